Context: an optimization exercise on an open-source flow, tuned for a short achievable clock period and few clock cycles. The choices shown serve that exercise and are no tape-out recipe.
In this exercise RTL edits were held to simulation tests only and were not proved equivalent to the original.
The runs stand in the order in which they began. Some may have run side by side, so a run need not build on the results above it, and the first need not be the original design.
The series may have gaps, and a smaller design here may also do less where the tests do not look.
Power and IR drop assume default switching activity.

==> flow/design.v <==
module Processor (
    input wire clk,
    input wire reset,
    output reg [31:0] mem_addr,
    output reg [31:0] mem_wdata,
    input wire [31:0] mem_rdata,
    output reg mem_wen
);
    localparam FETCH=0, DECODE=1, EXEC=2, MEM=3, WRITEBACK=4;
    reg [2:0] state, next_state;
    reg [31:0] PC, IR, MDR, A, B, ALUOut;
    reg [31:0] RegFile [0:15];
    wire [5:0] opcode = IR[31:26];
    wire [3:0] rs = IR[24:21];  
    wire [3:0] rt = IR[19:16];
    wire [3:0] rd = IR[14:11];
    wire [15:0] imm = IR[15:0];
    wire [31:0] sign_ext_imm = {{16{imm[15]}}, imm};
    wire [25:0] jump_addr = IR[25:0];
    integer i;
    always @(posedge clk or posedge reset) begin
        if (reset) begin
            for (i=0; i<16; i=i+1) RegFile[i] <= 0;
            PC <= 0;
            state <= FETCH;
            MDR <= 0;
        end else begin
            RegFile[0] <= 0;  
            state <= next_state;
            if (state == FETCH)  IR <= mem_rdata; 
            if (state == DECODE) begin A <= RegFile[rs]; B <= RegFile[rt]; end
            if (state == MEM)    MDR <= mem_rdata; 
            if (state == DECODE && opcode == 6'h03) RegFile[15] <= PC; 
            if (state == WRITEBACK) begin
                if (opcode == 6'h00) RegFile[rd] <= ALUOut;
                else if (opcode == 6'h23) RegFile[rt] <= MDR;
                else if (opcode[5:3] == 3'b001) RegFile[rt] <= ALUOut;
            end
            if (state == FETCH) PC <= PC + 1;
            else if (state == EXEC) begin
               if (opcode == 6'h04 && A == B) PC <= PC + sign_ext_imm;
               if (opcode == 6'h05 && A != B) PC <= PC + sign_ext_imm;
               if (opcode == 6'h02) PC <= jump_addr;
               if (opcode == 6'h03) PC <= jump_addr;
               if (opcode == 6'h00 && IR[5:0] == 6'h08) PC <= A;
            end
        end
    end
    reg [31:0] ALUResult;
    reg [31:0] Operand2;
    always @(*) begin
        if (state == EXEC && (opcode[5:3] == 3'b001 || opcode == 6'h23 || opcode == 6'h2B)) 
            Operand2 = sign_ext_imm;
        else 
            Operand2 = B;
        case (opcode)
            6'h00: begin  
                case (IR[5:0]) 
                    6'h20: ALUResult = A + Operand2; 
                    6'h22: ALUResult = A - Operand2; 
                    6'h24: ALUResult = A & Operand2; 
                    6'h25: ALUResult = A | Operand2; 
                    6'h2A: ALUResult = (A < Operand2) ? 1 : 0; 
                    default: ALUResult = 0;
                endcase
            end
            6'h08: ALUResult = A + Operand2; 
            6'h0C: ALUResult = A & Operand2; 
            6'h23: ALUResult = A + Operand2;  
            6'h2B: ALUResult = A + Operand2;  
            default: ALUResult = 0;
        endcase
    end
    always @(posedge clk) if (state == EXEC || state == DECODE) ALUOut <= ALUResult;
    always @(*) begin
        mem_wen = 0;
        mem_addr = PC;
        mem_wdata = B; 
        case (state)
            FETCH: begin mem_addr = PC; next_state = DECODE; end
            DECODE: next_state = EXEC; 
            EXEC: begin
                if (opcode == 6'h23 || opcode == 6'h2B) next_state = MEM;
                else if (opcode == 6'h00 || opcode[5:3] == 3'b001) next_state = WRITEBACK;
                else next_state = FETCH;
            end
            MEM: begin
                mem_addr = ALUOut; 
                if (opcode == 6'h2B) begin mem_wen = 1; next_state = FETCH; end 
                else next_state = WRITEBACK; 
            end
            WRITEBACK: next_state = FETCH;
            default: next_state = FETCH;
        endcase
    end
endmodule
==> flow/run.sh <==
#!/bin/bash
# synth_recipe.tcl (not shown) runs the flow's synth.tcl, then flattens the netlist and writes it again
# the make line also repeats each setting of config.mk as NAME=value (left out here)
make -C /OpenROAD-flow-scripts/flow DESIGN_CONFIG=/design/flow/config.mk WORK_HOME=/design/flow/orfs CLKGATE_MAP_FILE= SYNTH_SCRIPT=/design/flow/synth_recipe.tcl finish
==> flow/config.mk <==
export PLATFORM = sky130hd
export DESIGN_NAME = Processor
export DESIGN_NICKNAME = Processor
export VERILOG_FILES = /design/flow/design.v
export SDC_FILE = /design/flow/constraint.sdc
export NUM_CORES = 4
export LEC_CHECK = 0
export CAP_MARGIN = 20
export CORE_MARGIN = 2
export CORE_UTILIZATION = 40
export PLACE_DENSITY = 0.6
export SLEW_MARGIN = 20
==> flow/constraint.sdc <==
create_clock -name core_clock -period 5.5 [get_ports {clk}]
set_input_delay 1.1000 -clock core_clock [delete_from_list [all_inputs] [get_ports {clk}]]
set_output_delay 1.1000 -clock core_clock [all_outputs]
set_load 0.01 [all_outputs]
==> impl_metrics.tcl, run 1 <==
set metrics [dict create \
    worstHoldStart "RegFile[7][12]$_DFFE_PP0P_" \
    cp.required_ns 5.92 \
    max_freq_mhz 201 \
    place_ws_ns 0.716 \
    sw_frac_of_total_pct 42.5 \
    hold_end "RegFile[7][12]$_DFFE_PP0P_" \
    hpwl_mm 117 \
    setup_ws_ns 0.524 \
    wire_per_inst_microns 30.4 \
    leakagePower_nw 19.3 \
    critPathMaxFanout 10 \
    rows 118 \
    max_stage_delay_ns 0.56 \
    slowest_stage "o211ai_1" \
    power_density_nw_per_um2 487 \
    power.internal_mw 13.1 \
    via_per_inst 6.57 \
    antenna_found_initial 10 \
    cap_violations 0 \
    grt_pass1_wl_mm 260 \
    clkLatencyLatePin_ns 0.67 \
    pin_count 99 \
    holdBufCountCts 0 \
    ant_nets 0 \
    tns_ns 0 \
    gr-usage-met2_pct 49.0 \
    hold_violations 0 \
    synth.most_common_cell "dfrtp_1" \
    clock-root-buffer "clkbuf_16" \
    setup.worst_path.end_class "flip-flop" \
    rr_worst_depth 16 \
    wl_mm 180 \
    synthArstFlopShare_pct 81.9 \
    yosys_register_bits 707 \
    cts_num_sinks 707 \
    core-area_sq_um 103000 \
    synth_area_leaders "dfrtp_1 (35%), edfxtp_1 (9.3%), a22oi_1 (8.0%)" \
    startpoint_type "flip-flop" \
    fin_crit_sh_pct 90.5 \
    synthFlopType "dfrtp_1" \
    grt_most_used_layer "met2" \
    grt_use_met1_pct 43.6 \
    hold_path.class "flip-flop to flip-flop" \
    grt_pass1_vias 37000 \
    holdPathStages 2 \
    grt_usage_pct 33.0 \
    die_x_microns 326 \
    cts_buffer_depth 3 \
    status "finished clean" \
    reg2reg_from "IR[26]$_DFFE_PP_" \
    dr.pass1.iters 9 \
    start_util_pct 40.2 \
    r2r_setup_slack_ns 0.52 \
    htreeDepth 3 \
    syn_area_sq_um 41500 \
    layoutNonFillerInstCount 5923 \
    setup_viol 0 \
    finalMaxSlewViolations 0 \
    placed_area_sq_um 44100 \
    vdd_drop_max_v 0.000329 \
    cp_cell_sequence "nand3_1 > nor3_1 > o211ai_1 > buf_4 > mux2_2 > inv_1 > ha_1 > o211ai_1 > or2_1 > nor3_1 > o22ai_1 > o22ai_1 > o21ai_0 > a21oi_1 > xnor2_1 > o21ai_1" \
    cts_buffers 78 \
    cts_tree "yes" \
    drive_above_1_share_pct 10.4 \
    synth_nets 4695 \
    switching_power_mw 9.71 \
    p_comb_share_pct 39.5 \
    met3_usage_pct 9.39 \
    critPathBufInv 2 \
    r2r-end "ALUOut[27]$_DFFE_PP_" \
    crit_family "compound AO/OA/AOI/OAI gates" \
    finalNetCount 4642 \
    ys_seq_area_share_pct 44.2 \
    timing.slew.headroom_pct 19.3 \
    post_cts_resized 0 \
    postCtsSetupBuffers 0 \
    stdcell_area_sq_um 46900 \
    syn_area_per_cell_sq_um 9.17 \
    synth_top_cell_by_area "dfrtp_1" \
    drc 0 \
    pwr-share-clk_pct 24.9 \
    gp_congestion 0.977 \
    synth_common_cells "dfrtp_1 (579), a21oi_1 (563), nor2_1 (530)" \
    area_growth_pct 12.9 \
    yosys_warnings 2 \
    timing.critical_path.arrival_ns 5.39 \
    dieArea_sq_um 106000 \
    p_seq_share_pct 35.5 \
    port_buffers 98 \
    worst_slew_pin_slew_ns 1.21 \
    period_needed_ns 4.98 \
    die_y_microns 326 \
    placed_cells_incl_taps 5776 \
    synth-edff-count 128 \
    grt_start_max_net_pins 131 \
    clkTransAtPathRegs_ns 0.07 \
    gr-total-overflow 0 \
    vias 38900 \
    post-synth-top-area-fraction_pct 34.9 \
    synthesis.instances 4529 \
    power_mw 22.8 \
    worstSetupPathType "flip-flop to flip-flop" \
    grt_setup_unrepaired "false" \
    drtIter0Drc 5007 \
    synth_cell_types 102 \
    skew_ns 0.0379 \
]
worst max-delay path by stage:
stage | startpoint | to | slack, ns | cells past startpoint
after floorplan | reset | A[0]$_DFFE_PP_ | -6.24 | 2
after global placement | IR[26]$_DFFE_PP_ | ALUOut[30]$_DFFE_PP_ | 0.76 | 16
after detailed placement | IR[26]$_DFFE_PP_ | ALUOut[30]$_DFFE_PP_ | 0.72 | 16
after CTS | IR[26]$_DFFE_PP_ | ALUOut[30]$_DFFE_PP_ | 0.70 | 16
after global routing | IR[26]$_DFFE_PP_ | ALUOut[27]$_DFFE_PP_ | 0.39 | 16
final | IR[26]$_DFFE_PP_ | ALUOut[27]$_DFFE_PP_ | 0.52 | 16
kinds of logic (layout without fill, tap and decap cells):
family	count (synthesis)	in the layout	share of synthesized area (%)
AND/OR/NAND/NOR	1188	1188	13.1
other	0	4	0
multiplexers	153	153	3.93
flip-flops	707	707	44.2
buffers and inverters	490	500	4.79
AO/OA/AOI/OAI	1762	1762	28.0
XOR/XNOR	97	97	2.05
adder cells (fa/ha/maj)	132	132	4.03
state kept, by name, summed over array words and instances, names as in the netlist:
signal / flops
A: 32
B: 32
ALUOut: 32
MDR: 32
IR: 32
RegFile: 512
PC: 32
state: 3
tightest hold or removal path, cell delays in order, from the launching register on:
cell and delay [ns]:
dfrtp_1 0.36, nand2_1 0.05, o21ai_0 0.06
stage by stage:
stage	utilization (%)	hold slack (ns)
after floorplan	-	0.471
after global placement	42.8	0.486
after detailed placement	42.8	0.496
after CTS	45.4	0.510
after global routing	45.4	0.540
final	45.4	0.511
layout by cell type, fill, tap and decap left out, types with 70 or more instances in the layout:
cell               n
dfrtp_1          579
a21oi_1          561
nor2_1           509
a22oi_1          442
nand2_1          279
o21ai_0          248
buf_4            140
ha_1             129
edfxtp_1         128
inv_1            110
nand4_1          109
clkdlybuf4s50_1   98
clkbuf_16         84
mux2_2            79
nand3_1           78
xnor2_1           75
mux2i_1           70
power groups by stage:
stage          clock network (mW)  logic, mW  registers (mW)
2_1_floorplan                   0       5.95            7.23
3_3_place_gp                    0       8.67            8.08
3_5_place_dp                    0       8.71            8.09
4_1_cts                      5.72       8.77            8.01
5_1_grt                      5.94       9.61            8.18
6_report                     5.69       9.03            8.12
per-layer routing:
layer	up-vias	wire length (microns)	share of wire, %
met5	-	228	0.13
met4	8	10700	6.0
met3	623	21000	12
met2	2585	77300	43
met1	18900	70500	39
li1	16800	-	-
area by class of cell:
type / count / area [sq um]
fillers: 9904 / 56300
multi-input cells: 3332 / 21500
flip-flops and latches: 707 / 18300
clock buffers: 109 / 2320
repair buffers: 243 / 2130
well taps: 1380 / 1730
inverters: 114 / 432
clock inverters: 34 / 418
diodes: 4 / 10.0
Testbench counts, summed over its fixed seeds: cycles 340,854.
==> inputs of run 2 (changes only) <==
==> flow/design.v (replaced) <==
module Processor (
    input wire clk,
    input wire reset,
    output wire [31:0] mem_addr,
    output wire [31:0] mem_wdata,
    input wire [31:0] mem_rdata,
    output wire mem_wen
);
    reg [31:0] fpc;        
    reg [31:0] maddr;      
    reg        wen_q;
    reg [31:0] wdata_q;
    reg        Mv;         
    reg        M_lw;
    reg [3:0]  M_rt;
    reg [31:0] ras;        
    assign mem_addr  = maddr;
    assign mem_wdata = wdata_q;
    assign mem_wen   = wen_q;
    reg [31:0] rf [1:15];
    reg        Dv;
    reg [31:0] IR_D;
    reg [31:0] pc_D;
    reg        Ev;
    reg [31:0] A_E, B_E, O2_E;
    reg [1:0]  fn_E;       
    reg        cin_E;
    reg        we_E;
    reg [3:0]  wd_E;
    reg        isbr_E, bne_E, pred_E, isjr_E, isld_E, isst_E;
    reg        a_rs_E, o2_b_E, inv_E;
    reg [3:0]  rs_E, rt_E;
    reg [31:0] alt_E;      
    reg [31:0] pc_E;
    wire [5:0]  op    = IR_D[31:26];
    wire [3:0]  rs    = IR_D[24:21];
    wire [3:0]  rt    = IR_D[19:16];
    wire [3:0]  rd    = IR_D[14:11];
    wire [5:0]  fnct  = IR_D[5:0];
    wire [31:0] simm  = {{16{IR_D[15]}}, IR_D[15:0]};
    wire d_r    = (op == 6'h00);
    wire d_imm  = (op[5:3] == 3'b001);
    wire d_lw   = (op == 6'h23);
    wire d_sw   = (op == 6'h2B);
    wire d_beq  = (op == 6'h04);
    wire d_bne  = (op == 6'h05);
    wire d_br   = d_beq | d_bne;
    wire d_j    = (op == 6'h02);
    wire d_jal  = (op == 6'h03);
    wire d_jr   = d_r & (fnct == 6'h08);
    wire same_rsrt = (rs == rt);
    wire d_pred = d_beq ? same_rsrt : ~same_rsrt;    
    reg [1:0] d_fn;
    reg       d_inv;       
    reg       d_o2imm;     
    reg       d_o2zero;    
    always @(*) begin
        d_fn = 2'd0; d_inv = 1'b0; d_o2imm = 1'b0; d_o2zero = 1'b0;
        if (d_r) begin
            case (fnct)
                6'h20: d_fn = 2'd0;
                6'h22: begin d_fn = 2'd0; d_inv = 1'b1; end
                6'h24: d_fn = 2'd1;
                6'h25: d_fn = 2'd2;
                6'h2A: begin d_fn = 2'd3; d_inv = 1'b1; end
                default: begin d_fn = 2'd1; d_o2zero = 1'b1; end
            endcase
        end else if (d_imm) begin
            if (op[2:0] == 3'b000) d_o2imm = 1'b1;
            else if (op[2:0] == 3'b100) begin d_fn = 2'd1; d_o2imm = 1'b1; end
            else begin d_fn = 2'd1; d_o2zero = 1'b1; end
        end else if (d_lw | d_sw) begin
            d_o2imm = 1'b1;
        end else if (d_jal) begin
            d_o2zero = 1'b1;
        end
    end
    wire [3:0] d_dest = d_r ? rd : d_jal ? 4'd15 : rt;
    wire d_we = (d_r | d_imm | d_jal) & (d_dest != 4'd0);
    wire [31:0] pcp_D  = pc_D + 32'd1;
    wire [31:0] btgt_D = pcp_D + simm;
    wire d_redir = d_j | d_jal | d_jr | (d_br & d_pred);
    wire [31:0] d_tgt = d_jr ? ras : d_br ? btgt_D : {6'b0, IR_D[25:0]};
    wire [32:0] sum = {1'b0, A_E} + {1'b0, O2_E} + {32'd0, cin_E};
    reg  [31:0] res_E;
    always @(*) begin
        case (fn_E)
            2'd0: res_E = sum[31:0];
            2'd1: res_E = A_E & O2_E;
            2'd2: res_E = A_E | O2_E;
            default: res_E = {31'd0, ~sum[32]};
        endcase
    end
    wire eq_E = (A_E == B_E);
    wire jrmis_E = (A_E != alt_E);
    wire mis_E = isbr_E ? ((bne_E ^ eq_E) != pred_E) : (isjr_E & jrmis_E);
    wire [31:0] etgt = isjr_E ? A_E : alt_E;
    wire e_go   = Ev & ~Mv;
    wire redirE = e_go & mis_E;
    wire toM    = e_go & (isld_E | isst_E);
    wire d_go   = Dv & ~Mv & ~redirE;
    wire redirD = d_go & d_redir;
    wire fetch_ok = ~Mv & ~redirE & ~redirD;
    wire [31:0] nfpc = redirE ? etgt : redirD ? d_tgt : fpc + 32'd1;
    wire byp_a = e_go & we_E & (wd_E == rs);
    wire byp_b = e_go & we_E & (wd_E == rt);
    wire [31:0] rf_a = (rs == 4'd0) ? 32'd0 : rf[rs];
    wire [31:0] rf_b = (rt == 4'd0) ? 32'd0 : rf[rt];
    wire [31:0] va = byp_a ? res_E : rf_a;
    wire [31:0] vb = byp_b ? res_E : rf_b;
    wire sm_E = wen_q & Ev & (maddr == pc_E);
    wire sm_D = wen_q & Dv & (maddr == pc_D);
    always @(posedge clk or posedge reset) begin
        if (reset) begin
            fpc <= 32'd0;
            maddr <= 32'd0;
            wen_q <= 1'b0;
            Mv <= 1'b0;
            Dv <= 1'b0;
            Ev <= 1'b0;
        end else if (Mv) begin
            Mv <= 1'b0;
            wen_q <= 1'b0;
            if (sm_E) begin
                Ev <= 1'b0; Dv <= 1'b0; fpc <= pc_E; maddr <= pc_E;
            end else if (sm_D) begin
                Dv <= 1'b0; fpc <= pc_D; maddr <= pc_D;
            end else begin
                maddr <= fpc;
            end
        end else begin
            fpc <= nfpc;
            maddr <= toM ? sum[31:0] : nfpc;
            Mv <= toM;
            wen_q <= toM & isst_E;
            Dv <= fetch_ok;
            Ev <= d_go;
        end
    end
    always @(posedge clk) begin
        if (Mv) begin
            if (M_lw & Ev) begin
                if (a_rs_E & (rs_E == M_rt)) A_E <= mem_rdata;
                if (rt_E == M_rt) begin
                    B_E <= mem_rdata;
                    if (o2_b_E) O2_E <= inv_E ? ~mem_rdata : mem_rdata;
                end
            end
        end else begin
            if (toM) begin
                wdata_q <= B_E;
                M_lw <= isld_E & (wd_E != 4'd0);
                M_rt <= wd_E;
            end
            if (fetch_ok) begin
                IR_D <= mem_rdata;
                pc_D <= fpc;
            end
            if (d_go & d_jal) ras <= pcp_D;
            if (d_go) begin
                A_E <= d_jal ? pcp_D : va;
                B_E <= vb;
                O2_E <= d_o2zero ? 32'd0 : d_o2imm ? simm : d_inv ? ~vb : vb;
                fn_E <= d_fn;
                cin_E <= d_inv;
                inv_E <= d_inv;
                a_rs_E <= ~d_jal;
                o2_b_E <= ~d_o2zero & ~d_o2imm;
                we_E <= d_we;
                wd_E <= d_dest;
                isbr_E <= d_br;
                bne_E <= d_bne;
                pred_E <= d_pred;
                isjr_E <= d_jr;
                isld_E <= d_lw;
                isst_E <= d_sw;
                rs_E <= rs;
                rt_E <= rt;
                alt_E <= d_jr ? ras : d_pred ? pcp_D : btgt_D;
                pc_E <= pc_D;
            end
        end
    end
    integer i;
    always @(posedge clk or posedge reset) begin
        if (reset) begin
            for (i = 1; i < 16; i = i + 1) rf[i] <= 32'd0;
        end else if (Mv) begin
            if (M_lw) rf[M_rt] <= mem_rdata;
        end else if (Ev & we_E) begin
            rf[wd_E] <= res_E;
        end
    end
endmodule
--- a/flow/config.mk
+++ b/flow/config.mk
@@ -5,8 +5,11 @@
 export SDC_FILE = /design/flow/constraint.sdc
 export NUM_CORES = 4
 export LEC_CHECK = 0
+export ABC_CLOCK_PERIOD_IN_PS = 2200
 export CAP_MARGIN = 20
 export CORE_MARGIN = 2
 export CORE_UTILIZATION = 40
 export PLACE_DENSITY = 0.6
+export SETUP_SLACK_MARGIN = 3.3
 export SLEW_MARGIN = 20
+export TNS_END_PERCENT = 100
==> run 2 against run 1 <==
  * Still clean
  * Non-clock buffer count increased by 702
  * Sequential cell count grew 158
  * Clock skew decreased by 0.0047 ns
  * First-iteration DRC count up 82%
  * Clock-buffer cell count rose by 18
  * Maximum frequency grew 19%
  * Utilization up 12 points
  * Cell count up 27%
==> impl_metrics.tcl, run 2 <==
set metrics [dict create \
    status "finished clean" \
    rr_worst_depth 17 \
    cts_buffers 97 \
    reg2reg_from "pc_D[0]$_DFFE_PP_" \
    ant_nets 0 \
    cp_cell_sequence "buf_4 > nand2_4 > nor4_4 > buf_6 > nand4_1 > xnor2_2 > ha_1 > and3_4 > buf_4 > a221oi_2 > nor2b_1 > a311o_1 > a221oi_4 > o21ai_2 > mux2i_2 > o21ai_2 > a211oi_2" \
    clkLatencyLatePin_ns 0.72 \
    grt_pass1_wl_mm 356 \
    dr.pass1.iters 17 \
    hold_path.class "flip-flop to flip-flop" \
    max_freq_mhz 239 \
    drtIter0Drc 9101 \
    synth_top_cell_by_area "dfrtp_1" \
    via_per_inst 6.79 \
    start_util_pct 40.4 \
    path_depth 17 \
    largest_reg_flops 480 \
    wire_per_inst_microns 35.1 \
    gp_congestion 1.04 \
    rows 127 \
    synthArstFlopShare_pct 63.4 \
    cap_violations 0 \
    synth_nets 5290 \
    die_y_microns 352 \
    syn_area_sq_um 48600 \
    layout_commonest_cell "nand2_1" \
    area_growth_pct 43.0 \
    synth.most_common_cell "nand2_1" \
    syn_area_per_cell_sq_um 9.43 \
    skew_ns 0.0332 \
    htreeDepth 3 \
    nFillCells 10000 \
    placed_area_sq_um 52700 \
    setup.worst_path.end_class "flip-flop" \
    die_x_microns 352 \
    cts_buffer_depth 3 \
    cts_num_sinks 865 \
    hold_violations 0 \
    timing.slew.headroom_pct 17.9 \
    post-synth-top-area-fraction_pct 28.2 \
    critPathMaxFanout 5 \
    crit_end "maddr[30]$_DFF_PP0_" \
    slowest_stage "edfxtp_1" \
    core-area_sq_um 120000 \
    yosys_register_bits 865 \
    finalNetCount 5968 \
    port_buffers 98 \
    critPathBufInv 3 \
    clkTransAtPathRegs_ns 0.06 \
    gr-total-overflow 0 \
    dieArea_sq_um 124000 \
    synth_cell_types 109 \
    grt_setup_unrepaired "true" \
    crit_family "compound AO/OA/AOI/OAI gates" \
    grt_usage_pct 39.7 \
    fin_crit_sh_pct 75.9 \
    r2r-end "maddr[30]$_DFF_PP0_" \
    startpoint_type "flip-flop" \
    r2r_setup_slack_ns 1.32 \
    multiInputGateArea_sq_um 29700 \
    hpwl_mm 158 \
    startpoint "pc_D[0]$_DFFE_PP_" \
    period_needed_ns 4.18 \
    final_cell_mix "nand2_1 (690), dfrtp_1 (522), buf_4 (461)" \
    worst_slew_pin_slew_ns 1.23 \
    pin_count 99 \
    antenna_found_initial 14 \
    drive_above_1_share_pct 37.0 \
    finalMaxSlewViolations 0 \
    clock-root-buffer "clkbuf_16" \
    synth-edff-count 317 \
    stdcell_area_sq_um 69400 \
    cp.required_ns 6.11 \
    synth_common_cells "nand2_1 (739), o21ai_0 (609), dfrtp_1 (548)" \
    ys_seq_area_share_pct 47.8 \
    vias 51100 \
    max_stage_delay_ns 0.45 \
    synthFlopType "dfrtp_1" \
    synthesis.instances 5149 \
    grt_start_max_net_pins 132 \
    seq_area_sq_um 23300 \
    grt_pass1_vias 47000 \
    cts_tree "yes" \
    wl_mm 264 \
    timing.critical_path.arrival_ns 4.78 \
    setup_viol 0 \
    worstSetupPathType "flip-flop to flip-flop" \
    yosys_warnings 2 \
    synth_area_leaders "dfrtp_1 (28%), edfxtp_1 (20%), o21ai_0 (6.3%)" \
    drc 0 \
]
run 2: worst min path at each step:
stage / slack [ns] / cells after the start / start / endpoint
global route: 0.52 / 0 / B_E[1]$_DFFE_PP_ / wdata_q[1]$_DFFE_PP_
detailed placement: 0.49 / 0 / B_E[3]$_DFFE_PP_ / wdata_q[3]$_DFFE_PP_
finish: 0.50 / 0 / B_E[3]$_DFFE_PP_ / wdata_q[3]$_DFFE_PP_
global placement: 0.48 / 2 / rf[1][27]$_DFFE_PP0P_ / rf[1][27]$_DFFE_PP0P_
floorplan: 0.42 / 0 / wd_E[0]$_DFFE_PP_ / M_rt[0]$_DFFE_PP_
CTS: 0.50 / 0 / B_E[3]$_DFFE_PP_ / wdata_q[3]$_DFFE_PP_
run 2: repair_timing:
| action | CTS | global route |
|---|---|---|
| buffers inserted | 430 | 142 |
| gates cloned | 59 | 19 |
| pin swaps | 443 | 397 |
| setup endpoints to repair | 1082 | 1134 |
| hold buffers | 0 | 0 |
| endpoints found under the hold margin | 0 | 0 |
| gates resized for setup | 1552 | 802 |
run 2: cells by family (layout without fill, tap and decap cells):
group                    Yosys count  count (layout)  share of synthesized area [%]
flip-flops                       865             865                           47.8
AO/OA/AOI/OAI                   1711            1714                           22.4
buffers and inverters            498            1241                           4.06
XOR/XNOR                         318             318                           5.77
AND/OR/NAND/NOR                 1510            1521                           14.2
multiplexers                     140             140                           2.99
other                              0               4                              0
adder cells (fa/ha/maj)          107             107                           2.80
run 2: area by class of cell:
class | count | share of cell area (%)
multi-input cells | 3800 | 42.8
flip-flops and latches | 865 | 33.5
repair buffers | 945 | 15.3
clock buffers | 127 | 3.86
well taps | 1612 | 2.91
clock inverters | 51 | 0.879
inverters | 117 | 0.762
diodes | 4 | 0.0144
repair inverters | 1 | 0.0126
run 2: worst reg2reg max path, delay by kind of cell (launching register included):
family / cells / cell delay [ns]
buf+inv: 3 / 0.48
compound gates: 6 / 1.42
fa+ha+maj: 1 / 0.37
mux: 1 / 0.24
xor+xnor: 1 / 0.37
flops: 1 / 0.45
simple gates: 5 / 0.75
run 2: metal layers:
metal,track usage [%],up-vias,share of wire (%)
met5,0,-,0.13
met4,29.2,20,9.7
met3,13.1,1310,14
met2,58.2,4413,42
met1,48.9,24900,35
li1,-,20400,-
run 2: stage by stage:
stage	hold WS [ns]	util, %	cells	setup TNS [ns]	setup slack [ns]
after global placement	0.481	43.8	6689	0	0.780
after global routing	0.516	57.8	7518	0	1.19
after CTS	0.502	54.3	7357	0	1.47
after detailed placement	0.488	43.8	6690	0	0.705
final	0.496	57.8	7522	0	1.32
after floorplan	0.424	-	5149	-1674.62	-3.06
Testbench counts for the RTL of run 2, summed over its fixed seeds: cycles 127,179.
Power of run 2 is not shown: the default activity estimate is doubtful for this run.
==> inputs of run 3 (changes only) <==
--- a/flow/design.v
+++ b/flow/design.v
@@ -17,21 +17,41 @@
     assign mem_addr  = maddr;
     assign mem_wdata = wdata_q;
     assign mem_wen   = wen_q;
+    localparam BB = 4;             
+    localparam BT = 6;             
+    localparam BN = 1 << BB;
+    reg          btb_v   [0:BN-1];
+    reg [BT-1:0] btb_tag [0:BN-1];
+    reg [31:0]   btb_tgt [0:BN-1];
+    reg          btb_ret [0:BN-1];
+    wire [BB-1:0] fidx  = fpc[BB-1:0];
+    wire          bhit  = btb_v[fidx] & (btb_tag[fidx] == fpc[BB+BT-1:BB]);
+    wire [31:0]   bpred = btb_ret[fidx] ? ras : btb_tgt[fidx];
+    reg          upd_v;
+    reg          upd_set;      
+    reg [31:0]   upd_pc;
+    reg [31:0]   upd_tgt;
+    reg          upd_ret;
     reg [31:0] rf [1:15];
     reg        Dv;
     reg [31:0] IR_D;
     reg [31:0] pc_D;
+    reg [31:0] pcp_D;      
+    reg        hit_D;      
+    reg [31:0] ptgt_D;     
     reg        Ev;
     reg [31:0] A_E, B_E, O2_E;
     reg [1:0]  fn_E;       
     reg        cin_E;
     reg        we_E;
     reg [3:0]  wd_E;
-    reg        isbr_E, bne_E, pred_E, isjr_E, isld_E, isst_E;
+    reg        isbr_E, bne_E, isjr_E, isld_E, isst_E;
     reg        a_rs_E, o2_b_E, inv_E;
     reg [3:0]  rs_E, rt_E;
-    reg [31:0] alt_E;      
-    reg [31:0] pc_E;
+    reg [31:0] pc_E, pcp_E, btgt_E;
+    reg        hit_E;      
+    reg [31:0] ptgt_E;     
+    reg        z_E;        
     wire [5:0]  op    = IR_D[31:26];
     wire [3:0]  rs    = IR_D[24:21];
     wire [3:0]  rt    = IR_D[19:16];
@@ -47,9 +67,8 @@
     wire d_br   = d_beq | d_bne;
     wire d_j    = (op == 6'h02);
     wire d_jal  = (op == 6'h03);
+    wire d_jj   = d_j | d_jal;
     wire d_jr   = d_r & (fnct == 6'h08);
-    wire same_rsrt = (rs == rt);
-    wire d_pred = d_beq ? same_rsrt : ~same_rsrt;    
     reg [1:0] d_fn;
     reg       d_inv;       
     reg       d_o2imm;     
@@ -77,10 +96,11 @@
     end
     wire [3:0] d_dest = d_r ? rd : d_jal ? 4'd15 : rt;
     wire d_we = (d_r | d_imm | d_jal) & (d_dest != 4'd0);
-    wire [31:0] pcp_D  = pc_D + 32'd1;
+    wire [31:0] jtgt = {6'b0, IR_D[25:0]};
+    wire d_jok  = hit_D & (ptgt_D == jtgt);
+    wire d_bad  = d_jj ? ~d_jok : d_jr ? ~hit_D : (~d_br & hit_D);
+    wire [31:0] d_tgt = d_jj ? jtgt : d_jr ? ras : pcp_D;
     wire [31:0] btgt_D = pcp_D + simm;
-    wire d_redir = d_j | d_jal | d_jr | (d_br & d_pred);
-    wire [31:0] d_tgt = d_jr ? ras : d_br ? btgt_D : {6'b0, IR_D[25:0]};
     wire [32:0] sum = {1'b0, A_E} + {1'b0, O2_E} + {32'd0, cin_E};
     reg  [31:0] res_E;
     always @(*) begin
@@ -91,19 +111,23 @@
             default: res_E = {31'd0, ~sum[32]};
         endcase
     end
-    wire eq_E = (A_E == B_E);
-    wire jrmis_E = (A_E != alt_E);
-    wire mis_E = isbr_E ? ((bne_E ^ eq_E) != pred_E) : (isjr_E & jrmis_E);
-    wire [31:0] etgt = isjr_E ? A_E : alt_E;
+    wire eq_E   = (A_E == B_E);
+    wire tk_E   = bne_E ^ eq_E;
+    wire tok_E  = (ptgt_E == btgt_E);
+    wire jrok_E = (A_E == ptgt_E);
+    wire bmis_E = tk_E ? ~(hit_E ? tok_E : z_E) : hit_E;
+    wire mis_E  = isbr_E ? bmis_E : (isjr_E & ~jrok_E);
+    wire [31:0] etgt = isjr_E ? A_E : tk_E ? btgt_E : pcp_E;
     wire e_go   = Ev & ~Mv;
     wire redirE = e_go & mis_E;
     wire toM    = e_go & (isld_E | isst_E);
-    wire d_go   = Dv & ~Mv & ~redirE;
-    wire redirD = d_go & d_redir;
-    wire fetch_ok = ~Mv & ~redirE & ~redirD;
-    wire [31:0] nfpc = redirE ? etgt : redirD ? d_tgt : fpc + 32'd1;
-    wire byp_a = e_go & we_E & (wd_E == rs);
-    wire byp_b = e_go & we_E & (wd_E == rt);
+    wire d_run  = Dv & ~Mv;
+    wire redirD = d_run & d_bad;
+    wire [31:0] fpc1 = fpc + 32'd1;
+    wire [31:0] nfpc_noE = redirD ? d_tgt : bhit ? bpred : fpc1;
+    wire [31:0] nfpc = redirE ? etgt : nfpc_noE;
+    wire byp_a = Ev & we_E & (wd_E == rs);
+    wire byp_b = Ev & we_E & (wd_E == rt);
     wire [31:0] rf_a = (rs == 4'd0) ? 32'd0 : rf[rs];
     wire [31:0] rf_b = (rt == 4'd0) ? 32'd0 : rf[rt];
     wire [31:0] va = byp_a ? res_E : rf_a;
@@ -122,9 +146,11 @@
             Mv <= 1'b0;
             wen_q <= 1'b0;
             if (sm_E) begin
-                Ev <= 1'b0; Dv <= 1'b0; fpc <= pc_E; maddr <= pc_E;
+                Ev <= 1'b0; Dv <= 1'b0;
+                fpc <= pc_E; maddr <= pc_E;
             end else if (sm_D) begin
-                Dv <= 1'b0; fpc <= pc_D; maddr <= pc_D;
+                Dv <= 1'b0;
+                fpc <= pc_D; maddr <= pc_D;
             end else begin
                 maddr <= fpc;
             end
@@ -133,8 +159,8 @@
             maddr <= toM ? sum[31:0] : nfpc;
             Mv <= toM;
             wen_q <= toM & isst_E;
-            Dv <= fetch_ok;
-            Ev <= d_go;
+            Dv <= ~redirE & ~redirD;
+            Ev <= Dv & ~redirE;
         end
     end
     always @(posedge clk) begin
@@ -147,38 +173,72 @@
                 end
             end
         end else begin
-            if (toM) begin
-                wdata_q <= B_E;
-                M_lw <= isld_E & (wd_E != 4'd0);
-                M_rt <= wd_E;
+            wdata_q <= B_E;
+            M_lw <= isld_E & (wd_E != 4'd0);
+            M_rt <= wd_E;
+            IR_D <= mem_rdata;
+            pc_D <= fpc;
+            pcp_D <= fpc1;
+            hit_D <= bhit;
+            ptgt_D <= bpred;
+            if (Dv & d_jal) ras <= pcp_D;
+            A_E <= d_jal ? pcp_D : va;
+            B_E <= vb;
+            O2_E <= d_o2zero ? 32'd0 : d_o2imm ? simm : d_inv ? ~vb : vb;
+            fn_E <= d_fn;
+            cin_E <= d_inv;
+            inv_E <= d_inv;
+            a_rs_E <= ~d_jal;
+            o2_b_E <= ~d_o2zero & ~d_o2imm;
+            we_E <= d_we;
+            wd_E <= d_dest;
+            isbr_E <= d_br;
+            bne_E <= d_bne;
+            isjr_E <= d_jr;
+            isld_E <= d_lw;
+            isst_E <= d_sw;
+            rs_E <= rs;
+            rt_E <= rt;
+            pc_E <= pc_D;
+            pcp_E <= pcp_D;
+            btgt_E <= btgt_D;
+            hit_E <= hit_D;
+            ptgt_E <= (d_jr & ~hit_D) ? ras : ptgt_D;
+            z_E <= (IR_D[15:0] == 16'd0);
+        end
+    end
+    always @(posedge clk or posedge reset) begin
+        if (reset) begin
+            upd_v <= 1'b0;
+        end else begin
+            upd_v <= 1'b0;
+            if (e_go & isbr_E) begin
+                if (tk_E & ~z_E & ~(hit_E & tok_E)) begin
+                    upd_v <= 1'b1; upd_set <= 1'b1;
+                end else if (~tk_E & hit_E) begin
+                    upd_v <= 1'b1; upd_set <= 1'b0;
+                end
+                upd_pc <= pc_E; upd_tgt <= btgt_E; upd_ret <= 1'b0;
+            end else begin
+                upd_v <= redirD;
+                upd_set <= d_jj | d_jr;
+                upd_pc <= pc_D; upd_tgt <= jtgt; upd_ret <= d_jr;
             end
-            if (fetch_ok) begin
-                IR_D <= mem_rdata;
-                pc_D <= fpc;
-            end
-            if (d_go & d_jal) ras <= pcp_D;
-            if (d_go) begin
-                A_E <= d_jal ? pcp_D : va;
-                B_E <= vb;
-                O2_E <= d_o2zero ? 32'd0 : d_o2imm ? simm : d_inv ? ~vb : vb;
-                fn_E <= d_fn;
-                cin_E <= d_inv;
-                inv_E <= d_inv;
-                a_rs_E <= ~d_jal;
-                o2_b_E <= ~d_o2zero & ~d_o2imm;
-                we_E <= d_we;
-                wd_E <= d_dest;
-                isbr_E <= d_br;
-                bne_E <= d_bne;
-                pred_E <= d_pred;
-                isjr_E <= d_jr;
-                isld_E <= d_lw;
-                isst_E <= d_sw;
-                rs_E <= rs;
-                rt_E <= rt;
-                alt_E <= d_jr ? ras : d_pred ? pcp_D : btgt_D;
-                pc_E <= pc_D;
-            end
+        end
+    end
+    integer k;
+    always @(posedge clk or posedge reset) begin
+        if (reset) begin
+            for (k = 0; k < BN; k = k + 1) btb_v[k] <= 1'b0;
+        end else if (upd_v) begin
+            btb_v[upd_pc[BB-1:0]] <= upd_set;
+        end
+    end
+    always @(posedge clk) begin
+        if (upd_v) begin
+            btb_tag[upd_pc[BB-1:0]] <= upd_pc[BB+BT-1:BB];
+            btb_tgt[upd_pc[BB-1:0]] <= upd_tgt;
+            btb_ret[upd_pc[BB-1:0]] <= upd_ret;
         end
     end
     integer i;
==> run 3 against run 2 <==
  * First-iteration DRC count up 25%
  * Via count up 27%
  * Cell count up 31%
  * Critical endpoint is now O2_E[22]$_DFFE_PP_
  * Still clean on timing, DRC and antenna
==> impl_metrics.tcl, run 3 <==
set metrics [dict create \
    vias 65100 \
    ant_nets 0 \
    post-synth-top-area-fraction_pct 42.3 \
    nFillCells 16200 \
    core-area_sq_um 197000 \
    synth_top_cell_by_area "edfxtp_1" \
    hold_path.class "flip-flop to flip-flop" \
    grt_usage_pct 32.8 \
    synthArstFlopShare_pct 33.6 \
    layout_commonest_cell "edfxtp_1" \
    final_cell_mix "edfxtp_1 (1115), nand2_1 (683), dfrtp_1 (532)" \
    via_per_inst 6.61 \
    grt_pass1_wl_mm 472 \
    synthFlopType "edfxtp_1" \
    die_y_microns 449 \
    grt_pass1_vias 60800 \
    syn_area_per_cell_sq_um 12.6 \
    setup_viol 0 \
    fin_crit_sh_pct 73.2 \
    gp_congestion 1.02 \
    setup.worst_path.end_class "flip-flop" \
    syn_area_sq_um 79100 \
    yosys_warnings 3 \
    cts_tree "yes" \
    cap_violations 0 \
    synth_cell_types 93 \
    finalMaxSlewViolations 0 \
    hold_violations 0 \
    startpoint_type "flip-flop" \
    skew_ns 0.0598 \
    hpwl_mm 195 \
    clkTransAtPathRegs_ns 0.07 \
    pin_count 99 \
    critPathMaxFanout 4 \
    worstSetupPathType "flip-flop to flip-flop" \
    cts_buffers 180 \
    htreeDepth 4 \
    wire_per_inst_microns 35.1 \
    dr.pass1.iters 10 \
    start_util_pct 40.2 \
    worst_slew_pin_slew_ns 1.30 \
    wl_mm 346 \
    grt_start_max_net_pins 99 \
    synth_common_cells "edfxtp_1 (1115), nand2_1 (719), o21ai_0 (683)" \
    area_growth_pct 30.9 \
    drive_above_1_share_pct 33.5 \
    die_x_microns 449 \
    synth_area_leaders "edfxtp_1 (42%), dfrtp_1 (18%), mux4_2 (4.9%)" \
    antenna_found_initial 30 \
    ys_seq_area_share_pct 60.2 \
    cts_buffer_depth 3 \
    clock-root-buffer "clkbuf_16" \
    synth-edff-count 1115 \
    max_freq_mhz 248 \
    status "finished clean" \
    drtIter0Drc 11400 \
    yosys_register_bits 1680 \
    synthesis.instances 6296 \
    dieArea_sq_um 201000 \
    synth.most_common_cell "edfxtp_1" \
    grt_setup_unrepaired "true" \
    largest_reg_flops 512 \
    gr-total-overflow 0 \
    drc 0 \
    cts_num_sinks 1680 \
    synth_nets 6432 \
    port_buffers 98 \
    cp.required_ns 6.19 \
    finalNetCount 7176 \
    period_needed_ns 4.03 \
    clkLatencyLatePin_ns 0.87 \
    tns_ns 0 \
    timing.critical_path.arrival_ns 4.72 \
    holdBufCountCts 0 \
    rows 163 \
    timing.slew.headroom_pct 13.2 \
]
==> run 3: critical path: stages (launching register included) <==
cell and delay (ns):
edfxtp_1 0.44, fa_2 0.44, fa_2 0.39, a211oi_4 0.25, o211ai_1 0.18, a221o_2 0.45
o2111ai_4 0.28, buf_6 0.15, o21ai_4 0.07, or4b_4 0.51, o2111ai_4 0.14, o21ai_2 0.12
mux2_2 0.30, o22ai_1 0.16
==> run 3: what timing repair did <==
action | in CTS | in global routing
cloned | 69 | 12
endpoints found under the setup margin | 1921 | 1028
gates resized for setup | 1550 | 673
pin swaps | 363 | 255
buffers inserted | 434 | 155
==> run 3: cell families after synthesis <==
| family | synth area share, % |
|---|---|
| adders and majority gates | 1.64 |
| and+or+nand+nor | 7.90 |
| AOI/OAI and AO/OA | 14.0 |
| DFF | 60.2 |
| muxes | 9.60 |
| xor gates and xnor gates | 3.74 |
| buffers and inverters | 2.91 |
==> run 3: final cells by class <==
cell class / count / area, sq um / share of cell area [%]
clock inverters: 95 / 1210 / 1.16
flip-flops and latches: 1680 / 47700 / 46.0
clock buffers: 242 / 4990 / 4.82
inverters: 116 / 492 / 0.475
well taps: 2640 / 3300 / 3.19
repair buffers: 988 / 11300 / 10.9
multi-input cells: 4072 / 34500 / 33.4
repair inverters: 2 / 23.8 / 0.0230
diodes: 15 / 37.5 / 0.0362
==> run 3: routing by layer <==
metal,GRT usage [%],vias to the layer above,routed length [microns]
met3,10.3,1575,47000
li1,-,25600,-
met1,41.9,32400,121000
met4,22.4,16,32000
met2,47.5,5435,145000
met5,0,-,132
==> run 3: per-stage QoR <==
stage	instance area, sq um	setup WS, ns	std cells	utilization, %	hold slack, ns
2_1_floorplan	79600	-6.05	6296	-	0.420
3_3_place_gp	84300	1.06	8827	42.8	0.454
3_5_place_dp	84300	1.02	8828	42.8	0.466
4_1_cts	99800	1.58	9668	50.7	0.486
5_1_grt	104000	1.47	9840	52.6	0.500
6_report	104000	1.47	9850	52.6	0.481
==> run 3: worst paths after layout <==
kind                                    from               endpoint  slack, ns  depth (start not counted)
min reg2reg                B_E[29]$_DFFE_PP_  wdata_q[29]$_DFFE_PN_       0.48                          0
max                          inv_E$_DFFE_PN_     O2_E[22]$_DFFE_PP_       1.47                         13
max in group asynchronous              reset  rf[3][24]$_DFFE_PP0P_       3.49                          4
max reg2reg                  inv_E$_DFFE_PN_     O2_E[22]$_DFFE_PP_       1.47                         13
min                        B_E[29]$_DFFE_PP_  wdata_q[29]$_DFFE_PN_       0.48                          0
min in group asynchronous              reset        upd_v$_DFF_PP0_       0.91                          3
Testbench counts for the RTL of run 3, summed over its fixed seeds: cycles 117,502.
Power of run 3 is not shown: the default activity estimate is doubtful for this run.
==> inputs of run 4 (changes only) <==
--- a/flow/design.v
+++ b/flow/design.v
@@ -8,6 +8,7 @@
 );
     reg [31:0] fpc;        
     reg [31:0] maddr;      
+    reg [31:0] saddr;      
     reg        wen_q;
     reg [31:0] wdata_q;
     reg        Mv;         
@@ -25,22 +26,46 @@
     reg [31:0]   btb_tgt [0:BN-1];
     reg          btb_ret [0:BN-1];
     wire [BB-1:0] fidx  = fpc[BB-1:0];
-    wire          bhit  = btb_v[fidx] & (btb_tag[fidx] == fpc[BB+BT-1:BB]);
+    reg           bhit;
+    integer       be;
+    always @(*) begin
+        bhit = 1'b0;
+        for (be = 0; be < BN; be = be + 1)
+            if (fidx == be[BB-1:0] && btb_v[be] && btb_tag[be] == fpc[BB+BT-1:BB])
+                bhit = 1'b1;
+    end
     wire [31:0]   bpred = btb_ret[fidx] ? ras : btb_tgt[fidx];
     reg          upd_v;
     reg          upd_set;      
     reg [31:0]   upd_pc;
     reg [31:0]   upd_tgt;
     reg          upd_ret;
+    localparam CB = 5;
+    localparam CN = 1 << CB;
+    reg           ic_v   [0:CN-1];
+    reg [9:CB]    ic_tag [0:CN-1];
+    reg [31:0]    ic_dat [0:CN-1];
+    reg           frz;             
+    reg           smE_q, smD_q;    
+    reg [31:0]    ic_w;
     reg [31:0] rf [1:15];
     reg        Dv;
     reg [31:0] IR_D;
     reg [31:0] pc_D;
     reg [31:0] pcp_D;      
+    reg [15:0] sa_D, sb_D;   
     reg        hit_D;      
     reg [31:0] ptgt_D;     
     reg        Ev;
     reg [31:0] A_E, B_E, O2_E;
+    reg        fa_E, fb_E;           
+    reg        fbp_E, fbn_E;         
+    reg [5:0]  ssel_E;               
+    reg        byw_a, byw_b;         
+    reg        bym_a, bym_b;         
+    reg [31:0] res_W, resn_W;        
+    reg        wW;                   
+    reg [3:0]  wdW;
     reg [1:0]  fn_E;       
     reg        cin_E;
     reg        we_E;
@@ -100,40 +125,78 @@
     wire d_jok  = hit_D & (ptgt_D == jtgt);
     wire d_bad  = d_jj ? ~d_jok : d_jr ? ~hit_D : (~d_br & hit_D);
     wire [31:0] d_tgt = d_jj ? jtgt : d_jr ? ras : pcp_D;
-    wire [31:0] btgt_D = pcp_D + simm;
-    wire [32:0] sum = {1'b0, A_E} + {1'b0, O2_E} + {32'd0, cin_E};
+    wire [16:0] bt_lo = {1'b0, pcp_D[15:0]} + {1'b0, IR_D[15:0]};
+    wire [15:0] bt_hp = pcp_D[31:16] + 16'd1;
+    wire [15:0] bt_hm = pcp_D[31:16] - 16'd1;
+    wire [15:0] bt_hi = IR_D[15] ? (bt_lo[16] ? pcp_D[31:16] : bt_hm)
+                                 : (bt_lo[16] ? bt_hp : pcp_D[31:16]);
+    wire [31:0] btgt_D = {bt_hi, bt_lo[15:0]};
+    wire [31:0] A_op  = fa_E ? res_W : A_E;
+    wire [31:0] B_op  = fb_E ? res_W : B_E;
+    wire [31:0] O2_op = fbp_E ? res_W : fbn_E ? resn_W : O2_E;
+    wire [33:0] x1 = {1'b0, A_E, 1'b1}   + {1'b0, O2_E, cin_E};
+    wire [33:0] x2 = {1'b0, res_W, 1'b1} + {1'b0, O2_E, cin_E};
+    wire [32:0] x3 = {1'b0, A_E} + {1'b0, res_W};
+    wire [33:0] x4 = {1'b0, A_E, 1'b1}   + {1'b0, resn_W, 1'b1};
+    wire [32:0] x5 = {res_W, 1'b0};
+    wire [32:0] x6 = {1'b1, 32'd0};
+    wire [32:0] sum = ({33{ssel_E[0]}} & x1[33:1]) | ({33{ssel_E[1]}} & x2[33:1])
+                    | ({33{ssel_E[2]}} & x3)       | ({33{ssel_E[3]}} & x4[33:1])
+                    | ({33{ssel_E[4]}} & x5)       | ({33{ssel_E[5]}} & x6);
     reg  [31:0] res_E;
     always @(*) begin
         case (fn_E)
             2'd0: res_E = sum[31:0];
-            2'd1: res_E = A_E & O2_E;
-            2'd2: res_E = A_E | O2_E;
+            2'd1: res_E = A_op & O2_op;
+            2'd2: res_E = A_op | O2_op;
             default: res_E = {31'd0, ~sum[32]};
         endcase
     end
-    wire eq_E   = (A_E == B_E);
+    wire eqAB = (A_E == B_E);
+    wire eqWB = (res_W == B_E);
+    wire eqAW = (A_E == res_W);
+    wire eq_E   = fa_E ? (fb_E | eqWB) : (fb_E ? eqAW : eqAB);
     wire tk_E   = bne_E ^ eq_E;
     wire tok_E  = (ptgt_E == btgt_E);
-    wire jrok_E = (A_E == ptgt_E);
+    wire jrok_E = fa_E ? (res_W == ptgt_E) : (A_E == ptgt_E);
     wire bmis_E = tk_E ? ~(hit_E ? tok_E : z_E) : hit_E;
     wire mis_E  = isbr_E ? bmis_E : (isjr_E & ~jrok_E);
-    wire [31:0] etgt = isjr_E ? A_E : tk_E ? btgt_E : pcp_E;
-    wire e_go   = Ev & ~Mv;
+    wire [31:0] etgt = isjr_E ? A_op : hit_E ? (tok_E ? pcp_E : pc_E) : btgt_E;
+    wire e_go   = Ev & ~frz;
     wire redirE = e_go & mis_E;
     wire toM    = e_go & (isld_E | isst_E);
-    wire d_run  = Dv & ~Mv;
+    wire d_run  = Dv & ~frz;
     wire redirD = d_run & d_bad;
-    wire [31:0] fpc1 = fpc + 32'd1;
+    wire [31:0] fpc1;
+    genvar gi;
+    generate for (gi = 0; gi < 32; gi = gi + 1) begin : inc
+        if (gi == 0) begin : b0
+            assign fpc1[gi] = ~fpc[gi];
+        end else begin : bn
+            assign fpc1[gi] = fpc[gi] ^ (&fpc[gi-1:0]);
+        end
+    end endgenerate
     wire [31:0] nfpc_noE = redirD ? d_tgt : bhit ? bpred : fpc1;
     wire [31:0] nfpc = redirE ? etgt : nfpc_noE;
-    wire byp_a = Ev & we_E & (wd_E == rs);
-    wire byp_b = Ev & we_E & (wd_E == rt);
-    wire [31:0] rf_a = (rs == 4'd0) ? 32'd0 : rf[rs];
-    wire [31:0] rf_b = (rt == 4'd0) ? 32'd0 : rf[rt];
-    wire [31:0] va = byp_a ? res_E : rf_a;
-    wire [31:0] vb = byp_b ? res_E : rf_b;
-    wire sm_E = wen_q & Ev & (maddr == pc_E);
-    wire sm_D = wen_q & Dv & (maddr == pc_D);
+    reg [31:0] rf_a, rf_b;
+    integer ri;
+    always @(*) begin
+        rf_a = 32'd0; rf_b = 32'd0;
+        for (ri = 1; ri < 16; ri = ri + 1) begin
+            rf_a = rf_a | ({32{sa_D[ri]}} & rf[ri]);
+            rf_b = rf_b | ({32{sb_D[ri]}} & rf[ri]);
+        end
+    end
+    wire [31:0] va = byw_a ? res_W : bym_a ? mem_rdata : rf_a;
+    wire [31:0] vb = byw_b ? res_W : bym_b ? mem_rdata : rf_b;
+    wire fwd_a = Ev & we_E & (wd_E == rs);
+    wire fwd_b = Ev & we_E & (wd_E == rt);
+    wire sa_f = fwd_a & ~d_jal;
+    wire sp_f = fwd_b & ~d_o2zero & ~d_o2imm & ~d_inv;
+    wire sn_f = fwd_b & ~d_o2zero & ~d_o2imm & d_inv;
+    wire [5:0] ssel_D = {sa_f & sn_f, sa_f & sp_f, ~sa_f & sn_f, ~sa_f & sp_f,
+                         sa_f & ~sp_f & ~sn_f, ~sa_f & ~sp_f & ~sn_f};
+    wire [31:0] in_w = Mv ? ic_w : mem_rdata;
     always @(posedge clk or posedge reset) begin
         if (reset) begin
             fpc <= 32'd0;
@@ -142,13 +205,13 @@
             Mv <= 1'b0;
             Dv <= 1'b0;
             Ev <= 1'b0;
-        end else if (Mv) begin
+        end else if (frz) begin
             Mv <= 1'b0;
             wen_q <= 1'b0;
-            if (sm_E) begin
+            if (smE_q & Ev) begin
                 Ev <= 1'b0; Dv <= 1'b0;
                 fpc <= pc_E; maddr <= pc_E;
-            end else if (sm_D) begin
+            end else if (smD_q & Dv) begin
                 Dv <= 1'b0;
                 fpc <= pc_D; maddr <= pc_D;
             end else begin
@@ -164,27 +227,45 @@
         end
     end
     always @(posedge clk) begin
-        if (Mv) begin
+        if (frz) begin
             if (M_lw & Ev) begin
-                if (a_rs_E & (rs_E == M_rt)) A_E <= mem_rdata;
+                if (a_rs_E & (rs_E == M_rt)) begin
+                    A_E <= mem_rdata; fa_E <= 1'b0;
+                end
                 if (rt_E == M_rt) begin
-                    B_E <= mem_rdata;
-                    if (o2_b_E) O2_E <= inv_E ? ~mem_rdata : mem_rdata;
+                    B_E <= mem_rdata; fb_E <= 1'b0;
+                    if (o2_b_E) begin
+                        O2_E <= inv_E ? ~mem_rdata : mem_rdata;
+                        fbp_E <= 1'b0; fbn_E <= 1'b0;
+                    end
                 end
             end
         end else begin
-            wdata_q <= B_E;
+            res_W <= res_E;
+            resn_W <= ~res_E;
+            wdW <= wd_E;
+            if (toM) begin
+                wdata_q <= B_op;
+                saddr <= sum[31:0];
+            end
             M_lw <= isld_E & (wd_E != 4'd0);
             M_rt <= wd_E;
-            IR_D <= mem_rdata;
+            IR_D <= in_w;
             pc_D <= fpc;
             pcp_D <= fpc1;
+            sa_D <= 16'd1 << in_w[24:21];
+            sb_D <= 16'd1 << in_w[19:16];
             hit_D <= bhit;
             ptgt_D <= bpred;
             if (Dv & d_jal) ras <= pcp_D;
             A_E <= d_jal ? pcp_D : va;
             B_E <= vb;
             O2_E <= d_o2zero ? 32'd0 : d_o2imm ? simm : d_inv ? ~vb : vb;
+            fa_E <= fwd_a & ~d_jal;
+            fb_E <= fwd_b;
+            fbp_E <= fwd_b & ~d_o2zero & ~d_o2imm & ~d_inv;
+            fbn_E <= fwd_b & ~d_o2zero & ~d_o2imm & d_inv;
+            ssel_E <= ssel_D;
             fn_E <= d_fn;
             cin_E <= d_inv;
             inv_E <= d_inv;
@@ -241,14 +322,72 @@
             btb_ret[upd_pc[BB-1:0]] <= upd_ret;
         end
     end
+    wire          f_low  = (fpc[31:10] == 22'd0);
+    wire          f1_low = f_low & (fpc[9:0] != 10'h3FF);    
+    wire          s_low  = (saddr[31:10] == 22'd0);
+    wire [CB-1:0] la_idx = fpc1[CB-1:0];
+    reg la_any;
+    integer le;
+    always @(*) begin
+        la_any = 1'b0;
+        for (le = 0; le < CN; le = le + 1)
+            if (la_idx == le[CB-1:0] && ic_v[le] && ic_tag[le] == fpc1[9:CB])
+                la_any = 1'b1;
+    end
+    wire la_hit = la_any & f1_low;
+    wire seq = ~redirE & ~redirD & ~bhit;
+    wire seq_m = ~redirD & ~bhit;       
+    wire [9:0] s_lo  = sum[9:0];
+    wire d_use_rt = d_r | d_br | d_sw;
+    wire dep_n  = isld_E & (wd_E != 4'd0) & Dv & ((wd_E == rs) | (d_use_rt & (wd_E == rt)));
+    wire smE_n  = isst_E & Dv & (s_lo == pc_D[9:0]);
+    wire smD_n  = isst_E & (s_lo == fpc[9:0]);
+    wire smF_n  = isst_E & (s_lo == fpc1[9:0]);
+    wire smL_n  = Mv & wen_q & (saddr[9:0] == fpc1[9:0]);
+    wire frz_n  = toM & ~(seq_m & la_hit & ~dep_n & ~smE_n & ~smD_n & ~smF_n & ~smL_n);
+    integer c;
+    always @(posedge clk or posedge reset) begin
+        if (reset) begin
+            for (c = 0; c < CN; c = c + 1) ic_v[c] <= 1'b0;
+            frz <= 1'b0;
+            wW <= 1'b0;
+            smE_q <= 1'b0; smD_q <= 1'b0;
+            byw_a <= 1'b0; byw_b <= 1'b0; bym_a <= 1'b0; bym_b <= 1'b0;
+        end else begin
+            frz <= ~frz & frz_n;
+            wW <= ~frz & e_go & we_E;
+            if (~frz) begin
+                smE_q <= smE_n;
+                smD_q <= smD_n;
+            end
+            for (c = 0; c < CN; c = c + 1) begin
+                if (~Mv) begin
+                    if (f_low & (fpc[CB-1:0] == c[CB-1:0])) ic_v[c] <= 1'b1;
+                end else if (wen_q & s_low & (saddr[CB-1:0] == c[CB-1:0])
+                             & (ic_tag[c] == saddr[9:CB])) begin
+                    ic_v[c] <= 1'b0;
+                end
+            end
+            byw_a <= ~frz & e_go & we_E & (wd_E == in_w[24:21]);
+            byw_b <= ~frz & e_go & we_E & (wd_E == in_w[19:16]);
+            bym_a <= ~frz & toM & isld_E & (wd_E != 4'd0) & (wd_E == in_w[24:21]);
+            bym_b <= ~frz & toM & isld_E & (wd_E != 4'd0) & (wd_E == in_w[19:16]);
+        end
+    end
+    always @(posedge clk) begin
+        ic_w <= ic_dat[la_idx];
+        if (~Mv & f_low) begin
+            ic_tag[fpc[CB-1:0]] <= fpc[9:CB];
+            ic_dat[fpc[CB-1:0]] <= mem_rdata;
+        end
+    end
     integer i;
     always @(posedge clk or posedge reset) begin
         if (reset) begin
             for (i = 1; i < 16; i = i + 1) rf[i] <= 32'd0;
-        end else if (Mv) begin
-            if (M_lw) rf[M_rt] <= mem_rdata;
-        end else if (Ev & we_E) begin
-            rf[wd_E] <= res_E;
+        end else begin
+            if (Mv & M_lw) rf[M_rt] <= mem_rdata;
+            if (wW) rf[wdW] <= res_W;
         end
     end
 endmodule
==> flow/config.mk (replaced) <==
export PLATFORM = sky130hd
export DESIGN_NAME = Processor
export DESIGN_NICKNAME = Processor
export VERILOG_FILES = /design/flow/design.v
export SDC_FILE = /design/flow/constraint.sdc
export NUM_CORES = 4
export LEC_CHECK = 0
export CAP_MARGIN = 20
export CORE_MARGIN = 2
export CORE_UTILIZATION = 55
export PLACE_DENSITY = 0.75
export SETUP_SLACK_MARGIN = 2.8
export SLEW_MARGIN = 20
export TNS_END_PERCENT = 10
==> run 4 against run 3 <==
  * Critical path type unchanged
  * Global-route usage increased by 9.8 points
  * Die area grew 35%
  * Non-clock buffer count is 188 higher
  * Still clean
==> impl_metrics.tcl, run 4 <==
set metrics [dict create \
    gr-total-overflow 0 \
    wire_per_inst_microns 39.0 \
    worstSetupPathType "flip-flop to flip-flop" \
    stdcell_area_sq_um 176000 \
    synth_nets 11100 \
    setup.worst_path.end_class "flip-flop" \
    synthFlopType "edfxtp_1" \
    startpoint_type "flip-flop" \
    cap_violations 0 \
    port_buffers 98 \
    die_y_microns 521 \
    grt_pass1_wl_mm 817 \
    syn_area_sq_um 147000 \
    timing.slew.headroom_pct 16.6 \
    area_growth_pct 20.0 \
    synthArstFlopShare_pct 19.7 \
    hold_violations 0 \
    drtIter0Drc 23300 \
    fin_crit_sh_pct 71.2 \
    drive_above_1_share_pct 24.5 \
    cts_tree "yes" \
    synth-edff-count 2435 \
    hold_path.class "flip-flop to flip-flop" \
    clkTransAtPathRegs_ns 0.07 \
    synth_area_leaders "edfxtp_1 (50%), dfrtp_1 (10%), mux4_2 (7.4%)" \
    seq_area_sq_um 88900 \
    dieArea_sq_um 271000 \
    drc 0 \
    dr.pass1.iters 13 \
    ys_seq_area_share_pct 60.6 \
    pin_count 99 \
    critPathMaxFanout 11 \
    rows 189 \
    worst_slew_pin_slew_ns 1.25 \
    timing.critical_path.arrival_ns 4.75 \
    wl_mm 605 \
    synth_cell_types 99 \
    synthesis.instances 11000 \
    synth.most_common_cell "edfxtp_1" \
    via_per_inst 7.35 \
    antenna_found_initial 65 \
    start_util_pct 55.3 \
    clkLatencyLatePin_ns 0.99 \
    syn_area_per_cell_sq_um 13.4 \
    nFillCells 17600 \
    die_x_microns 521 \
    cts_buffers 319 \
    grt_pass1_vias 107000 \
    finalMaxSlewViolations 0 \
    clock-root-buffer "clkbuf_16" \
    holdWs_ns 0.451 \
    placed_area_sq_um 153000 \
    final_cell_mix "edfxtp_1 (2435), nand2_1 (822), buf_4 (723)" \
    largest_reg_flops 1024 \
    yosys_warnings 4 \
    vias 114000 \
    gp_congestion 1.10 \
    max_freq_mhz 255 \
    grt_start_max_net_pins 183 \
    core-area_sq_um 265000 \
    grt_setup_unrepaired "true" \
    finalNetCount 11800 \
    multiInputGateArea_sq_um 58800 \
    cts_num_sinks 3072 \
    layout_commonest_cell "edfxtp_1" \
    cts_buffer_depth 4 \
    synth_top_cell_by_area "edfxtp_1" \
    post-synth-top-area-fraction_pct 49.8 \
    grt_usage_pct 42.6 \
    ant_nets 0 \
    skew_ns 0.161 \
    hpwl_mm 339 \
    synth_common_cells "edfxtp_1 (2435), nand2_1 (872), nor2_1 (742)" \
    status "finished clean" \
    cp.required_ns 6.34 \
    yosys_register_bits 3072 \
    period_needed_ns 3.92 \
    setup_viol 0 \
    htreeDepth 5 \
]
==> run 4: metrics by stage <==
| stage | utilization [%] | setup slack, ns | setup TNS [ns] | cells |
|---|---|---|---|---|
| 2_1_floorplan | - | -6.72 | -3463.46 | 11000 |
| 3_3_place_gp | 57.7 | 0.320 | 0 | 14200 |
| 3_5_place_dp | 57.7 | 0.659 | 0 | 14200 |
| 4_1_cts | 64.7 | 1.75 | 0 | 15200 |
| 5_1_grt | 66.4 | 1.58 | 0 | 15500 |
| 6_report | 66.4 | 1.58 | 0 | 15500 |
==> run 4: cell type report <==
class                   instances  share of cell area [%]
clock buffers                 430                    4.98
diodes                         45                  0.0639
flip-flops and latches       3072                    50.5
repair buffers               1176                    7.34
repair inverters                1                 0.00639
clock inverters               151                   0.878
multi-input cells            6953                    33.4
inverters                     133                   0.335
well taps                    3533                    2.51
==> run 4: cell families after synthesis <==
family	share of synthesized area, %
fa+ha+maj	1.38
buf+inv	2.51
compound gates	9.70
simple gates	7.79
xor+xnor	4.91
flops	60.6
mux	13.2
==> run 4: layer usage <==
| metal | vias to the layer above | GRT usage, % | share of wire, % |
|---|---|---|---|
| li1 | 43500 | - | - |
| met1 | 55100 | 53.5 | 32 |
| met2 | 12000 | 60.4 | 42 |
| met3 | 3215 | 15.8 | 17 |
| met4 | 56 | 31.4 | 9.8 |
| met5 | - | 0.667 | 0.13 |
==> run 4: worst max-delay path: stages, from the launching register on <==
cell       delay (ns)
dfrtp_4          0.51
ha_4             0.17
and4_4           0.15
nand4_1          0.14
inv_2            0.08
ha_4             0.36
buf_4            0.30
xnor2_1          0.16
nand4_1          0.19
nor4b_2          0.42
nand4_1          0.26
o2111ai_2        0.18
nor4_2           0.08
a31oi_2          0.25
or4_4            0.21
o211ai_1         0.09
o31a_1           0.25
==> run 4: path summary, 6_finish.rpt <==
path | from | to | slack (ns) | cells after the start
min | pc_D[25]$_DFFE_PN_ | pc_E[25]$_DFFE_PN_ | 0.45 | 0
max | fpc[0]$_DFF_PP0_ | frz$_DFF_PP0_ | 1.58 | 16
min in group asynchronous | reset | fpc[0]$_DFF_PP0_ | 1.05 | 3
max in group asynchronous | reset | rf[11][25]$_DFF_PP0_ | 3.05 | 5
max reg2reg | fpc[0]$_DFF_PP0_ | frz$_DFF_PP0_ | 1.58 | 16
min reg2reg | pc_D[25]$_DFFE_PN_ | pc_E[25]$_DFFE_PN_ | 0.45 | 0
==> run 4: what timing repair did <==
| item | 4_1_cts | 5_1_grt |
|---|---|---|
| setup endpoints to repair | 2169 | 2243 |
| gates cloned | 72 | 10 |
| pin swaps | 187 | 180 |
| setup buffers | 361 | 214 |
| hold buffers | 0 | 0 |
| resized for setup | 758 | 415 |
Testbench counts for the RTL of run 4, summed over its fixed seeds: cycles 111,125.
Power of run 4 is not shown: the default activity estimate is doubtful for this run.
==> inputs of run 5 (changes only) <==
--- a/flow/design.v
+++ b/flow/design.v
@@ -40,7 +40,7 @@
     reg [31:0]   upd_pc;
     reg [31:0]   upd_tgt;
     reg          upd_ret;
-    localparam CB = 5;
+    localparam CB = 4;
     localparam CN = 1 << CB;
     reg           ic_v   [0:CN-1];
     reg [9:CB]    ic_tag [0:CN-1];
==> run 5 against run 4 <==
  * First-iteration DRC count shrank 20%
  * Sequential share of layout area up 0.086 points
  * Setup slack worse by 0.16 ns
  * Register-to-register slack worse by 0.16 ns
  * Synthesized cell count is 12% lower
  * Global-route usage down 2.8 points
==> impl_metrics.tcl, run 5 <==
set metrics [dict create \
    skew_ns 0.0643 \
    drc 0 \
    start_util_pct 55.4 \
    timing.slew.headroom_pct 17.3 \
    synth-edff-count 1859 \
    port_buffers 98 \
    synth.most_common_cell "edfxtp_1" \
    holdPathStages 0 \
    synth_cell_types 94 \
    vias 93700 \
    multiInputGateArea_sq_um 49600 \
    cts_tree "yes" \
    syn_area_sq_um 122000 \
    rr_worst_depth 12 \
    gp_congestion 1.04 \
    timing.critical_path.arrival_ns 4.77 \
    worstSetupPathType "flip-flop to flip-flop" \
    grt_pass1_vias 89700 \
    grt_start_max_net_pins 142 \
    dr.pass1.iters 11 \
    layout_commonest_cell "edfxtp_1" \
    hpwl_mm 271 \
    startpoint_type "flip-flop" \
    place_ws_ns 0.837 \
    wire_per_inst_microns 35.3 \
    rows 172 \
    grt_setup_unrepaired "true" \
    clkTransAtPathRegs_ns 0.06 \
    synth_nets 9828 \
    antenna_found_initial 19 \
    hold_path.class "flip-flop to flip-flop" \
    placed_cells_incl_taps 12300 \
    setup.worst_path.end_class "flip-flop" \
    cap_violations 0 \
    synth_area_leaders "edfxtp_1 (46%), dfrtp_1 (12%), mux4_2 (6.0%)" \
    pin_count 99 \
    cp.required_ns 6.19 \
    syn_area_per_cell_sq_um 12.6 \
    synthArstFlopShare_pct 23.8 \
    synth_top_cell_by_area "edfxtp_1" \
    cts_num_sinks 2480 \
    worst_slew_pin_slew_ns 1.24 \
    core-area_sq_um 220000 \
    clkLatencyLatePin_ns 0.97 \
    holdBufCountCts 0 \
    drtIter0Drc 18500 \
    nFillCells 15700 \
    holdWs_ns 0.441 \
    power_density_nw_per_um2 691 \
    wl_mm 462 \
    synthesis.instances 9635 \
    seq_area_sq_um 71200 \
    cts_buffer_depth 4 \
    cts_buffers 274 \
    via_per_inst 7.15 \
    grt_usage_pct 39.8 \
    die_x_microns 475 \
    drive_above_1_share_pct 19.3 \
    fin_crit_sh_pct 74.1 \
    die_y_microns 475 \
    synthFlopType "edfxtp_1" \
    status "finished clean" \
    finalNetCount 10100 \
    placed_area_sq_um 127000 \
    vdd_drop_max_v 0.000601 \
    clock-root-buffer "clkbuf_16" \
    ant_nets 0 \
    yosys_warnings 4 \
    final_cell_mix "edfxtp_1 (1859), a21oi_1 (691), nand2_1 (683)" \
    finalMaxSlewViolations 0 \
    critPathMaxFanout 3 \
    area_growth_pct 15.7 \
    setup_viol 0 \
    yosys_register_bits 2480 \
    gr-total-overflow 0 \
    layoutNonFillerInstCount 13100 \
    dieArea_sq_um 225000 \
    post-synth-top-area-fraction_pct 45.8 \
    grt_pass1_wl_mm 642 \
    setup_ws_ns 1.43 \
    stdcell_area_sq_um 141000 \
    synth_common_cells "edfxtp_1 (1859), a21oi_1 (713), nand2_1 (709)" \
    tns_ns 0 \
    max_freq_mhz 245 \
    leakagePower_nw 48.6 \
    period_needed_ns 4.07 \
    hold_violations 0 \
    ys_seq_area_share_pct 58.5 \
    htreeDepth 5 \
]
run 5: changes by cell type in the layout (fill, tap and decap cells not counted), moves of 52 or more:
cell,previous run,this run
xnor2_1,523,394
edfxtp_1,2435,1859
buf_16,76,19
mux4_2,486,323
a21oi_1,635,691
buf_6,120,62
buf_12,111,36
buf_4,723,508
nand2_1,822,683
mux2_4,58,6
run 5: what timing repair did:
action | 4_1_cts | 5_1_grt
cloned | 14 | 11
gates resized for setup | 401 | 202
pin swaps | 141 | 117
buffers inserted | 170 | 119
endpoints found under the setup margin | 1651 | 1819
run 5: area by class of cell:
| cell class | count | share of cell area [%] |
|---|---|---|
| well taps | 2958 | 2.63 |
| multi-input cells | 6328 | 35.2 |
| inverters | 98 | 0.289 |
| diodes | 8 | 0.0142 |
| repair buffers | 753 | 5.13 |
| clock buffers | 369 | 5.42 |
| flip-flops and latches | 2480 | 50.6 |
| clock inverters | 99 | 0.719 |
run 5: logic make-up (layout without fill, tap and decap cells):
family	after synthesis	in the layout	synth area share, %
DFF	2480	2480	58.5
and+or+nand+nor	2204	2205	8.34
AOI/OAI and AO/OA	2156	2156	11.2
muxes	1118	1118	12.7
buffers and inverters	828	1319	2.63
xor gates and xnor gates	690	690	4.98
adders and majority gates	159	159	1.66
other	0	8	0
run 5: worst max-delay path, cell delays in order (launching register included):
cell and delay, ns:
edfxtp_1 0.50, ha_2 0.26, fa_2 0.39, a211oi_2 0.29, o21bai_2 0.13, a221o_1 0.41
a32o_2 0.33, a31o_4 0.25, a221oi_4 0.28, and2b_1 0.21, xnor2_1 0.09, a221o_1 0.38
a221o_1 0.33
run 5: per-stage QoR:
stage          utilization (%)  total power [mW]
2_1_floorplan                -              55.7
3_5_place_dp              57.6              70.3
5_1_grt                   64.0              99.8
4_1_cts                   63.0              92.1
3_3_place_gp              57.6              69.5
6_report                  64.0              97.3
run 5: where the power goes:
part	switching (mW)	leakage [nW]	internal, mW
Clock	7.71	4.23	10.6
Combinational	27.8	20.7	18.9
Sequential	5.56	23.7	26.6
run 5: per-layer routing:
metal,track usage [%],vias up,share of wire (%)
met1,51.1,45800,34
met5,0.498,-,0.040
met3,14.7,2115,16
li1,-,37300,-
met4,24.8,16,8.0
met2,57.2,8473,42
run 5: final timing paths:
path,startpoint,end,slack [ns]
setup / recovery,res_W[0]$_DFFE_PN_,res_W[28]$_DFFE_PN_,1.43
hold / removal,pc_D[25]$_DFFE_PN_,pc_E[25]$_DFFE_PN_,0.44
setup reg to reg,res_W[0]$_DFFE_PN_,res_W[28]$_DFFE_PN_,1.43
hold reg to reg,pc_D[25]$_DFFE_PN_,pc_E[25]$_DFFE_PN_,0.44
max in group asynchronous,reset,rf[6][30]$_DFF_PP0_,2.88
min in group asynchronous,reset,maddr[17]$_DFF_PP0_,0.79
Testbench counts for the RTL of run 5, summed over its fixed seeds: cycles 112,057.
==> inputs of run 6 (changes only) <==
--- a/flow/design.v
+++ b/flow/design.v
@@ -40,7 +40,7 @@
     reg [31:0]   upd_pc;
     reg [31:0]   upd_tgt;
     reg          upd_ret;
-    localparam CB = 4;
+    localparam CB = 5;
     localparam CN = 1 << CB;
     reg           ic_v   [0:CN-1];
     reg [9:CB]    ic_tag [0:CN-1];
--- a/flow/config.mk
+++ b/flow/config.mk
@@ -7,8 +7,8 @@
 export LEC_CHECK = 0
 export CAP_MARGIN = 20
 export CORE_MARGIN = 2
-export CORE_UTILIZATION = 55
-export PLACE_DENSITY = 0.75
+export CORE_UTILIZATION = 65
+export PLACE_DENSITY = 0.85
 export SETUP_SLACK_MARGIN = 2.8
 export SLEW_MARGIN = 20
 export TNS_END_PERCENT = 10
==> run 6 against run 5 <==
  * The run now fails in 5_1_grt
  * Synthesized area increased by 21%
  * Synthesized cell count increased by 14%
==> impl_metrics.tcl, run 6 <==
set metrics [dict create \
    status "did not finish" \
    failing_step "5_1_grt" \
    first-error "[ERROR GRT-0232] Routing congestion too high. Check the congestion heatmap in the GUI." \
    die_y_microns 479 \
    synthArstFlopShare_pct 19.7 \
    yosys_register_bits 3072 \
    hpwl_mm 360 \
    synth-edff-count 2435 \
    holdBufCountCts 0 \
    pin_count 99 \
    synth_common_cells "edfxtp_1 (2435), nand2_1 (872), nor2_1 (742)" \
    grt_start_max_net_pins 160 \
    synth_top_cell_by_area "edfxtp_1" \
    start_util_pct 65.3 \
    placed_area_sq_um 152000 \
    clock-root-buffer "clkbuf_16" \
    yosys_warnings 4 \
    synth.most_common_cell "edfxtp_1" \
    yosys.area_share.simple_pct 7.79 \
    grt_usage_pct 74.0 \
    synthFlopType "edfxtp_1" \
    htreeDepth 5 \
    yosys.area_share.xor_xnor_pct 4.91 \
    cts_buffers 325 \
    gr-total-overflow 105 \
    muxShareOfSynthArea_pct 13.2 \
    gp_congestion 1.06 \
    post-synth-top-area-fraction_pct 49.8 \
    rows 174 \
    cts_buffer_depth 4 \
    synth_area_leaders "edfxtp_1 (50%), dfrtp_1 (10%), mux4_2 (7.4%)" \
    syn_area_per_cell_sq_um 13.4 \
    die_x_microns 479 \
    cts_num_sinks 3072 \
    ys_seq_area_share_pct 60.6 \
    synth_nets 11100 \
    synth_fa_ha_area_share_pct 1.38 \
    synth_top_family_by_area "multiplexers" \
    syn_area_sq_um 147000 \
    synth_compound_area_share_pct 9.70 \
    synth_cell_types 99 \
    port_buffers 98 \
    synthesis.instances 11000 \
]
-- run 6: worst min-delay path by stage --
stage                                     to  slack [ns]          startpoint  cells after the start
after floorplan           pc_D[23]$_DFFE_PN_        0.42   fpc[23]$_DFF_PP0_                      0
after global placement    pc_E[30]$_DFFE_PN_        0.43  pc_D[30]$_DFFE_PN_                      0
after detailed placement  pc_E[30]$_DFFE_PN_        0.43  pc_D[30]$_DFFE_PN_                      0
after CTS                 pc_E[30]$_DFFE_PN_        0.45  pc_D[30]$_DFFE_PN_                      0
-- run 6: routing by layer --
metal,global-route usage [%],GRT overflow
met1,77.7,10
met2,87.2,40
met3,61.7,9
met4,65.5,45
met5,36.9,1
-- run 6: cell families after synthesis --
kind of cell	after synthesis
muxes	1294
AOI/OAI and AO/OA	2210
adders and majority gates	159
buffers and inverters	933
and+or+nand+nor	2490
xor gates and xnor gates	794
DFF	3072
-- run 6: repair_timing --
item,4_1_cts
buffers inserted,323
setup endpoints to repair,2278
pin swaps,152
gates cloned,47
resized for setup,683
-- run 6: through the flow --
step / std cells / utilization (%) / setup TNS, ns / setup slack (ns)
3_3_place_gp: 13600 / 67.8 / 0 / 0.663
2_1_floorplan: 11000 / - / -3463.46 / -6.72
3_5_place_dp: 13600 / 67.9 / 0 / 0.617
4_1_cts: 14600 / 75.8 / 0 / 1.67
Testbench counts for the RTL of run 6, summed over its fixed seeds: cycles 111,125.
==> inputs of run 7 (changes only) <==
--- a/flow/config.mk
+++ b/flow/config.mk
@@ -7,8 +7,8 @@
 export LEC_CHECK = 0
 export CAP_MARGIN = 20
 export CORE_MARGIN = 2
-export CORE_UTILIZATION = 65
-export PLACE_DENSITY = 0.85
+export CORE_UTILIZATION = 50
+export PLACE_DENSITY = 0.7
 export SETUP_SLACK_MARGIN = 2.8
 export SLEW_MARGIN = 20
 export TNS_END_PERCENT = 10
==> run 7 against run 6 <==
  * Now clean on timing, DRC and antenna
  * Synthesized cell count unchanged
  * Synthesized area unchanged
==> impl_metrics.tcl, run 7 <==
set metrics [dict create \
    final_cell_mix "edfxtp_1 (2435), nand2_1 (824), nor2_1 (671)" \
    holdBufCountCts 0 \
    hold_path.class "flip-flop to flip-flop" \
    power_mw 120 \
    p_seq_share_pct 30.7 \
    synth_cell_types 99 \
    pwr-share-clk_pct 18.7 \
    dieArea_sq_um 298000 \
    cts_buffers 320 \
    gr-total-overflow 0 \
    placed_area_sq_um 154000 \
    start_util_pct 50.3 \
    grt_usage_pct 37.4 \
    nFillCells 21400 \
    seq_area_sq_um 88900 \
    max_freq_mhz 256 \
    setup_viol 0 \
    skew_ns 0.0944 \
    cts_tree "yes" \
    synth.most_common_cell "edfxtp_1" \
    grt_setup_unrepaired "true" \
    port_buffers 98 \
    yosys_register_bits 3072 \
    cts_buffer_depth 4 \
    power.internal_mw 69.5 \
    syn_area_sq_um 147000 \
    post-synth-top-area-fraction_pct 49.8 \
    grt_start_max_net_pins 153 \
    vdd_drop_max_v 0.000458 \
    synth_top_cell_by_area "edfxtp_1" \
    synth_area_leaders "edfxtp_1 (50%), dfrtp_1 (10%), mux4_2 (7.4%)" \
    multiInputGateArea_sq_um 58300 \
    grt_pass1_wl_mm 795 \
    dr.pass1.iters 11 \
    clock-root-buffer "clkbuf_16" \
    synth-edff-count 2435 \
    stdcell_area_sq_um 176000 \
    yosys_warnings 4 \
    fin_crit_sh_pct 70.9 \
    synthesis.instances 11000 \
    layoutNonFillerInstCount 15800 \
    area_growth_pct 19.7 \
    worst_slew_pin_slew_ns 1.28 \
    wire_per_inst_microns 37.0 \
    startpoint_type "flip-flop" \
    via_per_inst 7.01 \
    p_comb_share_pct 50.6 \
    finalMaxSlewViolations 0 \
    hold_violations 0 \
    vias 111000 \
    layout_commonest_cell "edfxtp_1" \
    cap_violations 0 \
    clkTransAtPathRegs_ns 0.07 \
    largest_reg_flops 1024 \
    period_needed_ns 3.90 \
    core-area_sq_um 292000 \
    critPathMaxFanout 4 \
    timing.slew.headroom_pct 14.7 \
    gp_congestion 1.07 \
    htreeDepth 5 \
    die_x_microns 546 \
    leakagePower_nw 60.3 \
    syn_area_per_cell_sq_um 13.4 \
    placed_cells_incl_taps 14600 \
    cts_num_sinks 3072 \
    worstSetupPathType "flip-flop to flip-flop" \
    drtIter0Drc 21000 \
    synthArstFlopShare_pct 19.7 \
    switching_power_mw 50.6 \
    power_density_nw_per_um2 683 \
    cp.required_ns 6.12 \
    antenna_found_initial 65 \
    synth_common_cells "edfxtp_1 (2435), nand2_1 (872), nor2_1 (742)" \
    ys_seq_area_share_pct 60.6 \
    clkLatencyLatePin_ns 0.94 \
    finalNetCount 11800 \
    synthFlopType "edfxtp_1" \
    hpwl_mm 335 \
    status "finished clean" \
    timing.critical_path.arrival_ns 4.52 \
    rows 198 \
    drc 0 \
    synth_nets 11100 \
    sw_frac_of_total_pct 42.1 \
    wl_mm 584 \
    ant_nets 0 \
    grt_pass1_vias 105000 \
    pin_count 99 \
    die_y_microns 546 \
    setup.worst_path.end_class "flip-flop" \
    drive_above_1_share_pct 23.8 \
]
[run 7: cell type report]
| type | instances | area share [%] |
|---|---|---|
| Antenna cell | 39 | 0.0555 |
| Clock buffer | 399 | 4.89 |
| Clock inverter | 183 | 1.12 |
| Timing Repair Buffer | 1106 | 7.00 |
| Tap cell | 3900 | 2.78 |
| Sequential cell | 3072 | 50.6 |
| Multi-Input combinational cell | 6951 | 33.2 |
| Inverter | 133 | 0.328 |
[run 7: through the flow]
| step | setup TNS, ns | hold slack (ns) | utilization [%] | worst slack (ns) |
|---|---|---|---|---|
| CTS | 0 | 0.436 | 59.1 | 1.68 |
| detailed placement | 0 | 0.439 | 52.8 | 0.575 |
| floorplan | -3463.46 | 0.423 | - | -6.72 |
| finish | 0 | 0.445 | 60.3 | 1.60 |
| global placement | 0 | 0.429 | 52.8 | 0.520 |
| global route | 0 | 0.455 | 60.2 | 1.53 |
[run 7: per-layer routing]
| metal | track usage [%] | wire, microns | vias up |
|---|---|---|---|
| li1 | - | - | 43400 |
| met1 | 49.4 | 197000 | 54500 |
| met2 | 53.7 | 246000 | 10400 |
| met3 | 11.6 | 92200 | 2449 |
| met4 | 23.6 | 47900 | 40 |
| met5 | 0.160 | 294 | - |
[run 7: worst paths after layout]
check	cells past startpoint	start	slack (ns)	to
setup / recovery	14	A_E[0]$_DFFE_PP_	1.60	res_W[26]$_DFFE_PN_
hold / removal	0	pc_D[26]$_DFFE_PN_	0.44	pc_E[26]$_DFFE_PN_
setup reg to reg	14	A_E[0]$_DFFE_PP_	1.60	res_W[26]$_DFFE_PN_
hold reg to reg	0	pc_D[26]$_DFFE_PN_	0.44	pc_E[26]$_DFFE_PN_
max in group asynchronous	4	reset	2.92	rf[4][1]$_DFF_PP0_
min in group asynchronous	3	reset	1.05	ic_v[6]$_DFFE_PP0P_
[run 7: power by group through the flow]
stage | Clock (mW) | Sequential, mW | Combinational, mW
4_1_cts | 22.3 | 36.5 | 55.8
2_1_floorplan | 0 | 34.8 | 30.6
3_5_place_dp | 0 | 37.2 | 46.3
6_report | 22.4 | 36.9 | 60.7
5_1_grt | 23.2 | 37.0 | 62.4
3_3_place_gp | 0 | 37.1 | 45.8
[run 7: critical path, stage by stage, from the launching register on]
cell	delay, ns
edfxtp_1	0.43
buf_6	0.16
buf_6	0.11
ha_4	0.22
a211oi_4	0.27
o32ai_2	0.11
buf_4	0.17
a21oi_4	0.38
o2111a_2	0.35
nor4_4	0.07
buf_4	0.15
or3_1	0.31
and3_4	0.19
or4_4	0.52
a21o_1	0.18
[run 7: logic make-up after synthesis]
logic type,after synthesis,share of synthesized area [%]
flops,3072,60.6
xor+xnor,794,4.91
simple gates,2490,7.79
buf+inv,933,2.51
mux,1294,13.2
compound gates,2210,9.70
fa+ha+maj,159,1.38
[run 7: repair_timing]
action,CTS,global route
resized for setup,755,340
hold endpoints to repair,0,0
cloned,60,19
endpoints found under the setup margin,2312,2378
setup buffers,330,164
pin swaps,212,158

[static timing again, ports no longer ideal]
The results above use ideal ports. As a check the final layouts listed here were re-extracted and re-timed, cells and wires unchanged.
Step 1 sets driving cells, clkbuf_16 on the clock port and buf_2 on the other inputs (assumed; they add their load-dependent delay and slew).
Step 2 moves the port delays by t, midway between the first and last clock arrival at a register: inputs arrive t later, outputs are due t later. That takes back most of the time a late clock gives input paths.
Three values: ideal ports, drivers, drivers and shift; two values: the first two.
run	t (ns)	slack for setup (ns)	worst hold slack (ns)	latest minus earliest clock arrival (ns)	cell pins on the clock port's net
run 1	0.735	0.524 / 0.524 / 0.524	0.511 / 0.511 / 0.511	0.038 / 0.038	1
run 2	0.784	1.323 / 1.323 / 1.323	0.496 / 0.496 / 0.496	0.033 / 0.033	1
run 3	0.928	1.473 / 1.473 / 1.473	0.481 / 0.481 / 0.481	0.061 / 0.060	1
run 4	1.017	1.584 / 1.584 / 1.584	0.451 / 0.451 / 0.451	0.166 / 0.166	1
run 5	1.036	1.426 / 1.426 / 1.426	0.441 / 0.441 / 0.441	0.065 / 0.065	1
run 7	1.001	1.600 / 1.600 / 1.600	0.445 / 0.445 / 0.445	0.095 / 0.094	1
After both steps setup and hold are still met in every run listed.
